Background: an optimization exercise with open tools, aiming at small area and a short achievable clock period. Do not read the settings as production practice. Function was checked by simulation only, so behaviour that the tests miss may differ from the original. The runs stand in the order in which they began. Some may have run side by side, so a run need not build on the results above it, and the first need not be the original design. Not every run is shown, and edits may drop behaviour that the tests do not exercise. Power and IR drop assume default switching activity.

## config.mk

```make
export PLATFORM = sky130hd
export DESIGN_NAME = arp_reply
export DESIGN_NICKNAME = arp_reply
export VERILOG_FILES = /design/flow/design.v
export SDC_FILE = /design/flow/constraint.sdc
export NUM_CORES = 4
export LEC_CHECK = 0
export CAP_MARGIN = 20
export CORE_MARGIN = 2
export CORE_UTILIZATION = 40
export PLACE_DENSITY = 0.6
export SLEW_MARGIN = 20
```

## constraint.sdc

```tcl
create_clock -name core_clock -period 5.5 [get_ports {axis_aclk}]
set_input_delay 1.1000 -clock core_clock [delete_from_list [all_inputs] [get_ports {axis_aclk}]]
set_output_delay 1.1000 -clock core_clock [all_outputs]
set_load 0.01 [all_outputs]
```

## run.sh

```bash
#!/bin/bash
# synth_recipe.tcl (not shown) runs the flow's synth.tcl, then flattens the netlist and writes it again
# the make line also repeats each setting of config.mk as NAME=value (left out here)
make -C /OpenROAD-flow-scripts/flow DESIGN_CONFIG=/design/flow/config.mk WORK_HOME=/design/flow/orfs CLKGATE_MAP_FILE= SYNTH_SCRIPT=/design/flow/synth_recipe.tcl finish
```

## design.v

```verilog
`timescale 1 ns / 1 ps
module lutram_w #(
  parameter ADDR_WIDTH = 12,
  parameter DATA_WIDTH = 32,
  parameter WORDS = 4096
) (
  input  wire                  clk,
  input  wire                  we,
  input  wire [ADDR_WIDTH-1:0] r_addr,
  output wire [DATA_WIDTH-1:0] r_data,
  input  wire [ADDR_WIDTH-1:0] w_addr,
  input  wire [DATA_WIDTH-1:0] w_data
);
  (* ram_style = "DISTRIBUTED" *) reg [DATA_WIDTH-1:0] ram [WORDS-1:0];
  reg [ADDR_WIDTH-1:0] read_addr;
  always @(posedge clk) begin
    if (we) ram[w_addr] <= w_data;
  end
  always @(posedge clk) begin
    read_addr <= r_addr;
  end
  assign r_data = ram[read_addr];
endmodule
`timescale 1 ns / 1 ps
module axis_lut_fifo #(
  parameter AXIS_DATA_WIDTH=256,
  parameter AXIS_TUSER_WIDTH=128,
  parameter ADDR_WIDTH = 12
) (
  input  wire       aclk,
  input  wire       resetn,
  input  wire [AXIS_DATA_WIDTH - 1:0]   write_tdata,
  input  wire [AXIS_DATA_WIDTH/8 - 1:0] write_tkeep,
  input  wire [AXIS_TUSER_WIDTH - 1:0]  write_tuser,
  input  wire                           write_tvalid,
  input  wire                           write_tlast,
  output wire                           write_tready,
  output wire [AXIS_DATA_WIDTH - 1:0]   read_tdata,
  output wire [AXIS_DATA_WIDTH/8 - 1:0] read_tkeep,
  output wire [AXIS_TUSER_WIDTH - 1:0]  read_tuser,
  output wire                           read_tvalid,
  output wire                           read_tlast,
  input  wire                           read_tready
);
  localparam WORDS = 1 << ADDR_WIDTH;
  reg  [ADDR_WIDTH:0] write_ptr;
  reg  [ADDR_WIDTH:0] read_ptr;
  reg  [ADDR_WIDTH:0] next_read_ptr;
  wire                empty;
  wire                full;
  wire                we;
  wire                re;
  lutram_w #(
    .ADDR_WIDTH (ADDR_WIDTH),
    .DATA_WIDTH (AXIS_DATA_WIDTH + AXIS_DATA_WIDTH/8 + AXIS_TUSER_WIDTH + 1),
    .WORDS      (WORDS)
  )
  lutram_w_inst (
    .clk    (aclk),
    .we     (we),
    .r_addr (next_read_ptr[ADDR_WIDTH-1:0]),
    .r_data ({read_tdata, read_tkeep, read_tuser, read_tlast}),
    .w_addr (write_ptr[ADDR_WIDTH-1:0]),
    .w_data ({write_tdata, write_tkeep, write_tuser, write_tlast})
  );
  assign full = ((write_ptr[ADDR_WIDTH]  != read_ptr[ADDR_WIDTH])
                && (write_ptr[ADDR_WIDTH-1:0] == read_ptr[ADDR_WIDTH-1:0]));
  assign write_tready = ~full;
  assign we = write_tready & write_tvalid;
  always @(posedge aclk) begin
    if (!resetn)
      write_ptr <= 0;
    else
      if (we) write_ptr <= write_ptr + 1;
  end
  assign empty = (write_ptr == read_ptr);
  assign read_tvalid = ~empty;
  assign re = read_tready & read_tvalid;
  always @(posedge aclk) begin
    if (!resetn)
      read_ptr <= 0;
    else
      read_ptr <= next_read_ptr;
  end
  always @(*) begin
    if (re)
      next_read_ptr = read_ptr + 1;
    else
      next_read_ptr = read_ptr;
  end
endmodule
`timescale 1 ns / 1 ps
module arp_reply #(
  parameter AXIS_DATA_WIDTH   = 512,
  parameter AXIS_TUSER_WIDTH  = 256,
  parameter [47:0] MAC_ADDR_0 = 48'hDA_02_03_04_05_00,
  parameter [47:0] MAC_ADDR_1 = 48'hDA_02_03_04_05_01,
  parameter [47:0] MAC_ADDR_2 = 48'hDA_02_03_04_05_02,
  parameter [47:0] MAC_ADDR_3 = 48'hDA_02_03_04_05_03,
  parameter [31:0] IP_ADDR_0  = 32'hC0_A8_01_0a,
  parameter [31:0] IP_ADDR_1  = 32'hC0_A8_01_0b,
  parameter [31:0] IP_ADDR_2  = 32'hC0_A8_01_0c,
  parameter [31:0] IP_ADDR_3  = 32'hC0_A8_01_0d
)
(
  input  wire                           axis_aclk,
  input  wire                           axis_resetn,
  input  wire [AXIS_DATA_WIDTH - 1:0]   s_axis_tdata,
  input  wire [AXIS_DATA_WIDTH/8 - 1:0] s_axis_tkeep,
  input  wire [AXIS_TUSER_WIDTH - 1:0]  s_axis_tuser,
  input  wire                           s_axis_tvalid,
  output wire                           s_axis_tready,
  input  wire                           s_axis_tlast,
  output wire [AXIS_DATA_WIDTH - 1:0]   m_axis_tdata,
  output wire [AXIS_DATA_WIDTH/8 - 1:0] m_axis_tkeep,
  output wire [AXIS_TUSER_WIDTH - 1:0]  m_axis_tuser,
  output wire                           m_axis_tvalid,
  input  wire                           m_axis_tready,
  output wire                           m_axis_tlast
);
  localparam [15:0] TYPE_ARP = 16'h0806;
  localparam [47:0] BROADCAST_MAC_ADDR = 48'hFF_FF_FF_FF_FF_FF;
  localparam [15:0] OPER_RQST = 16'h1;
  localparam [0:0] HEADER = 0, PAYLOAD = 1;
  reg  state;
  wire we;
  wire valid;
  wire [AXIS_DATA_WIDTH - 1:0]   i_axis_tdata;
  wire [AXIS_DATA_WIDTH/8 - 1:0] i_axis_tkeep;
  wire [AXIS_TUSER_WIDTH-1:0]    i_axis_tuser;
  wire                           i_axis_tvalid;
  wire                           i_axis_tready;
  wire                           i_axis_tlast;
  reg  [AXIS_DATA_WIDTH - 1:0]   o_axis_tdata;
  wire [AXIS_DATA_WIDTH/8 - 1:0] o_axis_tkeep;
  wire [AXIS_TUSER_WIDTH-1:0]    o_axis_tuser;
  wire                           o_axis_tvalid;
  wire                           o_axis_tready;
  wire                           o_axis_tlast;
  wire [47:0] dest_mac_addr;   
  wire [47:0] src_mac_addr;    
  wire [15:0] eth_type;            
  wire [15:0] htype;           
  wire [15:0] ptype;           
  wire  [7:0] hlen;            
  wire  [7:0] plen;            
  wire [15:0] oper;            
  wire [47:0] sha;             
  wire [31:0] spa;             
  wire [47:0] tha;             
  wire [31:0] tpa;             
  axis_lut_fifo #(
    .AXIS_DATA_WIDTH  (AXIS_DATA_WIDTH),
    .AXIS_TUSER_WIDTH (AXIS_TUSER_WIDTH),
    .ADDR_WIDTH       (2)
  )
  axis_lut_fifo_pre (
    .aclk   (axis_aclk),
    .resetn (axis_resetn),
    .write_tdata  (s_axis_tdata ),
    .write_tkeep  (s_axis_tkeep ),
    .write_tuser  (s_axis_tuser ),
    .write_tvalid (s_axis_tvalid),
    .write_tlast  (s_axis_tlast ),
    .write_tready (s_axis_tready),
    .read_tdata   (i_axis_tdata ),
    .read_tkeep   (i_axis_tkeep ),
    .read_tuser   (i_axis_tuser ),
    .read_tvalid  (i_axis_tvalid),
    .read_tlast   (i_axis_tlast ),
    .read_tready  (i_axis_tready)
  );
  axis_lut_fifo #(
    .AXIS_DATA_WIDTH  (AXIS_DATA_WIDTH),
    .AXIS_TUSER_WIDTH (AXIS_TUSER_WIDTH),
    .ADDR_WIDTH (2)
  )
  axis_lut_fifo_post (
    .aclk   (axis_aclk),
    .resetn (axis_resetn),
    .write_tdata  (o_axis_tdata ),
    .write_tkeep  (o_axis_tkeep ),
    .write_tuser  (o_axis_tuser ),
    .write_tvalid (o_axis_tvalid),
    .write_tlast  (o_axis_tlast ),
    .write_tready (o_axis_tready),
    .read_tdata   (m_axis_tdata ),
    .read_tkeep   (m_axis_tkeep ),
    .read_tuser   (m_axis_tuser ),
    .read_tvalid  (m_axis_tvalid),
    .read_tlast   (m_axis_tlast ),
    .read_tready  (m_axis_tready)
  );
  assign valid = (eth_type == TYPE_ARP && oper == OPER_RQST
                && (dest_mac_addr == BROADCAST_MAC_ADDR
                  || dest_mac_addr == MAC_ADDR_0
                  || dest_mac_addr == MAC_ADDR_1
                  || dest_mac_addr == MAC_ADDR_2
                  || dest_mac_addr == MAC_ADDR_3)
                && (tpa == IP_ADDR_0
                  || tpa == IP_ADDR_1
                  || tpa == IP_ADDR_2
                  || tpa == IP_ADDR_3));
  assign we = ((state == HEADER && valid) || state == PAYLOAD);
  assign o_axis_tkeep  = i_axis_tkeep;
  assign o_axis_tvalid = i_axis_tvalid & we;
  assign o_axis_tlast  = i_axis_tlast;
  assign i_axis_tready = o_axis_tready;
  assign o_axis_tuser =
    {i_axis_tuser[255:160], i_axis_tuser[151:144], i_axis_tuser[151:144], i_axis_tuser[143:128],
     i_axis_tuser[127: 32], i_axis_tuser[ 23: 16], i_axis_tuser[ 23: 16], i_axis_tuser[ 15:  0]};
  always @(posedge axis_aclk) begin
    if (!axis_resetn)
      state <= HEADER;
    else begin
      if (i_axis_tready && i_axis_tvalid) begin
        if (i_axis_tlast)
          state <= HEADER;
        else
          if (we) state <= PAYLOAD;
      end
    end
  end
  assign dest_mac_addr =
    {
      i_axis_tdata [  7:  0],
      i_axis_tdata [ 15:  8],
      i_axis_tdata [ 23: 16],
      i_axis_tdata [ 31: 24],
      i_axis_tdata [ 39: 32],
      i_axis_tdata [ 47: 40]
    };
  assign src_mac_addr =
    {
      i_axis_tdata [ 55: 48],
      i_axis_tdata [ 63: 56],
      i_axis_tdata [ 71: 64],
      i_axis_tdata [ 79: 72],
      i_axis_tdata [ 87: 80],
      i_axis_tdata [ 95: 88]
    };
  assign eth_type =
    {
      i_axis_tdata [103: 96],
      i_axis_tdata [111:104]
    };
  assign htype =
    {
      i_axis_tdata [119:112],
      i_axis_tdata [127:120]
    };
  assign ptype =
    {
      i_axis_tdata [135:128],
      i_axis_tdata [143:136]
    };
  assign hlen = i_axis_tdata [151:144];
  assign plen = i_axis_tdata [159:152];
  assign oper =
    {
      i_axis_tdata [167:160],
      i_axis_tdata [175:168]
    };
  assign sha =
    {
      i_axis_tdata [183:176],
      i_axis_tdata [191:184],
      i_axis_tdata [199:192],
      i_axis_tdata [207:200],
      i_axis_tdata [215:208],
      i_axis_tdata [223:216]
    };
  assign spa =
    {
      i_axis_tdata [231:224],
      i_axis_tdata [239:232],
      i_axis_tdata [247:240],
      i_axis_tdata [255:248]
    };
  assign tha =
    {
      i_axis_tdata [263:256],
      i_axis_tdata [271:264],
      i_axis_tdata [279:272],
      i_axis_tdata [287:280],
      i_axis_tdata [295:288],
      i_axis_tdata [303:296]
    };
  assign tpa =
    {
      i_axis_tdata [311:304],
      i_axis_tdata [319:312],
      i_axis_tdata [327:320],
      i_axis_tdata [335:328]
    };
  always @(*) begin
    case (state)
      HEADER: begin
        {
          o_axis_tdata [  7:  0],
          o_axis_tdata [ 15:  8],
          o_axis_tdata [ 23: 16],
          o_axis_tdata [ 31: 24],
          o_axis_tdata [ 39: 32],
          o_axis_tdata [ 47: 40]
        }                         = src_mac_addr;          
        case (tpa)                                         
          IP_ADDR_0:
            {
              o_axis_tdata [ 55: 48],
              o_axis_tdata [ 63: 56],
              o_axis_tdata [ 71: 64],
              o_axis_tdata [ 79: 72],
              o_axis_tdata [ 87: 80],
              o_axis_tdata [ 95: 88]
            }                         = MAC_ADDR_0;
          IP_ADDR_1:
            {
              o_axis_tdata [ 55: 48],
              o_axis_tdata [ 63: 56],
              o_axis_tdata [ 71: 64],
              o_axis_tdata [ 79: 72],
              o_axis_tdata [ 87: 80],
              o_axis_tdata [ 95: 88]
            }                         = MAC_ADDR_1;
          IP_ADDR_2:
            {
              o_axis_tdata [ 55: 48],
              o_axis_tdata [ 63: 56],
              o_axis_tdata [ 71: 64],
              o_axis_tdata [ 79: 72],
              o_axis_tdata [ 87: 80],
              o_axis_tdata [ 95: 88]
            }                         = MAC_ADDR_2;
          IP_ADDR_3:
            {
              o_axis_tdata [ 55: 48],
              o_axis_tdata [ 63: 56],
              o_axis_tdata [ 71: 64],
              o_axis_tdata [ 79: 72],
              o_axis_tdata [ 87: 80],
              o_axis_tdata [ 95: 88]
            }                         = MAC_ADDR_3;
          default: o_axis_tdata [ 95: 48] = 48'h0;
        endcase
        {
          o_axis_tdata [103: 96],
          o_axis_tdata [111:104]
        }                         = eth_type;                  
        {
          o_axis_tdata [119:112],
          o_axis_tdata [127:120]
        }                         = htype;                 
        {
          o_axis_tdata [135:128],
          o_axis_tdata [143:136]
        }                         = ptype;                 
        o_axis_tdata [151:144]    = hlen;                  
        o_axis_tdata [159:152]    = plen;                  
        {
          o_axis_tdata [167:160],
          o_axis_tdata [175:168]
        }                         = 16'h2;                 
        case (tpa)                                         
          IP_ADDR_0:
            {
              o_axis_tdata [183:176],
              o_axis_tdata [191:184],
              o_axis_tdata [199:192],
              o_axis_tdata [207:200],
              o_axis_tdata [215:208],
              o_axis_tdata [223:216]
            }                         = MAC_ADDR_0;
          IP_ADDR_1:
            {
              o_axis_tdata [183:176],
              o_axis_tdata [191:184],
              o_axis_tdata [199:192],
              o_axis_tdata [207:200],
              o_axis_tdata [215:208],
              o_axis_tdata [223:216]
            }                         = MAC_ADDR_1;
          IP_ADDR_2:
            {
              o_axis_tdata [183:176],
              o_axis_tdata [191:184],
              o_axis_tdata [199:192],
              o_axis_tdata [207:200],
              o_axis_tdata [215:208],
              o_axis_tdata [223:216]
            }                         = MAC_ADDR_2;
          IP_ADDR_3:
            {
              o_axis_tdata [183:176],
              o_axis_tdata [191:184],
              o_axis_tdata [199:192],
              o_axis_tdata [207:200],
              o_axis_tdata [215:208],
              o_axis_tdata [223:216]
            }                         = MAC_ADDR_3;
          default: o_axis_tdata [223:176] = 48'h0;
        endcase
        {
          o_axis_tdata [231:224],
          o_axis_tdata [239:232],
          o_axis_tdata [247:240],
          o_axis_tdata [255:248]
        }                         = tpa;                   
        {
          o_axis_tdata [263:256],
          o_axis_tdata [271:264],
          o_axis_tdata [279:272],
          o_axis_tdata [287:280],
          o_axis_tdata [295:288],
          o_axis_tdata [303:296]
        }                         = sha;                   
        {
          o_axis_tdata [311:304],
          o_axis_tdata [319:312],
          o_axis_tdata [327:320],
          o_axis_tdata [335:328]
        }                         = spa;                   
        o_axis_tdata [511: 336] = i_axis_tdata [511:336];
        end
      PAYLOAD: o_axis_tdata = i_axis_tdata;
    endcase
  end
endmodule
```

==> results of run 1 <==
==> worst register-to-register path: stages (launching register included) <==
cell	delay [ps]
dfxtp_4	560
buf_4	480
mux4_2	560
nor4_1	690
buf_4	240
nand4_1	80
or3_1	460
a211oi_4	340
buf_4	220
o21a_1	160
and2_4	220
buf_12	230
buf_12	530
==> flip-flops by register name, indices dropped and copies added (netlist names), named ones only <==
name / cells
axis_lut_fifo_pre.read_ptr: 3
axis_lut_fifo_post.lutram_w_inst.ram: 3268
axis_lut_fifo_post.read_ptr: 3
axis_lut_fifo_pre.write_ptr: 3
axis_lut_fifo_post.write_ptr: 3
axis_lut_fifo_pre.lutram_w_inst.ram: 3268
state: 1
==> power breakdown <==
part | switching (mW) | total [mW] | internal (mW)
Clock | 19.1 | 43.3 | 24.2
Sequential | 0.355 | 59.8 | 59.4
Combinational | 8.84 | 15.4 | 6.51
==> metal layers <==
layer	global-route usage [%]	part of all wire [%]	vias to the layer above
met5	0	0.17	-
met2	35.1	50	4558
met3	6.42	9.4	1200
met1	26.1	37	58859
met4	7.61	3.6	164
li1	-	-	44168
==> metrics by stage <==
| step | power, mW | worst slack [ps] |
|---|---|---|
| after floorplan | 71.4 | -9150 |
| after global placement | 76.0 | 66.3 |
| after detailed placement | 76.7 | 180 |
| after CTS | 120 | 150 |
| after global routing | 123 | 103 |
| final | 118 | 323 |
==> layout by cell type, fill, tap and decap left out, types with 93 or more instances in the layout <==
cell type        instances
clkbuf_1               161
buf_12                 187
mux4_2                1630
edfxtp_1              6536
mux2_2                 161
diode_2                140
buf_4                  242
clkinv_1               159
clkbuf_16              668
and2_1                  93
clkdlybuf4s50_1       1655
==> path summary, 6_finish.rpt <==
kind,depth (start not counted),startpoint,slack (ps),endpoint
worst max-delay path,12,flip-flop,320,axis_lut_fifo_post.lutram_w_inst.ram[1][227]$_DFFE_PP_
worst min-delay path,2,axis_lut_fifo_post.write_ptr[2]$_SDFFE_PN0P_,490,axis_lut_fifo_post.write_ptr[2]$_SDFFE_PN0P_
worst max register to register,12,flip-flop,320,axis_lut_fifo_post.lutram_w_inst.ram[1][227]$_DFFE_PP_
worst min register to register,2,axis_lut_fifo_post.write_ptr[2]$_SDFFE_PN0P_,490,axis_lut_fifo_post.write_ptr[2]$_SDFFE_PN0P_
==> area by class of cell <==
| class | count | area (µm²) |
|---|---|---|
| fill | 46708 | 304000 |
| sequential | 6553 | 197000 |
| multi-input combinational | 2063 | 40400 |
| timing repair buffer | 2088 | 22200 |
| clock buffer | 829 | 17300 |
| tap | 7837 | 9810 |
| clock inverter | 362 | 3800 |
| antenna | 140 | 350 |
| inverter | 6 | 26.3 |
==> cell families (layout without fill, tap and decap cells) <==
group,count (synthesis),count (layout)
xor gates and xnor gates,13,13
adders and majority gates,10,10
AOI/OAI and AO/OA,11,11
DFF,6553,6553
other,0,140
muxes,1796,1796
buffers and inverters,423,3285
and+or+nand+nor,233,233
==> impl_metrics.tcl, run 1 <==
set metrics [dict create \
    synth.most_common_cell "edfxtp_1" \
    drive_above_1_share_pct 26.3 \
    synth_ff_type "edfxtp_1" \
    path_buf_inv 5 \
    synth_fa_ha_area_share_pct 0.0524 \
    dieArea_um2 603000 \
    synth.cell_area_um2 239000 \
    synth_commonest_cells "6536 x edfxtp_1, 1628 x mux4_2, 199 x buf_1, 166 x clkbuf_1, 161 x mux2_2" \
    post-place-cells 18545 \
    path_cells "buf_4 > mux4_2 > nor4_1 > buf_4 > nand4_1 > or3_1 > a211oi_4 > buf_4 > o21a_1 > and2_4 > buf_12 > buf_12" \
    fin_skew_ps 105 \
    numPortBuffers 1655 \
    status "finished clean" \
    critPathMaxStageDelay_ps 690 \
    syn_nets 9886 \
    vdd_ir_drop_max_uv 355 \
    overflow 0 \
    critPathMaxFanout 36 \
    clock_sinks 6553 \
    initial_core_util_pct 40.2 \
    io_pins 1672 \
    place_hpwl_um 444000 \
    die_w_um 777 \
    synth-edff-count 6536 \
    critPathRequiredTime_ps 6200 \
    grt_pass1_vias 112191 \
    syn_avg_cell_area_um2 26.4 \
    insertion_delay_ps 1140 \
    drt-vias-per-instance 5.48 \
    crit_family "buffers and inverters" \
    die_h_um 777 \
    hold-worst-slack_ps 492 \
    dr_total_vias 108949 \
    synth_top_family_by_area "multiplexers" \
    path_class "reg2reg" \
    holdBufCountCts 0 \
    min_path_type "reg2reg" \
    synth_top_area_share_pct 82.2 \
    yosysSeqAreaShare_pct 82.4 \
    finalNonFillerCells 19878 \
    cts-buffers-inserted 667 \
    max_slew_margin_pct 33.9 \
    syn_inst 9039 \
    postCtsSetupBuffers 0 \
    cts_resized 0 \
    rsz0062_at_grt "no" \
    synth_xor_area_share_pct 0.0477 \
    area_growth_pct 21.7 \
    grt.total_usage_pct 21.1 \
    ys_warn_count 3 \
    synthMuxAreaShare_pct 16.2 \
    powerDensity_nw_per_um2 408 \
    ys_ff_latch 6553 \
    fp.coreArea_um2 594000 \
    start_kind "flip-flop" \
    firstDrtPassIters 5 \
    yosysTopAreaCell "edfxtp_1" \
    worst_pin_slew_ps 991 \
    p_leak_nw 88.7 \
    cts_root_buf "clkbuf_16" \
    path_common_cell "buf_4" \
    place.gp.congestion 0.809 \
    cp-end-kind "flip-flop" \
    synth-simple-area-share_pct 0.569 \
    drv_cap 0 \
    finalSetupViolCount 0 \
    yosysUniqueCellTypes 40 \
    synth_compound_area_share_pct 0.0367 \
    final_core_util_pct 48.9 \
    fp-row-count 283 \
    clk_path_buf_depth 4 \
    final.setup.tns_ps 0 \
    fin_nets 12226 \
    dpl_cell_area_um2 269000 \
    cts.htree.levels 6 \
    antenna_found_initial 324 \
    finalHoldViolCount 0 \
    grt_pass1_wl_um 894000 \
    arrival_ps 5880 \
    drtIter0Drc 10366 \
    postRouteAntennaNets 0 \
    drv_slew 0 \
    async_flop_share_pct 0 \
    grt_max_degree 151 \
    fin_area_um2 291000 \
    ys_top_cells_by_area "edfxtp_1 82%, mux4_2 15%, mux2_2 0.76%, buf_1 0.31%, clkbuf_1 0.26%" \
    fin_crit_sh_pct 94.1 \
    path_clk_slew_ps 60 \
    finalCriticalPeriod_ps 5180 \
    wl_per_cell_um 32.6 \
    critPathSlowestCell "nor4_1" \
    wirelength_um 648000 \
    cts_tree "done" \
    max_freq_ghz 0.193 \
    drc_errors 0 \
]
==> run 2: changes to the inputs <==
==> design.v (replaced) <==
`timescale 1 ns / 1 ps
module arp_reply #(
  parameter AXIS_DATA_WIDTH   = 512,
  parameter AXIS_TUSER_WIDTH  = 256,
  parameter [47:0] MAC_ADDR_0 = 48'hDA_02_03_04_05_00,
  parameter [47:0] MAC_ADDR_1 = 48'hDA_02_03_04_05_01,
  parameter [47:0] MAC_ADDR_2 = 48'hDA_02_03_04_05_02,
  parameter [47:0] MAC_ADDR_3 = 48'hDA_02_03_04_05_03,
  parameter [31:0] IP_ADDR_0  = 32'hC0_A8_01_0a,
  parameter [31:0] IP_ADDR_1  = 32'hC0_A8_01_0b,
  parameter [31:0] IP_ADDR_2  = 32'hC0_A8_01_0c,
  parameter [31:0] IP_ADDR_3  = 32'hC0_A8_01_0d
)
(
  input  wire                           axis_aclk,
  input  wire                           axis_resetn,
  input  wire [AXIS_DATA_WIDTH - 1:0]   s_axis_tdata,
  input  wire [AXIS_DATA_WIDTH/8 - 1:0] s_axis_tkeep,
  input  wire [AXIS_TUSER_WIDTH - 1:0]  s_axis_tuser,
  input  wire                           s_axis_tvalid,
  output wire                           s_axis_tready,
  input  wire                           s_axis_tlast,
  output wire [AXIS_DATA_WIDTH - 1:0]   m_axis_tdata,
  output wire [AXIS_DATA_WIDTH/8 - 1:0] m_axis_tkeep,
  output wire [AXIS_TUSER_WIDTH - 1:0]  m_axis_tuser,
  output wire                           m_axis_tvalid,
  input  wire                           m_axis_tready,
  output wire                           m_axis_tlast
);
  localparam DW = 512;
  localparam KW = 64;
  localparam UW = 240;    
  localparam W  = DW + KW + UW + 1;
  localparam NS = 7;      
  wire [7:0] b [0:63];
  genvar g;
  generate
    for (g = 0; g < 64; g = g + 1) begin : bytes
      assign b[g] = s_axis_tdata[8*g +: 8];
    end
  endgenerate
  wire [47:0] dmac = {b[0], b[1], b[2], b[3], b[4], b[5]};
  wire [31:0] tpa  = {b[38], b[39], b[40], b[41]};
  wire type_ok = ({b[12], b[13]} == 16'h0806);
  wire oper_ok = ({b[20], b[21]} == 16'h0001);
  wire mac_ok  = (dmac == 48'hFF_FF_FF_FF_FF_FF) || (dmac == MAC_ADDR_0) ||
                 (dmac == MAC_ADDR_1) || (dmac == MAC_ADDR_2) || (dmac == MAC_ADDR_3);
  wire ip_ok   = (tpa == IP_ADDR_0) || (tpa == IP_ADDR_1) ||
                 (tpa == IP_ADDR_2) || (tpa == IP_ADDR_3);
  wire req     = type_ok & oper_ok & mac_ok & ip_ok;
  reg  hs;                  
  wire fwd_in = ~hs | req;
  reg [47:0] my_mac;
  always @(*) begin
    case (tpa)
      IP_ADDR_0: my_mac = MAC_ADDR_0;
      IP_ADDR_1: my_mac = MAC_ADDR_1;
      IP_ADDR_2: my_mac = MAC_ADDR_2;
      IP_ADDR_3: my_mac = MAC_ADDR_3;
      default:   my_mac = 48'h0;
    endcase
  end
  wire [DW-1:0] hdr;
  generate
    for (g = 0; g < 64; g = g + 1) begin : rew
      if (g < 6)
        assign hdr[8*g +: 8] = b[g + 6];
      else if (g < 12)
        assign hdr[8*g +: 8] = my_mac[8*(11 - g) +: 8];
      else if (g < 20)
        assign hdr[8*g +: 8] = b[g];
      else if (g == 20)
        assign hdr[8*g +: 8] = 8'h00;
      else if (g == 21)
        assign hdr[8*g +: 8] = 8'h02;
      else if (g < 28)
        assign hdr[8*g +: 8] = my_mac[8*(27 - g) +: 8];
      else if (g < 32)
        assign hdr[8*g +: 8] = b[g + 10];
      else if (g < 38)
        assign hdr[8*g +: 8] = b[g - 10];
      else if (g < 42)
        assign hdr[8*g +: 8] = b[g - 10];
      else
        assign hdr[8*g +: 8] = b[g];
    end
  endgenerate
  wire [UW-1:0] user_in = {s_axis_tuser[255:160], s_axis_tuser[151:128],
                           s_axis_tuser[127: 32], s_axis_tuser[ 23:  0]};
  wire [W-1:0] din = {s_axis_tlast, user_in, s_axis_tkeep,
                      hs ? hdr : s_axis_tdata};
  reg           rdy;        
  reg  [2:0]    pcnt;       
  reg  [3:0]    pf;         
  reg  [2:0]    qcnt;       
  reg           mv;         
  reg  [NS-1:0] wp;         
  reg  [NS-1:0] hp;         
  wire       acc   = s_axis_tvalid & rdy;
  wire       judge = (pcnt != 3'd0) & (qcnt != 3'd4);
  wire       jf    = judge & pf[0];
  wire       pop   = mv & m_axis_tready;
  wire [2:0] qn    = qcnt + {2'b0, jf} - {2'b0, pop};
  wire [2:0] pn    = pcnt + {2'b0, acc} - {2'b0, judge};
  wire       hmove = (pop | ~mv) & (qn != 3'd0);
  reg  [3:0] pf_n;
  always @(*) begin
    pf_n = judge ? {1'b0, pf[3:1]} : pf;
    if (acc) pf_n[pcnt - {2'b0, judge}] = fwd_in;
  end
  always @(posedge axis_aclk) begin
    if (!axis_resetn) begin
      hs   <= 1'b1;
      rdy  <= 1'b1;
      pcnt <= 3'd0;
      pf   <= 4'd0;
      qcnt <= 3'd0;
      mv   <= 1'b0;
      wp   <= {{(NS-1){1'b0}}, 1'b1};
      hp   <= {{(NS-1){1'b0}}, 1'b1};
    end else begin
      if (acc) hs <= s_axis_tlast | (hs & ~req);
      rdy  <= (pn != 3'd4);
      pcnt <= pn;
      pf   <= pf_n;
      qcnt <= qn;
      mv   <= (qn != 3'd0);
      if (acc & fwd_in) wp <= {wp[NS-2:0], wp[NS-1]};
      if (hmove)        hp <= {hp[NS-2:0], hp[NS-1]};
    end
  end
  reg  [W-1:0] slot [0:NS-1];
  reg  [W-1:0] sel;
  integer i;
  generate
    for (g = 0; g < NS; g = g + 1) begin : slots
      always @(posedge axis_aclk)
        if (wp[g] & rdy) slot[g] <= din;
    end
  endgenerate
  always @(*) begin
    sel = {W{1'b0}};
    for (i = 0; i < NS; i = i + 1)
      sel = sel | ({W{hp[i]}} & slot[i]);
  end
  reg [W-1:0] r;
  always @(posedge axis_aclk)
    if (m_axis_tready | ~mv) r <= sel;
  wire [UW-1:0] ur = r[DW+KW +: UW];
  assign m_axis_tdata  = r[DW-1:0];
  assign m_axis_tkeep  = r[DW +: KW];
  assign m_axis_tuser  = {ur[239:144], ur[143:136], ur[143:120],
                          ur[119: 24], ur[ 23: 16], ur[ 23:  0]};
  assign m_axis_tlast  = r[W-1];
  assign m_axis_tvalid = mv;
  assign s_axis_tready = rdy;
endmodule
==> run 2 against run 1 <==
Effect of this change:
- sequential share of layout area is 3.5 points higher
- global-route usage is 2.4 points higher
- register-to-register slack better by 1700 ps
- worst hold slack better by 23 ps
- die area is 4.5% lower
- synthesized area is 4.5% lower
- clock power hardly changed
- core utilization is 0.27 points lower
- total power is 12% higher
- via count is 14% higher
- worst setup slack better by 1600 ps
- combinational power is 66% higher
- largest cell class unchanged
==> impl_metrics.tcl, run 2 <==
set metrics [dict create \
    max_slew_margin_pct 26.8 \
    grt_pass1_vias 117327 \
    reg_top3 "slot x5719, r x817" \
    fin_skew_ps 68.6 \
    clk_path_buf_depth 4 \
    yosysTopAreaCell "edfxtp_1" \
    arrival_ps 2480 \
    syn_avg_cell_area_um2 20.7 \
    holdBufCountCts 0 \
    path_buf_inv 1 \
    largest_reg_flops 5719 \
    multi_input_area_um2 28300 \
    powerDensity_nw_per_um2 480 \
    start_kind "flip-flop" \
    grt_pass1_wl_um 960000 \
    yosysSeqAreaShare_pct 86.4 \
    ys_warn_count 2 \
    die_h_um 759 \
    post-place-cells 19791 \
    critPathMaxStageDelay_ps 870 \
    cts_resized 0 \
    wl_per_cell_um 33.4 \
    ys_top_cells_by_area "edfxtp_1 86%, a22oi_1 5.4%, a222oi_1 3.6%, nand3_1 1.8%, clkbuf_1 1.1%" \
    synth.most_common_cell "edfxtp_1" \
    critPathRequiredTime_ps 4400 \
    drtIter0Drc 17498 \
    cts.htree.levels 6 \
    dpl_cell_area_um2 255000 \
    layout_setup_ws_ps 1920 \
    final.setup.tns_ps 0 \
    top_register "slot" \
    drc_errors 0 \
    grt.total_usage_pct 23.4 \
    min_path_type "reg2reg" \
    critPathMaxFanout 1 \
    syn_nets 11846 \
    p_leak_nw 88.5 \
    async_flop_share_pct 0 \
    postRouteAntennaNets 0 \
    overflow 0 \
    numPortBuffers 1655 \
    fin_area_um2 276000 \
    fp.coreArea_um2 568000 \
    crit_family "buffers and inverters" \
    area_growth_pct 21.3 \
    path_cells "clkdlybuf4s50_1" \
    synth.cell_area_um2 228000 \
    layout_commonest_cell "edfxtp_1" \
    cts_tree "done" \
    cts_root_buf "clkbuf_16" \
    finalHoldViolCount 0 \
    status "finished clean" \
    path_class "reg2out" \
    clock_sinks 6563 \
    grt_max_degree 128 \
    vdd_ir_drop_max_uv 382 \
    firstDrtPassIters 9 \
    fillCellCount 46406 \
    cts-buffers-inserted 656 \
    ys_ff_latch 6563 \
    drt-vias-per-instance 5.87 \
    antenna_found_initial 241 \
    postCtsSetupBuffers 0 \
    finalSetupViolCount 0 \
    fin_crit_sh_pct 65.1 \
    path_clk_slew_ps 60 \
    io_pins 1672 \
    fp-row-count 277 \
    cp-end-kind "primary output" \
    finalNonFillerCells 21112 \
    insertion_delay_ps 1050 \
    rsz0062_at_grt "no" \
    layout_common_cells "6536 x edfxtp_1, 1655 x clkdlybuf4s50_1, 1634 x a22oi_1" \
    synth_ff_type "edfxtp_1" \
    synth_top_area_share_pct 86.1 \
    synth_commonest_cells "6536 x edfxtp_1, 1634 x a22oi_1, 824 x nand3_1, 817 x a222oi_1, 648 x clkbuf_1" \
    max_freq_ghz 0.279 \
    dieArea_um2 576000 \
    drv_cap 0 \
    place.gp.congestion 0.822 \
    dr_total_vias 123937 \
    wirelength_um 706000 \
    worst_pin_slew_ps 1100 \
    seq_area_um2 197000 \
    drv_slew 0 \
    finalCriticalPeriod_ps 3580 \
    initial_core_util_pct 40.1 \
    die_w_um 759 \
    fin_nets 13761 \
    dp_worst_setup_slack_ps 676 \
    synth-edff-count 6536 \
    place_hpwl_um 428000 \
    syn_inst 11001 \
    drive_above_1_share_pct 10.2 \
    yosysUniqueCellTypes 46 \
    critPathSlowestCell "clkdlybuf4s50_1" \
]
-- run 2: cell types whose count changed after synthesis, moves of 84 or more --
cell | previous run | this run
nand3_1 | 6 | 824
nor2b_1 | 2 | 86
a22oi_1 | 0 | 1634
clkbuf_1 | 166 | 648
buf_1 | 199 | 24
and2_1 | 96 | 9
a222oi_1 | 0 | 817
mux4_2 | 1628 | 0
-- run 2: area by class of cell --
class | instances | area share, %
Clock buffer | 817 | 6.19
Tap cell | 7533 | 3.41
Clock inverter | 373 | 1.40
Antenna cell | 131 | 0.119
Timing Repair Buffer | 1950 | 7.37
Multi-Input combinational cell | 3709 | 10.2
Sequential cell | 6563 | 71.2
Inverter | 36 | 0.0489
-- run 2: where the power goes --
part	internal [mW]	switching, mW
registers	60.6	3.13
clock network	24.4	19.1
logic	10.0	15.4
-- run 2: logic make-up after synthesis --
group	after synthesis	synth area share (%)
flops	6563	86.4
fa+ha+maj	8	0.0505
buf+inv	729	1.23
simple gates	1013	2.31
xor+xnor	7	0.0269
mux	189	0.926
compound gates	2492	9.08
-- run 2: metrics by stage --
step	total power, mW	utilization [%]	hold WS [ps]
after floorplan	73.4	-	517
after global placement	90.2	44.9	530
after detailed placement	90.2	44.9	530
after CTS	134	48.6	515
after global routing	137	48.6	540
final	133	48.6	515
-- run 2: path summary, 6_finish.rpt --
kind / startpoint / end / slack, ps / cells past startpoint
setup / recovery: r[646]$_DFFE_PP_ / m_axis_tuser[78] / 1920 / 1
hold / removal: slot[2][219]$_DFFE_PP_ / r[219]$_DFFE_PP_ / 520 / 2
setup reg to reg: pcnt[1]$_SDFF_PN0_ / hp[0]$_SDFFE_PN1P_ / 2050 / 13
hold reg to reg: slot[2][219]$_DFFE_PP_ / r[219]$_DFFE_PP_ / 520 / 2
-- run 2: layer usage --
metal / up-vias / track usage, % / wire [µm]
met3: 1147 / 6.51 / 71200
met5: - / 0 / 718
met4: 114 / 8.00 / 24500
li1: 51422 / - / -
met1: 64697 / 30.8 / 272000
met2: 6557 / 37.5 / 337000
==> run 3: changes to the inputs <==
--- a/config.mk
+++ b/config.mk
@@ -9,4 +9,7 @@
 export CORE_MARGIN = 2
-export CORE_UTILIZATION = 40
-export PLACE_DENSITY = 0.6
+export CORE_UTILIZATION = 60
+export CTS_CLUSTER_DIAMETER = 100
+export CTS_CLUSTER_SIZE = 30
+export PLACE_DENSITY = 0.7
+export SETUP_SLACK_MARGIN = 2.5
 export SLEW_MARGIN = 20
==> run 3 against run 2 <==
Effect of this change:
- via count is 1.4% lower
- synthesized cell count stayed put
- largest cell class unchanged
- routed wire length is 7.7% lower
- worst hold slack better by 19 ps
- design area is 6.8% lower
- critical path depth up 6
- sequential share of layout area up 5.2 points
- sequential power shrank 2%
- first-iteration DRC count increased by 17%
- cell count down 17%
- clock skew is 14 ps lower
- register-to-register slack improved by 600 ps
==> impl_metrics.tcl, run 3 <==
set metrics [dict create \
    largest_reg_flops 5719 \
    numPortBuffers 1655 \
    critPathMaxFanout 5 \
    fin_skew_ps 54.4 \
    ys_warn_count 2 \
    grt_pass1_vias 115463 \
    layout_common_cells "6536 x edfxtp_1, 1634 x a22oi_1, 822 x nand3_1" \
    place.gp.congestion 0.842 \
    vdd_ir_drop_max_uv 492 \
    async_flop_share_pct 0 \
    synth_ff_type "edfxtp_1" \
    dieArea_um2 385000 \
    finalSetupViolCount 0 \
    path_clk_slew_ps 110 \
    grt.total_usage_pct 32.9 \
    dr_total_vias 122155 \
    firstDrtPassIters 12 \
    path_depth 7 \
    holdBufCountCts 0 \
    max_freq_ghz 0.331 \
    cts_tree "done" \
    drt-vias-per-instance 6.93 \
    layout_commonest_cell "edfxtp_1" \
    syn_avg_cell_area_um2 20.7 \
    cts-buffers-inserted 244 \
    dp_worst_setup_slack_ps 733 \
    antenna_found_initial 232 \
    place_hpwl_um 382000 \
    path_cells "clkdlybuf4s50_1 > nand4_1 > or4_1 > nor4_2 > o2111ai_4 > buf_4 > a31oi_1" \
    ys_ff_latch 6563 \
    clk_path_buf_depth 4 \
    ys_top_cells_by_area "edfxtp_1 86%, a22oi_1 5.4%, a222oi_1 3.6%, nand3_1 1.8%, clkbuf_1 1.1%" \
    min_path_type "reg2reg" \
    powerDensity_nw_per_um2 419 \
    synth_commonest_cells "6536 x edfxtp_1, 1634 x a22oi_1, 824 x nand3_1, 817 x a222oi_1, 648 x clkbuf_1" \
    overflow 0 \
    finalCriticalPeriod_ps 3020 \
    finalNonFillerCells 17621 \
    fp.coreArea_um2 379000 \
    drc_errors 0 \
    fin_crit_sh_pct 55.0 \
    cp-end-kind "flip-flop" \
    area_growth_pct 13.0 \
    fp-row-count 226 \
    path_buf_inv 2 \
    top_register "slot" \
    insertion_delay_ps 990 \
    grt_pass1_wl_um 888000 \
    power_mw 108 \
    io_pins 1672 \
    cts_root_buf "clkbuf_16" \
    grt_max_degree 162 \
    die_h_um 620 \
    synth_top_area_share_pct 86.1 \
    worst_pin_slew_ps 1280 \
    yosysSeqAreaShare_pct 86.4 \
    drv_cap 0 \
    synth.most_common_cell "edfxtp_1" \
    start_kind "input pin" \
    synth-edff-count 6536 \
    cts.htree.levels 4 \
    path_class "in2reg" \
    fin_nets 13271 \
    syn_inst 11001 \
    yosysUniqueCellTypes 46 \
    synth.cell_area_um2 228000 \
    yosysTopAreaCell "edfxtp_1" \
    die_w_um 620 \
    critPathSlowestCell "or4_1" \
    p_leak_nw 82.6 \
    reg2reg_depth 14 \
    postRouteAntennaNets 0 \
    critPathMaxStageDelay_ps 850 \
    max_slew_margin_pct 15.0 \
    syn_nets 11846 \
    reg_top3 "slot x5719, r x817" \
    crit_family "simple AND/OR/NAND/NOR gates" \
    rsz0062_at_grt "no" \
    wirelength_um 652000 \
    clock_sinks 6563 \
    wl_per_cell_um 37.0 \
    whs_path_depth 2 \
    critPathRequiredTime_ps 6410 \
    initial_core_util_pct 60.2 \
    post-place-cells 17187 \
    drive_above_1_share_pct 6.04 \
    finalHoldViolCount 0 \
    drv_slew 0 \
    arrival_ps 3930 \
    status "finished clean" \
    layout_setup_ws_ps 2480 \
    drtIter0Drc 20546 \
]
==> run 3: cell counts after synthesis <==
Identical to the previous run, type by type.
==> run 3: routing by layer <==
metal | track usage [%] | vias to the layer above | share of wire [%]
met5 | 0 | - | 0.097
met4 | 19.6 | 98 | 6.7
met3 | 7.28 | 1186 | 11
met2 | 50.0 | 8041 | 47
met1 | 44.2 | 62982 | 35
li1 | - | 49848 | -
==> run 3: path summary, 6_finish.rpt <==
path / startpoint / end / slack [ps]
setup / recovery: s_axis_tdata[11] / pf[2]$_SDFF_PN0_ / 2480
hold / removal: slot[6][538]$_DFFE_PP_ / r[538]$_DFFE_PP_ / 530
setup reg to reg: qcnt[1]$_SDFF_PN0_ / hp[0]$_SDFFE_PN1P_ / 2650
hold reg to reg: slot[6][538]$_DFFE_PP_ / r[538]$_DFFE_PP_ / 530
==> run 3: worst register-to-register path: cells and delay by family (launching register included) <==
family	cells	cell delay, ps
AND/OR/NAND/NOR	3	200
buffers and inverters	3	290
adder cells (fa/ha/maj)	3	880
AO/OA/AOI/OAI	2	420
flip-flops	1	390
multiplexers	1	180
XOR/XNOR	2	360
==> run 3: cells by family after synthesis <==
family	synth area share [%]
DFF	86.4
AOI/OAI and AO/OA	9.08
and+or+nand+nor	2.31
buffers and inverters	1.23
muxes	0.926
adders and majority gates	0.0505
xor gates and xnor gates	0.0269
==> run 3: metrics by stage <==
stage | cell area (µm²) | util (%) | hold slack [ps] | setup TNS, ps
finish | 258000 | 68.0 | 534 | 0
detailed placement | 251000 | 66.4 | 529 | 0
global route | 257000 | 68.0 | 564 | 0
global placement | 251000 | 66.3 | 523 | 0
floorplan | 228000 | - | 517 | -6234190
CTS | 257000 | 67.9 | 532 | 0
==> run 3: report_power, final <==
| part | switching, mW | internal [mW] |
|---|---|---|
| logic | 15.3 | 7.98 |
| registers | 2.26 | 60.4 |
| clock network | 13.9 | 8.19 |
==> run 3: layout make-up <==
type                       count  area (µm²)
antenna                      151         378
clock buffer                 255        6210
clock inverter                19         308
fill                       23801      121000
inverter                      36         135
multi-input combinational   3709       28500
sequential                  6563      197000
tap                         5016        6280
timing repair buffer        1872       18900
==> run 3: repair_timing <==
action | CTS | global route
buffers inserted | 8 | 1
pin swaps | 3 | 4
gates resized for setup | 1012 | 28
endpoints found under the setup margin | 1036 | 201
==> run 4: changes to the inputs <==
==> flow/run.sh (new file) <==
#!/bin/bash
# The standard layout, with plain buffers on the ports instead of the delay
# cells buffer_ports picks by default. Everything else is standard.sh.
set -euo pipefail
export BUFFER_PORTS_ARGS="-buffer_cell sky130_fd_sc_hd__buf_2"
bash standard.sh finish > standard_flow.log 2>&1
==> standard.sh (new file) <==
#!/bin/bash
# synth_recipe.tcl (not shown) runs the flow's synth.tcl, then flattens the netlist and writes it again
# the make line also repeats each setting of config.mk as NAME=value (left out here)
make -C /OpenROAD-flow-scripts/flow DESIGN_CONFIG=/design/flow/config.mk WORK_HOME=/design/flow/orfs CLKGATE_MAP_FILE= SYNTH_SCRIPT=/design/flow/synth_recipe.tcl "${@:-finish}"
--- a/config.mk
+++ b/config.mk
@@ -13,3 +13,3 @@
 export PLACE_DENSITY = 0.7
-export SETUP_SLACK_MARGIN = 2.5
+export SETUP_SLACK_MARGIN = 2.75
 export SLEW_MARGIN = 20
removed: run.sh
==> run 4 against run 3 <==
Effect of this change:
- design area fell by 2.4%
- critical path type is now reg2out
- largest cell class unchanged
- still clean on timing, DRC and antenna
- maximum frequency rose by 4.1%
- core utilization fell by 1.6 points
- worst setup slack improved by 120 ps
- routed wire length fell by 1.6%
- via count rose by 0.40%
==> impl_metrics.tcl, run 4 <==
set metrics [dict create \
    ys_warn_count 2 \
    max_slew_margin_pct 26.7 \
    fp-row-count 226 \
    clk_path_buf_depth 4 \
    final_core_util_pct 66.4 \
    antenna_found_initial 315 \
    syn_nets 11846 \
    reg_top3 "slot x5719, r x817" \
    synth.most_common_cell "edfxtp_1" \
    grt_max_degree 144 \
    finalHoldViolCount 0 \
    grt.total_usage_pct 32.3 \
    synth_ff_type "edfxtp_1" \
    async_flop_share_pct 0 \
    drv_cap 0 \
    layout_common_cells "6536 x edfxtp_1, 1634 x a22oi_1, 1594 x buf_2" \
    wl_per_cell_um 36.2 \
    drive_above_1_share_pct 19.2 \
    synth-edff-count 6536 \
    rsz0062_at_grt "yes" \
    ys_top_cells_by_area "edfxtp_1 86%, a22oi_1 5.4%, a222oi_1 3.6%, nand3_1 1.8%, clkbuf_1 1.1%" \
    wirelength_um 641000 \
    die_h_um 620 \
    drt-vias-per-instance 6.93 \
    status "finished clean" \
    fin_nets 13283 \
    syn_inst 11001 \
    finalCriticalPeriod_ps 2910 \
    fp.coreArea_um2 379000 \
    syn_avg_cell_area_um2 20.7 \
    synth_commonest_cells "6536 x edfxtp_1, 1634 x a22oi_1, 824 x nand3_1, 817 x a222oi_1, 648 x clkbuf_1" \
    fillCellCount 24249 \
    cts-buffers-inserted 262 \
    crit_family "flip-flops" \
    path_cells "buf_2" \
    finalNonFillerCells 17709 \
    critPathRequiredTime_ps 4400 \
    critPathSlowestCell "edfxtp_1" \
    yosysTopAreaCell "edfxtp_1" \
    firstDrtPassIters 10 \
    start_kind "flip-flop" \
    holdBufCountCts 0 \
    critPathMaxFanout 2 \
    multi_input_area_um2 28500 \
    hold-worst-slack_ps 379 \
    io_pins 1672 \
    fin_skew_ps 54.8 \
    postRouteAntennaNets 0 \
    critPathMaxStageDelay_ps 660 \
    grt_pass1_wl_um 876000 \
    drtIter0Drc 21461 \
    min_path_type "in2reg" \
    synth.cell_area_um2 228000 \
    grt_pass1_vias 115486 \
    yosysSeqAreaShare_pct 86.4 \
    yosysUniqueCellTypes 46 \
    insertion_delay_ps 970 \
    place_hpwl_um 372000 \
    p_leak_nw 81.9 \
    drv_slew 0 \
    area_growth_pct 10.3 \
    final.setup.tns_ps 0 \
    largest_reg_flops 5719 \
    path_clk_slew_ps 110 \
    dr_total_vias 122643 \
    max_freq_ghz 0.344 \
    top_register "slot" \
    post-place-cells 17176 \
    die_w_um 620 \
    path_class "reg2out" \
    layout_setup_ws_ps 2590 \
    cts_root_buf "clkbuf_16" \
    vdd_ir_drop_max_uv 405 \
    powerDensity_nw_per_um2 430 \
    synth_top_area_share_pct 86.1 \
    clock_sinks 6563 \
    cts.htree.levels 5 \
    seq_area_um2 197000 \
    fin_crit_sh_pct 52.8 \
    dieArea_um2 385000 \
    layout_commonest_cell "edfxtp_1" \
    path_buf_inv 1 \
    ys_ff_latch 6563 \
    arrival_ps 1810 \
    initial_core_util_pct 60.2 \
    overflow 0 \
    cp-end-kind "primary output" \
    place.gp.congestion 0.861 \
    dp_worst_setup_slack_ps 1240 \
    finalSetupViolCount 0 \
    drc_errors 0 \
    worst_pin_slew_ps 1100 \
    numPortBuffers 1655 \
    cts_tree "done" \
]
run 4: path summary, 6_finish.rpt:
check	slack (ps)	depth (start not counted)	from	endpoint
min	380	1	s_axis_tdata[419]	slot[0][419]$_DFFE_PP_
max	2590	1	r[23]$_DFFE_PP_	m_axis_tdata[23]
min reg2reg	540	2	slot[2][28]$_DFFE_PP_	r[28]$_DFFE_PP_
max reg2reg	2760	14	qcnt[1]$_SDFF_PN0_	hp[3]$_SDFFE_PN0P_
run 4: where the power goes:
group          switching (mW)  internal (mW)
registers                2.33           60.4
clock network            14.1           9.27
logic                    15.0           7.05
total                    31.4           76.7
run 4: per-layer routing:
metal	wire length, µm	part of all wire [%]	vias up	global-route usage, %
met4	43400	6.8	126	19.7
met3	74700	12	1316	7.90
met2	298000	46	8410	48.6
li1	-	-	49960	-
met1	225000	35	62831	43.1
met5	755	0.12	-	0
run 4: repair_timing:
| item | CTS | global route |
|---|---|---|
| resized for setup | 123 | 17 |
| buffers inserted | 9 | 4 |
| endpoints found under the setup margin | 331 | 129 |
| pin swaps | 5 | 10 |
run 4: metrics by stage:
step,power [mW],area [µm²]
2_1_floorplan,73.4,228000
3_3_place_gp,84.7,243000
3_5_place_dp,85.0,243000
4_1_cts,108,251000
5_1_grt,111,251000
6_report,108,251000
run 4: area by class of cell:
| type | count | share of cell area [%] |
|---|---|---|
| tap | 5016 | 2.50 |
| multi-input combinational | 3709 | 11.3 |
| timing repair buffer | 1866 | 4.66 |
| clock buffer | 274 | 2.72 |
| clock inverter | 32 | 0.218 |
| inverter | 36 | 0.0538 |
| sequential | 6563 | 78.3 |
| antenna | 213 | 0.212 |
run 4: cells by family (layout without fill, tap and decap cells):
kind of cell / Yosys count / after routing / synth area share (%)
flip-flops: 6563 / 6563 / 86.4
AO/OA/AOI/OAI: 2492 / 2492 / 9.08
AND/OR/NAND/NOR: 1013 / 1013 / 2.31
buffers and inverters: 729 / 2208 / 1.23
multiplexers: 189 / 189 / 0.926
adder cells (fa/ha/maj): 8 / 8 / 0.0505
XOR/XNOR: 7 / 7 / 0.0269
other: 0 / 213 / 0
==> run 5: changes to the inputs <==
==> run.sh (new file) <==
#!/bin/bash
# synth_recipe.tcl (not shown) runs the flow's synth.tcl, then flattens the netlist and writes it again
# the make line also repeats each setting of config.mk as NAME=value (left out here)
make -C /OpenROAD-flow-scripts/flow DESIGN_CONFIG=/design/flow/config.mk WORK_HOME=/design/flow/orfs CLKGATE_MAP_FILE= SYNTH_SCRIPT=/design/flow/synth_recipe.tcl finish
--- a/config.mk
+++ b/config.mk
@@ -9,6 +9,6 @@
 export CORE_MARGIN = 2
-export CORE_UTILIZATION = 60
-export CTS_CLUSTER_DIAMETER = 100
-export CTS_CLUSTER_SIZE = 30
-export PLACE_DENSITY = 0.7
+export CORE_UTILIZATION = 70
+export CTS_CLUSTER_DIAMETER = 80
+export CTS_CLUSTER_SIZE = 24
+export PLACE_DENSITY = 0.8
 export SETUP_SLACK_MARGIN = 2.75
removed: flow/run.sh
removed: standard.sh
==> run 5 against run 4 <==
Effect of this change:
- still clean on timing, DRC and antenna
- total power is 2.8% higher
- register-to-register slack better by 40 ps
- first-iteration DRC count is 20% higher
- non-clock buffer count is 2 higher
- maximum frequency is 2.0% lower
- sequential cell count stayed put
- clock power is 7% higher
- via count is 3.3% higher
- die area is 14% lower
- critical endpoint is now m_axis_tuser[187]
- largest cell class unchanged
==> impl_metrics.tcl, run 5 <==
set metrics [dict create \
    status "finished clean" \
    critPathRequiredTime_ps 4400 \
    fp-row-count 209 \
    place_hpwl_um 384000 \
    synth_fa_ha_area_share_pct 0.0505 \
    critPathMaxFanout 1 \
    grt_pass1_wl_um 896000 \
    path_cells "buf_2" \
    critPathMaxStageDelay_ps 700 \
    path_clk_slew_ps 90 \
    reg2reg_depth 14 \
    synth.cell_area_um2 228000 \
    top_register "slot" \
    drt-vias-per-instance 7.41 \
    clock_sinks 6563 \
    pwr-share-clk_pct 22.4 \
    fp.coreArea_um2 324000 \
    fin_skew_ps 56.1 \
    synth.most_common_cell "edfxtp_1" \
    timing.rr.end "hp[3]$_SDFFE_PN0P_" \
    postRouteAntennaNets 0 \
    finalSetupViolCount 0 \
    syn_avg_cell_area_um2 20.7 \
    synth-simple-area-share_pct 2.31 \
    r2r_start "pcnt[2]$_SDFF_PN0_" \
    whs_path_depth 2 \
    rsz0062_at_grt "yes" \
    layout_common_cells "6536 x edfxtp_1, 1634 x a22oi_1, 823 x nand3_1" \
    wirelength_um 656000 \
    initial_core_util_pct 70.3 \
    vdd_ir_drop_max_uv 431 \
    crit_family "flip-flops" \
    cts_tree "done" \
    finalHoldViolCount 0 \
    max_freq_ghz 0.337 \
    p_switching_mw 32.4 \
    wl_per_cell_um 38.4 \
    synth_top_family_by_area "compound AO/OA/AOI/OAI gates" \
    min_path_type "reg2reg" \
    combPwrFrac_pct 20.9 \
    p_leak_nw 82.7 \
    powerDensity_nw_per_um2 432 \
    grt_max_degree 154 \
    numPortBuffers 1655 \
    post-place-cells 16484 \
    drv_cap 0 \
    holdBufCountCts 0 \
    cts_root_buf "clkbuf_16" \
    synth_ff_type "edfxtp_1" \
    arrival_ps 1870 \
    layout_commonest_cell "edfxtp_1" \
    yosysSeqAreaShare_pct 86.4 \
    firstDrtPassIters 17 \
    cts.htree.levels 5 \
    max_slew_margin_pct 22.1 \
    reg_top3 "slot x5719, r x817" \
    drive_above_1_share_pct 11.7 \
    overflow 0 \
    syn_nets 11846 \
    p_int_mw 78.8 \
    finalNonFillerCells 17087 \
    p_seq_share_pct 56.6 \
    synth_compound_area_share_pct 9.08 \
    worst_pin_slew_ps 1170 \
    area_growth_pct 12.9 \
    async_flop_share_pct 0 \
    dr_total_vias 126650 \
    synth_top_area_share_pct 86.1 \
    syn_inst 11001 \
    dieArea_um2 330000 \
    drc_errors 0 \
    yosysTopAreaCell "edfxtp_1" \
    ys_ff_latch 6563 \
    path_class "reg2out" \
    finalCriticalPeriod_ps 2970 \
    synth_xor_area_share_pct 0.0269 \
    synth-edff-count 6536 \
    cts-buffers-inserted 314 \
    min_delay_worst_endpoint "r[637]$_DFFE_PP_" \
    drtIter0Drc 25663 \
    grt.total_usage_pct 38.6 \
    final_core_util_pct 79.4 \
    fin_crit_sh_pct 53.9 \
    synthMuxAreaShare_pct 0.926 \
    ys_top_cells_by_area "edfxtp_1 86%, a22oi_1 5.4%, a222oi_1 3.6%, nand3_1 1.8%, clkbuf_1 1.1%" \
    clk_path_buf_depth 4 \
    die_w_um 575 \
    rrSetupSlack_ps 2800 \
    drv_slew 0 \
    switching_share_pct 29.2 \
    critPathSlowestCell "edfxtp_1" \
    yosysUniqueCellTypes 46 \
    hold_start "slot[6][637]$_DFFE_PP_" \
    largest_reg_flops 5719 \
    cp-end-kind "primary output" \
    fin_nets 13337 \
    path_buf_inv 1 \
    place.gp.congestion 0.888 \
    ys_warn_count 2 \
    hold-worst-slack_ps 528 \
    antenna_found_initial 277 \
    synth_commonest_cells "6536 x edfxtp_1, 1634 x a22oi_1, 824 x nand3_1, 817 x a222oi_1, 648 x clkbuf_1" \
    grt_pass1_vias 119022 \
    start_kind "flip-flop" \
    die_h_um 575 \
    io_pins 1672 \
    insertion_delay_ps 990 \
]
run 5: cell counts after synthesis:
No cell type changed its count.
run 5: stage by stage:
step	cell area (µm²)	TNS, ps	power, mW	setup slack [ps]
4_1_cts	257000	0	110	2500
5_1_grt	257000	0	114	2470
3_5_place_dp	250000	0	88.4	685
3_3_place_gp	250000	0	87.9	648
2_1_floorplan	228000	-6234190	73.4	-1090
6_report	257000	0	111	2530
run 5: routing by layer:
| metal | vias to the layer above | GRT usage (%) | wire, µm |
|---|---|---|---|
| li1 | 50122 | - | - |
| met1 | 63603 | 50.7 | 204000 |
| met2 | 11324 | 57.4 | 303000 |
| met3 | 1507 | 11.1 | 99400 |
| met4 | 94 | 25.6 | 48700 |
| met5 | - | 0 | 642 |
run 5: how the worst max path moves through the flow:
stage | from | end | slack (ps) | cells after the start
3_3_place_gp | s_axis_tdata[331] | slot[4][88]$_DFFE_PP_ | 650 | 7
4_1_cts | r[747]$_DFFE_PP_ | m_axis_tuser[187] | 2500 | 1
3_5_place_dp | s_axis_tdata[331] | slot[1][88]$_DFFE_PP_ | 680 | 7
5_1_grt | r[747]$_DFFE_PP_ | m_axis_tuser[187] | 2470 | 1
6_report | r[747]$_DFFE_PP_ | m_axis_tuser[187] | 2530 | 1
2_1_floorplan | rdy$_SDFF_PN1_ | slot[0][0]$_DFFE_PP_ | -1090 | 2
run 5: timing repair:
item / CTS / global route
gates resized for setup: 3139 / 72
setup endpoints to repair: 1039 / 197
pin swaps: 7 / 10
setup buffers: 10 / 7
run 5: logic make-up after synthesis:
logic type / count (synthesis)
AOI/OAI and AO/OA: 2492
xor gates and xnor gates: 7
adders and majority gates: 8
buffers and inverters: 729
DFF: 6563
muxes: 189
and+or+nand+nor: 1013
run 5: power groups by stage:
stage	Combinational, mW	Clock (mW)	Sequential [mW]
3_3_place_gp	24.1	0	63.9
3_5_place_dp	24.4	0	64.0
6_report	23.3	25.0	63.0
5_1_grt	23.9	26.4	63.2
2_1_floorplan	8.88	0	64.6
4_1_cts	22.6	24.9	62.9
run 5: cell type report:
type / instances / area [µm²]
antenna: 235 / 588
clock buffer: 320 / 7900
clock inverter: 31 / 556
fill: 15626 / 66800
inverter: 36 / 135
multi-input combinational: 3709 / 28500
sequential: 6563 / 197000
tap: 4325 / 5410
timing repair buffer: 1868 / 17300
==> run 6: changes to the inputs <==
--- a/design.v
+++ b/design.v
@@ -140,10 +140,11 @@
   endgenerate
+  reg  [W-1:0] r;
+  wire         hold = mv & ~m_axis_tready;
   always @(*) begin
-    sel = {W{1'b0}};
+    sel = {W{hold}} & r;
     for (i = 0; i < NS; i = i + 1)
-      sel = sel | ({W{hp[i]}} & slot[i]);
+      sel = sel | ({W{hp[i] & ~hold}} & slot[i]);
   end
-  reg [W-1:0] r;
   always @(posedge axis_aclk)
-    if (m_axis_tready | ~mv) r <= sel;
+    r <= sel;
   wire [UW-1:0] ur = r[DW+KW +: UW];
==> flow/run.sh (new file) <==
#!/bin/bash
# The standard layout, with plain buffers on the ports instead of the delay
# cells buffer_ports picks by default. Everything else is standard.sh.
set -euo pipefail
export BUFFER_PORTS_ARGS="-buffer_cell sky130_fd_sc_hd__buf_2"
bash standard.sh finish > standard_flow.log 2>&1
==> standard.sh (new file) <==
#!/bin/bash
# synth_recipe.tcl (not shown) runs the flow's synth.tcl, then flattens the netlist and writes it again
# the make line also repeats each setting of config.mk as NAME=value (left out here)
make -C /OpenROAD-flow-scripts/flow DESIGN_CONFIG=/design/flow/config.mk WORK_HOME=/design/flow/orfs CLKGATE_MAP_FILE= SYNTH_SCRIPT=/design/flow/synth_recipe.tcl "${@:-finish}"
--- a/config.mk
+++ b/config.mk
@@ -13,3 +13,3 @@
 export PLACE_DENSITY = 0.8
-export SETUP_SLACK_MARGIN = 2.75
+export SETUP_SLACK_MARGIN = 2.9
 export SLEW_MARGIN = 20
removed: run.sh
==> run 6 against run 5 <==
Effect of this change:
- worst setup slack improved by 250 ps
- sequential cell count did not move
- synthesized cell count rose by 8.4%
- routed wire length rose by 2.7%
- design area fell by 0.26%
- clock power rose by 5%
- total power rose by 3.9%
- global-route usage rose by 0.87 points
- core utilization rose by 0.43 points
- maximum frequency rose by 9.2%
- count of clock-buffer cells in the layout rose by 217
- still clean on timing, DRC and antenna
- via count rose by 5.7%
==> impl_metrics.tcl, run 6 <==
set metrics [dict create \
    crit_family "simple AND/OR/NAND/NOR gates" \
    path_cells "nand2b_4 > and2_4 > buf_12 > buf_12 > a22o_1 > a221oi_1 > nand3_1" \
    layout_setup_ws_ps 2780 \
    syn_inst 11921 \
    layout_commonest_cell "edfxtp_1" \
    drt-vias-per-instance 7.31 \
    rsz0062_at_grt "yes" \
    wl_per_cell_um 36.8 \
    finalSetupViolCount 0 \
    place_hpwl_um 381000 \
    yosysSeqAreaShare_pct 83.3 \
    async_flop_share_pct 0 \
    max_freq_ghz 0.368 \
    syn_nets 12766 \
    powerDensity_nw_per_um2 450 \
    hold_start "s_axis_tuser[189]" \
    overflow 0 \
    reg2reg_depth 7 \
    fp.coreArea_um2 321000 \
    largest_reg_flops 5719 \
    rrSetupSlack_ps 2780 \
    place.gp.congestion 0.871 \
    insertion_delay_ps 1010 \
    startpoint "mv$_SDFF_PN0_" \
    synth_top_area_share_pct 75.9 \
    fp-row-count 208 \
    dieArea_um2 328000 \
    synth.most_common_cell "edfxtp_1" \
    finalCriticalPeriod_ps 2720 \
    drc_errors 0 \
    fin_nets 14302 \
    io_pins 1672 \
    numPortBuffers 1655 \
    fin_crit_sh_pct 49.4 \
    drtIter0Drc 22853 \
    path_class "reg2reg" \
    drive_above_1_share_pct 23.8 \
    power_mw 116 \
    r2r_start "mv$_SDFF_PN0_" \
    syn_avg_cell_area_um2 19.0 \
    die_h_um 573 \
    yosysUniqueCellTypes 47 \
    reg_top3 "slot x5719, r x817" \
    ys_warn_count 2 \
    arrival_ps 3510 \
    switching_share_pct 30.0 \
    synth_ff_type "edfxtp_1" \
    critPathSlowestCell "a221oi_1" \
    p_seq_share_pct 53.4 \
    grt_max_degree 136 \
    grt_pass1_vias 125156 \
    wirelength_um 673000 \
    p_int_mw 80.9 \
    whs_path_depth 1 \
    initial_core_util_pct 70.4 \
    path_common_cell "buf_12" \
    dp_worst_setup_slack_ps 1270 \
    cts.htree.levels 5 \
    die_w_um 573 \
    yosysTopAreaCell "edfxtp_1" \
    firstDrtPassIters 9 \
    vdd_ir_drop_max_uv 428 \
    grt_pass1_wl_um 917000 \
    synth_commonest_cells "5719 x edfxtp_1, 1633 x a22oi_1, 844 x dfxtp_1, 828 x nand3_1, 817 x a221oi_1" \
    grt.total_usage_pct 39.5 \
    area_growth_pct 13.4 \
    clock_sinks 6563 \
    drv_slew 0 \
    fin_skew_ps 78.9 \
    worst_pin_slew_ps 1250 \
    path_clk_slew_ps 100 \
    synth-edff-count 5719 \
    critPathMaxStageDelay_ps 420 \
    antenna_found_initial 365 \
    finalHoldViolCount 0 \
    status "finished clean" \
    synth.cell_area_um2 226000 \
    min_delay_worst_endpoint "slot[1][749]$_DFFE_PP_" \
    cts_tree "done" \
    max_slew_margin_pct 16.6 \
    ys_ff_latch 6563 \
    cts_root_buf "clkbuf_16" \
    drv_cap 0 \
    critPathRequiredTime_ps 6300 \
    p_switching_mw 34.6 \
    postRouteAntennaNets 0 \
    start_kind "flip-flop" \
    p_leak_nw 85.3 \
    combPwrFrac_pct 23.9 \
    clk_path_buf_depth 4 \
    cts-buffers-inserted 314 \
    top_register "slot" \
    ys_top_cells_by_area "edfxtp_1 76%, dfxtp_1 7.5%, a22oi_1 5.4%, a221oi_1 3.2%, a22o_1 3.2%" \
    final.setup.tns_ps 0 \
    timing.rr.end "r[385]$_DFF_P_" \
    finalNonFillerCells 18307 \
    pwr-share-clk_pct 22.6 \
    critPathMaxFanout 93 \
    dr_total_vias 133888 \
    layout_common_cells "5719 x edfxtp_1, 1633 x a22oi_1, 992 x buf_2" \
    min_path_type "in2reg" \
    post-place-cells 17314 \
    path_buf_inv 2 \
    cp-end-kind "flip-flop" \
    dpl_cell_area_um2 240000 \
    fin_area_um2 257000 \
]
==> run 6: changes by cell type in the layout (fill, tap and decap cells not counted), sizes merged, moves of 8 or more <==
cell / delta
and2: +20
edfxtp: -817
dfxtp: +817
dlymetal6s2s: -8
clkdlybuf4s15: -254
a22o: +815
clkbuf: +201
diode: +61
a221oi: +817
buf: +1235
a222oi: -816
dlygate4sd2: -25
clkdlybuf4s50: -809
==> run 6: through the flow <==
step | utilization (%) | hold slack (ps)
2_1_floorplan | - | 435
3_3_place_gp | 74.8 | 447
3_5_place_dp | 74.8 | 457
4_1_cts | 79.5 | 276
5_1_grt | 79.7 | 331
6_report | 79.8 | 332
==> run 6: power by group through the flow <==
stage	clock network (mW)	registers, mW	logic (mW)
2_1_floorplan	0	62.3	10.6
3_3_place_gp	0	61.2	22.6
3_5_place_dp	0	61.5	23.4
4_1_cts	26.0	61.5	26.7
5_1_grt	27.7	62.0	28.5
6_report	26.2	61.8	27.6
==> run 6: worst register-to-register path: stages, from the launching register on <==
cell,delay (ps)
dfxtp_4,400
nand2b_4,230
and2_4,360
buf_12,210
buf_12,240
a22o_1,450
a221oi_1,420
nand3_1,260
==> run 6: timing repair <==
action | 4_1_cts | 5_1_grt
setup endpoints to repair | 1224 | 496
gates resized for setup | 1795 | 82
cloned | 9 | 4
buffers inserted | 107 | 12
hold buffers | 0 | 0
pin swaps | 11 | 7
==> run 6: metal layers <==
metal	vias to the layer above	track usage [%]	routed length, µm
li1	53184	-	-
met1	67083	50.0	212000
met2	11534	58.8	307000
met3	1957	12.2	95900
met4	130	28.0	57300
met5	-	0	845
==> run 6: cell type report <==
cell class	instances	area, µm²
clock inverter	28	569
sequential	6563	190000
tap	4305	5390
timing repair buffer	1991	16600
clock buffer	537	8790
inverter	35	131
antenna	296	741
multi-input combinational	4552	34700
fill	15017	64800
==> run 6: worst max-delay path by stage <==
| stage | to | cells past startpoint |
|---|---|---|
| 6_report | r[385]$_DFF_P_ | 7 |
| 3_5_place_dp | hs$_SDFFE_PN1P_ | 6 |
| 4_1_cts | m_axis_tuser[145] | 1 |
| 2_1_floorplan | slot[0][0]$_DFFE_PP_ | 2 |
| 3_3_place_gp | hs$_SDFFE_PN1P_ | 6 |
| 5_1_grt | hp[0]$_SDFFE_PN1P_ | 14 |
==> run 6: logic make-up after synthesis <==
kind of cell             count (synthesis)  share of synthesized area [%]
flip-flops                            6563                           83.3
multiplexers                           185                          0.918
adder cells (fa/ha/maj)                  8                         0.0509
AND/OR/NAND/NOR                       1028                           2.36
XOR/XNOR                                 7                         0.0271
AO/OA/AOI/OAI                         3311                           11.9
buffers and inverters                  819                           1.44
==> run 7: changes to the inputs <==
--- a/config.mk
+++ b/config.mk
@@ -9,6 +9,6 @@
 export CORE_MARGIN = 2
-export CORE_UTILIZATION = 70
+export CORE_UTILIZATION = 78
 export CTS_CLUSTER_DIAMETER = 80
 export CTS_CLUSTER_SIZE = 24
-export PLACE_DENSITY = 0.8
+export PLACE_DENSITY = 0.88
 export SETUP_SLACK_MARGIN = 2.9
==> run 7 against run 6 <==
Effect of this change:
- the flow now stops in global routing (5_1_grt)
- synthesized area is the same
- synthesized cell count unchanged
==> impl_metrics.tcl, run 7 <==
set metrics [dict create \
    status "aborted with a tool error" \
    lastStage "global routing (5_1_grt)" \
    tool.error "[ERROR GRT-0232] Routing congestion too high. Check the congestion heatmap in the GUI." \
    io_pins 1672 \
    ys_ff_latch 6563 \
    holdBufCountCts 0 \
    syn_avg_cell_area_um2 19.0 \
    async_flop_share_pct 0 \
    overflow 9 \
    synth.most_common_cell "edfxtp_1" \
    grt_max_degree 161 \
    place.gp.congestion 0.907 \
    grt.total_usage_pct 74.1 \
    grt_worst_setup_endpoint "hp[1]$_SDFFE_PN0P_/D" \
    synth_top_area_share_pct 75.9 \
    yosysUniqueCellTypes 47 \
    post-place-cells 16795 \
    initial_core_util_pct 78.5 \
    die_w_um 543 \
    cts_root_buf "clkbuf_16" \
    die_h_um 543 \
    synth_ff_type "edfxtp_1" \
    yosysSeqAreaShare_pct 83.3 \
    cts-buffers-inserted 316 \
    place_hpwl_um 393000 \
    cts.htree.levels 5 \
    worstEpCategory "sequential cell input" \
    clock_sinks 6563 \
    syn_inst 11921 \
    yosysTopAreaCell "edfxtp_1" \
    syn_nets 12766 \
    antenna_found_initial 404 \
    ys_top_cells_by_area "edfxtp_1 76%, dfxtp_1 7.5%, a22oi_1 5.4%, a221oi_1 3.2%, a22o_1 3.2%" \
    synth_commonest_cells "5719 x edfxtp_1, 1633 x a22oi_1, 844 x dfxtp_1, 828 x nand3_1, 817 x a221oi_1" \
    ys_warn_count 2 \
    synth-edff-count 5719 \
    clk_path_buf_depth 4 \
    dp_worst_setup_slack_ps 1320 \
    fp-row-count 197 \
    synth.cell_area_um2 226000 \
    numPortBuffers 1655 \
]
[run 7: layer usage]
layer  overflow  track usage, %
met5          0            31.6
met1          0            74.1
met4          5            74.1
met3          3            60.5
met2          1            88.7
[run 7: worst min-delay path by stage]
stage                                   endpoint  slack, ps  cells past startpoint
after floorplan                   r[816]$_DFF_P_        430                      2
after detailed placement           r[42]$_DFF_P_        460                      2
after global placement            r[816]$_DFF_P_        440                      2
after CTS                 slot[2][757]$_DFFE_PP_        300                      1
[run 7: logic make-up after synthesis]
group,synth area share (%)
AOI/OAI and AO/OA,11.9
adders and majority gates,0.0509
buffers and inverters,1.44
xor gates and xnor gates,0.0271
and+or+nand+nor,2.36
DFF,83.3
muxes,0.918
[run 7: what timing repair did]
item                       in CTS
setup endpoints to repair    1527
hold endpoints to repair        0
buffers inserted              232
gates resized for setup      2088
gates cloned                   12
pin swaps                      18
[run 7: per-stage QoR]
step / setup TNS [ps] / utilization [%] / cell area [µm²]
after floorplan: -6383820 / - / 226000
after global placement: 0 / 83.1 / 240000
after detailed placement: 0 / 83.1 / 240000
after CTS: 0 / 89.0 / 257000
[run 7: power groups by stage]
stage | sequential (mW) | combinational [mW] | clock, mW
after CTS | 62.0 | 28.3 | 26.5
after floorplan | 62.3 | 10.6 | 0
after global placement | 61.3 | 22.2 | 0
after detailed placement | 61.7 | 23.2 | 0
==> run 8: changes to the inputs <==
--- a/config.mk
+++ b/config.mk
@@ -9,7 +9,7 @@
 export CORE_MARGIN = 2
-export CORE_UTILIZATION = 78
-export CTS_CLUSTER_DIAMETER = 80
-export CTS_CLUSTER_SIZE = 24
-export PLACE_DENSITY = 0.88
-export SETUP_SLACK_MARGIN = 2.9
+export CORE_UTILIZATION = 70
+export CTS_CLUSTER_DIAMETER = 90
+export CTS_CLUSTER_SIZE = 28
+export PLACE_DENSITY = 0.8
+export SETUP_SLACK_MARGIN = 2.85
 export SLEW_MARGIN = 20
==> run 8 against run 7 <==
Effect of this change:
- the run now finishes clean
- synthesized area is the same
- synthesized cell count is the same
==> impl_metrics.tcl, run 8 <==
set metrics [dict create \
    status "finished clean" \
    finalHoldViolCount 0 \
    powerDensity_nw_per_um2 441 \
    synth_commonest_cells "5719 x edfxtp_1, 1633 x a22oi_1, 844 x dfxtp_1, 828 x nand3_1, 817 x a221oi_1" \
    min_path_type "in2reg" \
    synth_ff_type "edfxtp_1" \
    io_pins 1672 \
    cts.htree.levels 5 \
    drive_above_1_share_pct 19.4 \
    r2r_start "wp[2]$_SDFFE_PN0P_" \
    synth.most_common_cell "edfxtp_1" \
    vdd_ir_drop_max_uv 438 \
    grt_pass1_wl_um 898000 \
    multi_input_area_um2 34700 \
    timing.rr.end "slot[2][24]$_DFFE_PP_" \
    start_kind "flip-flop" \
    combPwrFrac_pct 22.8 \
    fp.coreArea_um2 321000 \
    cts-buffers-inserted 277 \
    insertion_delay_ps 960 \
    max_slew_margin_pct 11.4 \
    clock_sinks 6563 \
    grt_pass1_vias 123162 \
    p_int_mw 77.4 \
    yosysSeqAreaShare_pct 83.3 \
    overflow 0 \
    switching_share_pct 30.1 \
    grt_busiest_layer "met2" \
    ys_top_cells_by_area "edfxtp_1 76%, dfxtp_1 7.5%, a22oi_1 5.4%, a221oi_1 3.2%, a22o_1 3.2%" \
    wl_per_cell_um 36.3 \
    grt_max_degree 136 \
    drt-vias-per-instance 7.27 \
    setup.worst_path.end "slot[2][24]$_DFFE_PP_" \
    drv_cap 0 \
    path_clk_slew_ps 110 \
    ys_warn_count 2 \
    fillCellCount 15983 \
    largest_reg_flops 5719 \
    synth.cell_area_um2 226000 \
    dieArea_um2 328000 \
    top_register "slot" \
    synth-edff-count 5719 \
    finalSetupViolCount 0 \
    grt.total_usage_pct 38.6 \
    synth_top_area_share_pct 75.9 \
    p_seq_share_pct 55.0 \
    hold-worst-slack_ps 373 \
    yosysUniqueCellTypes 47 \
    drv_slew 0 \
    clk_path_buf_depth 4 \
    arrival_ps 3250 \
    fin_crit_sh_pct 48.5 \
    reg_top3 "slot x5719, r x817" \
    initial_core_util_pct 70.4 \
    fp-row-count 208 \
    path_class "reg2reg" \
    cp-end-kind "flip-flop" \
    gr-usage-met3_pct 11.8 \
    dr_total_vias 131678 \
    place.gp.congestion 0.871 \
    fin_skew_ps 50.3 \
    seq_area_um2 189000 \
    postRouteAntennaNets 0 \
    layout_common_cells "5719 x edfxtp_1, 1633 x a22oi_1, 1326 x buf_2" \
    antenna_found_initial 354 \
    async_flop_share_pct 0 \
    area_growth_pct 11.1 \
    firstDrtPassIters 6 \
    drc_errors 0 \
    critPathMaxFanout 88 \
    use_met2_pct 57.4 \
    rsz0062_at_grt "yes" \
    p_switching_mw 33.4 \
    critPathRequiredTime_ps 6080 \
    p_leak_nw 83.5 \
    die_h_um 573 \
    finalCriticalPeriod_ps 2670 \
    syn_avg_cell_area_um2 19.0 \
    final.setup.tns_ps 0 \
    yosysTopAreaCell "edfxtp_1" \
    cts_root_buf "clkbuf_16" \
    cts_tree "done" \
    worst_pin_slew_ps 1330 \
    max_freq_ghz 0.375 \
    wirelength_um 657000 \
    reg2reg_depth 3 \
    die_w_um 573 \
    ys_ff_latch 6563 \
    syn_nets 12766 \
    rrSetupSlack_ps 2830 \
    numPortBuffers 1655 \
    startpoint "wp[2]$_SDFFE_PN0P_" \
    place_hpwl_um 381000 \
    finalNonFillerCells 18118 \
    met1_usage_pct 49.3 \
    layout_commonest_cell "edfxtp_1" \
    syn_inst 11921 \
    pwr-share-clk_pct 22.2 \
    drtIter0Drc 21312 \
    post-place-cells 17314 \
    fin_nets 14176 \
]
run 8: logic make-up (layout without fill, tap and decap cells):
family,after synthesis,after routing,share of synthesized area (%)
flops,6563,6563,83.3
compound gates,3311,3311,11.9
simple gates,1028,1038,2.36
buf+inv,819,2430,1.44
mux,185,185,0.918
fa+ha+maj,8,8,0.0509
xor+xnor,7,7,0.0271
other cells,0,271,0
run 8: routing by layer:
metal	part of all wire (%)	routed length (µm)
met1	32	211000
met2	46	300000
met3	14	91900
met4	8.2	53600
met5	0.15	987
run 8: power by group through the flow:
stage | sequential (mW) | clock (mW) | combinational [mW]
2_1_floorplan | 62.3 | 0 | 10.6
3_3_place_gp | 61.2 | 0 | 22.6
3_5_place_dp | 61.5 | 0 | 23.4
4_1_cts | 60.7 | 24.5 | 24.6
5_1_grt | 61.2 | 26.1 | 26.2
6_report | 60.9 | 24.6 | 25.3
run 8: final cells by class:
type | count | share of cell area [%]
antenna | 271 | 0.270
clock buffer | 463 | 3.12
clock inverter | 27 | 0.189
inverter | 35 | 0.0522
multi-input combinational | 4549 | 13.8
sequential | 6563 | 75.1
tap | 4305 | 2.14
timing repair buffer | 1905 | 5.29
run 8: what timing repair did:
item | in CTS | in global routing
pin swaps | 9 | 10
setup buffers | 23 | 10
hold buffers | 0 | 0
setup endpoints to repair | 713 | 705
gates cloned | 7 | 3
gates resized for setup | 633 | 60
run 8: through the flow:
step | util [%] | cell area (µm²) | setup slack [ps] | power (mW)
after global routing | 78.2 | 251000 | 2730 | 113
after floorplan | - | 226000 | -1120 | 72.9
final | 78.2 | 251000 | 2830 | 111
after detailed placement | 74.8 | 240000 | 1270 | 84.8
after global placement | 74.8 | 240000 | 1390 | 83.8
after CTS | 78.0 | 251000 | 2780 | 110
run 8: worst min path at each step:
| stage | start | endpoint | slack [ps] | cells past startpoint |
|---|---|---|---|---|
| finish | s_axis_tuser[209] | slot[2][769]$_DFFE_PP_ | 370 | 1 |
| detailed placement | slot[3][227]$_DFFE_PP_ | r[227]$_DFF_P_ | 460 | 2 |
| floorplan | slot[0][816]$_DFFE_PP_ | r[816]$_DFF_P_ | 430 | 2 |
| global route | s_axis_tuser[189] | slot[0][749]$_DFFE_PP_ | 360 | 1 |
| global placement | slot[5][182]$_DFFE_PP_ | r[182]$_DFF_P_ | 450 | 2 |
| CTS | s_axis_tkeep[17] | slot[0][529]$_DFFE_PP_ | 320 | 1 |
run 8: worst max-delay path, cell delays in order (launching register included):
cell     delay, ps
dfxtp_1        610
and2_4         650
buf_12         350
buf_12         470
==> run 9: changes to the inputs <==
--- a/design.v
+++ b/design.v
@@ -132,4 +132,3 @@
   reg  [W-1:0] slot [0:NS-1];
-  reg  [W-1:0] sel;
-  integer i;
+  wire [W-1:0] sel;
   generate
@@ -142,7 +141,13 @@
   wire         hold = mv & ~m_axis_tready;
-  always @(*) begin
-    sel = {W{hold}} & r;
-    for (i = 0; i < NS; i = i + 1)
-      sel = sel | ({W{hp[i] & ~hold}} & slot[i]);
-  end
+  wire [NS:0] sel_en = {hold, hp & {NS{~hold}}};
+  generate
+    for (g = 0; g < W; g = g + 1) begin : rsel
+      arp_reply_sel8 u_sel (
+        .s (sel_en),
+        .d ({r[g], slot[6][g], slot[5][g], slot[4][g], slot[3][g],
+             slot[2][g], slot[1][g], slot[0][g]}),
+        .y (sel[g])
+      );
+    end
+  endgenerate
   always @(posedge axis_aclk)
@@ -158 +163,18 @@
 endmodule
+module arp_reply_sel8 (
+  input  wire [7:0] s,
+  input  wire [7:0] d,
+  output wire       y
+);
+  wire n0, n1;
+  arp_reply_aoi222 u_g0 (.a(s[2:0]), .b(d[2:0]), .y(n0));
+  arp_reply_aoi222 u_g1 (.a(s[5:3]), .b(d[5:3]), .y(n1));
+  assign y = ~(n0 & n1 & ~(s[6] & d[6]) & ~(s[7] & d[7]));
+endmodule
+module arp_reply_aoi222 (
+  input  wire [2:0] a,
+  input  wire [2:0] b,
+  output wire       y
+);
+  assign y = ~((a[0] & b[0]) | (a[1] & b[1]) | (a[2] & b[2]));
+endmodule
--- a/config.mk
+++ b/config.mk
@@ -10,6 +10,7 @@
 export CORE_UTILIZATION = 70
-export CTS_CLUSTER_DIAMETER = 90
-export CTS_CLUSTER_SIZE = 28
+export CTS_CLUSTER_DIAMETER = 80
+export CTS_CLUSTER_SIZE = 24
 export PLACE_DENSITY = 0.8
-export SETUP_SLACK_MARGIN = 2.85
+export SETUP_SLACK_MARGIN = 2.9
 export SLEW_MARGIN = 20
+export SYNTH_HIERARCHICAL = 1
==> run 9 against run 8 <==
Effect of this change:
- worst hold slack improved by 0.71 ps
- total power increased by 3.1%
- core utilization increased by 2.4 points
- critical path type is now in2reg
- largest cell class unchanged
==> impl_metrics.tcl, run 9 <==
set metrics [dict create \
    status "finished clean" \
    reg_top3 "slot x5719, r x817" \
    ys_warn_count 8 \
    area_growth_pct 14.6 \
    wirelength_um 659000 \
    cts-buffers-inserted 317 \
    dr_total_vias 131561 \
    async_flop_share_pct 0 \
    drive_above_1_share_pct 25.0 \
    post-place-cells 16346 \
    yosysSeqAreaShare_pct 86.0 \
    grt.total_usage_pct 39.5 \
    fp.coreArea_um2 312000 \
    fin_nets 13474 \
    drv_slew 0 \
    postRouteAntennaNets 0 \
    holdBufCountCts 0 \
    grt_pass1_wl_um 895000 \
    cts_root_buf "clkbuf_16" \
    place.gp.congestion 0.859 \
    max_slew_margin_pct 23.9 \
    worst_pin_slew_ps 1140 \
    arrival_ps 3540 \
    drtIter0Drc 32537 \
    critPathMaxFanout 5 \
    place_hpwl_um 371000 \
    drc_errors 0 \
    max_freq_ghz 0.370 \
    vdd_ir_drop_max_uv 461 \
    path_class "in2reg" \
    path_cells "buf_4 > nor4_2 > nand3_1 > nor3_1 > o2111ai_4 > buf_12 > o41a_1" \
    critPathRequiredTime_ps 6340 \
    overflow 0 \
    wl_per_cell_um 38.1 \
    p_leak_nw 82.8 \
    clk_path_buf_depth 4 \
    syn_nets 11220 \
    ys_ff_latch 6563 \
    fp-row-count 205 \
    grt_max_degree 131 \
    numPortBuffers 1655 \
    synth.most_common_cell "edfxtp_1" \
    drv_cap 0 \
    io_pins 1672 \
    finalNonFillerCells 17285 \
    critPathMaxStageDelay_ps 540 \
    layout_setup_ws_ps 2800 \
    insertion_delay_ps 990 \
    hold-worst-slack_ps 374 \
    syn_inst 10375 \
    synth.cell_area_um2 219000 \
    fin_crit_sh_pct 49.1 \
    synth_commonest_cells "5719 x edfxtp_1, 1634 x a222oi_1, 844 x dfxtp_1, 829 x nand3_1, 817 x a22oi_1" \
    final.setup.tns_ps 0 \
    yosysUniqueCellTypes 47 \
    grt_pass1_vias 123094 \
    ys_top_cells_by_area "edfxtp_1 78%, dfxtp_1 7.7%, a222oi_1 7.5%, a22oi_1 2.8%, nand3_1 1.9%" \
    cts_tree "done" \
    rsz0062_at_grt "yes" \
    final_core_util_pct 80.6 \
    critPathSlowestCell "nor4_2" \
    drt-vias-per-instance 7.61 \
    initial_core_util_pct 70.3 \
    cts.htree.levels 5 \
    finalHoldViolCount 0 \
    dp_worst_setup_slack_ps 1000 \
    synth_top_area_share_pct 78.3 \
    fin_skew_ps 49.1 \
    start_kind "input pin" \
    layout_common_cells "5719 x edfxtp_1, 1634 x a222oi_1, 1029 x buf_2" \
    finalCriticalPeriod_ps 2700 \
    path_clk_slew_ps 90 \
    clock_sinks 6563 \
    syn_avg_cell_area_um2 21.1 \
    top_register "slot" \
    min_path_type "in2reg" \
    firstDrtPassIters 17 \
    synth_ff_type "edfxtp_1" \
    powerDensity_nw_per_um2 455 \
    die_w_um 564 \
    cp-end-kind "flip-flop" \
    largest_reg_flops 5719 \
    dieArea_um2 318000 \
    synth-edff-count 5719 \
    yosysTopAreaCell "edfxtp_1" \
    layout_commonest_cell "edfxtp_1" \
    antenna_found_initial 328 \
    die_h_um 564 \
    finalSetupViolCount 0 \
]
[run 9: changes by cell type after synthesis, sizes merged, moves of 2 or more]
cell and delta:
a222oi +1633, a221oi -817, a22oi -816, a22o -815, clkbuf -606, buf -122, and3 -2
[run 9: report_power, final]
| part | switching, mW | internal [mW] | total, mW |
|---|---|---|---|
| Sequential | 2.95 | 58.6 | 61.6 |
| Clock | 15.1 | 11.3 | 26.4 |
| Combinational | 15.9 | 10.4 | 26.3 |
| Total | 34.0 | 80.3 | 114 |
[run 9: logic make-up (layout without fill, tap and decap cells)]
group / Yosys count / count (layout) / synth area share (%)
flip-flops: 6563 / 6563 / 86.0
AO/OA/AOI/OAI: 2496 / 2496 / 10.4
AND/OR/NAND/NOR: 1024 / 1029 / 2.42
multiplexers: 185 / 185 / 0.947
buffers and inverters: 92 / 2594 / 0.195
adder cells (fa/ha/maj): 8 / 8 / 0.0525
XOR/XNOR: 7 / 7 / 0.0279
other: 0 / 263 / 0
[run 9: modules after synthesis, one instance, submodules excluded]
module	cells inside	times used	cell area, µm²
arp_reply	7107	1	193000
arp_reply_sel8	2	817	12.5
arp_reply_aoi222	1	1634	10.0
[run 9: metal layers]
layer  vias to the layer above  wire length, µm  track usage (%)
met5                         -              903                0
met3                      1929           103000             12.7
met4                       136            52700             27.1
li1                      51501                -                -
met1                     65155           200000             49.6
met2                     12840           303000             59.4
[run 9: worst paths after layout]
| check | from | to | slack [ps] | cells past startpoint |
|---|---|---|---|---|
| setup / recovery | s_axis_tdata[20] | hs$_SDFFE_PN1P_ | 2800 | 7 |
| hold / removal | s_axis_tdata[416] | slot[1][416]$_DFFE_PP_ | 370 | 1 |
| setup reg to reg | mv$_SDFF_PN0_ | r[786]$_DFF_P_ | 2810 | 5 |
| hold reg to reg | slot[4][21]$_DFFE_PP_ | r[21]$_DFF_P_ | 460 | 2 |
[run 9: layout make-up]
class | instances | area [µm²]
flip-flops and latches | 6563 | 190000
multi-input cells | 3725 | 30600
diodes | 263 | 658
repair buffers | 1986 | 15800
fillers | 14396 | 60500
inverters | 36 | 139
well taps | 4140 | 5180
clock inverters | 32 | 586
clock buffers | 540 | 8880
[run 9: repair_timing]
action,CTS,global route
gates resized for setup,1665,97
buffers inserted,84,14
pin swaps,6,11
cloned,0,6
endpoints found under the setup margin,1280,188
[run 9: per-stage QoR]
step | area [µm²] | total power, mW
floorplan | 219000 | 72.1
CTS | 250000 | 112
detailed placement | 236000 | 83.5
global route | 251000 | 117
global placement | 236000 | 82.7
finish | 251000 | 114
[run 9: worst max-delay path, delay by kind of cell]
kind	cells	cell delay [ps]
AND/OR/NAND/NOR	3	1460
AO/OA/AOI/OAI	2	560
buffers and inverters	2	400

-- port drivers added, routing unchanged --
The flow's constraints put no driver on any port. The routed layouts listed below were extracted and timed again, unchanged, in two steps. Step 1 (the two cells are an assumption about what drives the block):
set clk [get_ports {axis_aclk}]
set_driving_cell -lib_cell sky130_fd_sc_hd__clkbuf_16 $clk
set_driving_cell -lib_cell sky130_fd_sc_hd__buf_2 [delete_from_list [all_inputs] $clk]
Step 2 adds t to the input delays and takes it off the output delays; t is the mean of the earliest and latest rising clock arrival at the registers after step 1. Input paths then give back, and output paths get back, about the clock's delay inside the block. a / b / c = no drivers / after step 1 / after step 2; a / b = the first two.
run | t (ns) | setup slack, ns | pins driven straight from the clock port
run 1 | 1.202 | 0.323 / 0.314 / 0.323 | 1
run 2 | 1.167 | 1.918 / 1.782 / 0.893 | 1
run 3 | 1.095 | 2.475 / 2.423 / 1.467 | 1
run 4 | 1.058 | 2.594 / 2.474 / 1.761 | 1
run 5 | 1.066 | 2.534 / 2.417 / 1.538 | 1
run 6 | 1.082 | 2.784 / 2.754 / 1.715 | 1
run 8 | 1.062 | 2.832 / 2.745 / 1.819 | 1
run 9 | 1.059 | 2.799 / 2.724 / 1.683 | 1
After both steps every run listed still meets setup and hold. For run 9, which loses most, drivers alone change the setup slack by -0.075 ns; drivers and shift together by -1.116 ns.
